This is an optimization exercise on Yosys and OpenROAD, whose aim is small area, a short achievable clock period and few clock cycles, not a production implementation. Only simulation tests tie the RTL to the original design; equivalence was not proved. Runs are listed by start time; runs that overlapped did not see each other's results, and the first one shown may already differ from the original design. The series may have gaps, and a smaller design here may also do less where the tests do not look. No activity file was given, so power comes from the tool's default toggle rates.

===== design/flow/run.sh =====
#!/bin/bash
# synth_recipe.tcl (not shown) runs the flow's synth.tcl, then flattens the netlist and writes it again
# the make line also repeats each setting of config.mk as NAME=value (left out here)
make -C /OpenROAD-flow-scripts/flow DESIGN_CONFIG=/design/flow/config.mk WORK_HOME=/design/flow/orfs CLKGATE_MAP_FILE= SYNTH_SCRIPT=/design/flow/synth_recipe.tcl finish

===== design/flow/config.mk =====
export PLATFORM = sky130hd
export DESIGN_NAME = mp3
export DESIGN_NICKNAME = mp3
export VERILOG_FILES = /design/flow/design.v
export SDC_FILE = /design/flow/constraint.sdc
export NUM_CORES = 4
export LEC_CHECK = 0
export CAP_MARGIN = 20
export CORE_MARGIN = 2
export CORE_UTILIZATION = 40
export SLEW_MARGIN = 20

===== design/flow/design.v =====
package lc3b_types;
typedef logic [15:0] lc3b_word;
typedef logic  [7:0] lc3b_byte;
typedef logic  [8:0] lc3b_offset9;
typedef logic  [5:0] lc3b_offset6;
typedef logic  [2:0] lc3b_reg;
typedef logic  [2:0] lc3b_nzp;
typedef logic  [1:0] lc3b_mem_wmask;
typedef enum bit [3:0] {
    op_add  = 4'b0001,
    op_and  = 4'b0101,
    op_br   = 4'b0000,
    op_jmp  = 4'b1100,    
    op_jsr  = 4'b0100,    
    op_ldb  = 4'b0010,
    op_ldi  = 4'b1010,
    op_ldr  = 4'b0110,
    op_lea  = 4'b1110,
    op_not  = 4'b1001,
    op_rti  = 4'b1000,
    op_shf  = 4'b1101,
    op_stb  = 4'b0011,
    op_sti  = 4'b1011,
    op_str  = 4'b0111,
    op_trap = 4'b1111
} lc3b_opcode;
typedef enum bit [3:0] {
    alu_add,
    alu_and,
    alu_not,
    alu_pass,
    alu_sll,
    alu_srl,
    alu_sra
} lc3b_aluop;
typedef logic  [30-1:0] ctrl_signal_length;
typedef struct packed
{
	logic load_pc;
	logic load_ir;
	logic load_regfile;
	lc3b_aluop aluop;
	logic gccmux_sel;
	logic mem_read;
	logic mem_write;
	lc3b_mem_wmask mem_byte_enable;
	logic pcmux_sel;
	logic storemux_sel;
	logic alumux_sel;
	logic regfilemux_sel;
	logic load_cc;
	logic pcsr1mux_sel;
	logic imm5mux_sel;
	logic leamux_sel;
	logic offset6mux_sel;
	logic mdr_to_mar;
	logic jsr_sel;
	logic trap_sel;
	logic trapmux_sel;
	logic stb_high_byte_sel;
	logic jsr_direct;
	logic imm4mux_sel;
	logic byte_access;
	logic mem_indirect;
} ctrl_struct;
endpackage : lc3b_types
import lc3b_types::*;
module adj #(parameter width = 8)
(
    input [width-1:0] in,
    output lc3b_types::lc3b_word out
);
assign out = $signed({in, 1'b0});
endmodule
import lc3b_types::*;
module alu
(
    input lc3b_types::lc3b_aluop aluop,
    input lc3b_types::lc3b_word a, b,
    output lc3b_types::lc3b_word f
);
always_comb
begin
    case (aluop)
        alu_add: f = a + b;
        alu_and: f = a & b;
        alu_not: f = ~a;
        alu_pass: f = a;
        alu_sll: f = a << b;
        alu_srl: f = a >> b;
        alu_sra: f = $signed(a) >>> b;
        default: f = a;
    endcase
end
endmodule
import lc3b_types::*;
module br_adder
(
	input [8:0] offset9,
	input lc3b_types::lc3b_word pc,
	output lc3b_types::lc3b_word br_adder_out
);
always_comb 
	begin
		br_adder_out = $signed({offset9, 1'b0});
		br_adder_out +=pc;
	end
endmodule
import lc3b_types::*;
module branch_prediction_unit
(
	input clk, rst, stall, if_taken,
	input [16-1:0] source_pc, target_pc, source_ir, from_source,
	output [16-1:0]  to_target,
	output take_branch
);
logic true_branch;
logic [3:1] line_sel;
always_comb
begin
	true_branch = 0;
	if ((source_ir[15:12]==0) && (source_ir[11:9] != 0))
		true_branch = 1;
	line_sel = source_pc[3:1];
end
logic [16-1:0] array_src_pc, array_tgt_pc, array_from_source;
dp_array #(.width(16)) source_pc_array
(.*, .write(true_branch && (source_pc != array_src_pc) && !stall), 
.index(line_sel), .index_2(from_source[3:1]), .datain(source_pc), .dataout(array_src_pc), .dataout_2(array_from_source));
dp_array #(.width(16)) target_pc_array
(.*, .write(true_branch && (source_pc != array_src_pc) && !stall), 
.index(line_sel), .index_2(from_source[3:1]), .datain(target_pc), .dataout(array_tgt_pc), .dataout_2(to_target));
logic [1:0] array_hist_in, array_hist_out;
always_comb
begin
	array_hist_in = array_hist_out;
	if (source_pc == array_src_pc)
	begin
		if ((if_taken) && (array_hist_out != 2'b11))
			array_hist_in = array_hist_out+1;
		if ((!if_taken) && (array_hist_out != 2'b00))
			array_hist_in = array_hist_out-1;
	end
	if (source_pc != array_src_pc)
		array_hist_in = 2'b10;
end
logic [1:0] prediction;
dp_array #(.width(2)) branch_history
(.*, .write(true_branch && !stall), 
.index(line_sel), .index_2(from_source[3:1]), .datain(array_hist_in), .dataout(array_hist_out), .dataout_2(prediction));
assign take_branch = prediction[1] && (from_source==array_from_source);
endmodule
module cccomp #(parameter width = 3)
(
	input [width-1:0] a, b,
	output logic br_enb
);
always_comb
begin
	if ((a & b) == 0)
	br_enb = 0;
	else
	br_enb = 1;
end
endmodule
import lc3b_types::*;
module cpu
(
    input clk,
    input rst,
    output logic read_a,
    output logic write_a,
    output logic [1:0] wmask_a,
    output logic [15:0] address_a,
    output logic [15:0] wdata_a,
    input resp_a,
    input [15:0] rdata_a,
    output logic read_b,
    output logic write_b,
    output logic [1:0] wmask_b,
    output logic [15:0] address_b,
    output logic [15:0] wdata_b,
    input resp_b,
    input[15:0] rdata_b
);
assign wmask_a = 0;
assign wdata_a = 0;
assign write_a = 0;
logic [1:0] wmask_mux_out;
logic [15:0]
c_rdata_b, trap_mux_out, mem_read_mux_out, mem_write_mux_out, ex_DR_val, 
if_id_ir_out, id_ex_ir_out, ex_mem_ir_out, mem_wb_ir_out, 
if_id_pc_out, id_ex_pc_out, ex_mem_pc_out, mem_wb_pc_out,
jsr_adder_out, jsrmux_out,
sr1_out, sr2_out, regfilemux_out, fwd_data1, fwd_data2, fwd_to_mem_data,
id_ex_sr1_out, id_ex_sr2_out,
ex_mem_sr1_out, ex_mem_sr2_out,
pc_reg_out, pcmux_out, adj6_out, alumux_out, alu_out, br_dest, mem_wb_br_dest_out,
ex_mem_alu_out, mem_wb_mem_out, mem_wb_alu_out;
logic [7:0] ldb_mux_out;
logic [2:0] storemux_out, alu_cc, mem_cc, ex_mem_alu_nzp_out, gccmux_out, destReg_mux_out, cc_out, lea_cc, ex_CC_val;
logic branch_taken, c_resp_b;
logic [2:0] wb_reg_sel_0, wb_reg_sel_1;
logic [16-1:0] wb_reg_out_0, wb_reg_out_1;
lc3b_types::ctrl_struct decoder_out, id_ex_ctrl_out, ex_mem_ctrl_out, mem_wb_ctrl_out;
logic clear_if_id, clear_id_ex, clear_ex_mem, clear_mem_wb,	stall_pc, stall_if_id, stall_id_ex, stall_ex_mem, stall_mem_wb;
stall_unit stall_unit(.if_id_ir(if_id_ir_out), .id_ex_ir(id_ex_ir_out), .ex_mem_ir(ex_mem_ir_out),
.branch_taken(branch_taken),
.ir_read(read_a), .ir_write(write_a),  .ir_resp(resp_a),
.data_read(ex_mem_ctrl_out.mem_read), .data_write(ex_mem_ctrl_out.mem_write), .data_resp(c_resp_b),	
.*);
logic [16-1:0] predict_addr, predict_mux_out;
logic predict_take;
logic mis_predict, cor_predict;
assign mis_predict = (ex_mem_ir_out[15:12]==0) && (ex_mem_ir_out[11:9]!=0) &&  
(((ex_mem_alu_out+2 != id_ex_pc_out) && branch_taken) || ((ex_mem_pc_out+2 != id_ex_pc_out) && !branch_taken));
assign cor_predict = (ex_mem_ir_out[15:12]==0) && (ex_mem_ir_out[11:9]!=0) &&  
(((ex_mem_alu_out+2 == id_ex_pc_out) && branch_taken) || ((ex_mem_pc_out+2 == id_ex_pc_out) && !branch_taken));
decode_mux #(.width(16)) pcmux(.in_0(pc_reg_out+2), .out(pcmux_out),
.sel_1((branch_taken && (ex_mem_ir_out[15:12] == op_br)) || (ex_mem_ir_out[15:12] == op_jmp)), .in_1(ex_mem_alu_out), 
.sel_2(ex_mem_ir_out[15:12]==op_jsr), .in_2(jsrmux_out), 
.sel_3(ex_mem_ir_out[15:12]==op_trap), .in_3(c_rdata_b), 
.sel_4(cor_predict), .in_4(pc_reg_out+2), 
.sel_5(mis_predict &&  branch_taken), .in_5(ex_mem_alu_out), 
.sel_6(mis_predict && !branch_taken), .in_6(ex_mem_pc_out), 
.sel_7(0), .in_7(0));
logic redirect_mem;
assign redirect_mem = (ex_mem_ir_out[15:12] == op_jmp) || (ex_mem_ir_out[15:12] == op_jsr) || (ex_mem_ir_out[15:12] == op_trap);
mux2 #(.width(16)) predict_mux(.sel(predict_take && !mis_predict && !redirect_mem), .a(pcmux_out), .b(predict_addr), .f(predict_mux_out));
register #(.width(16)) pc_reg (.*, .clear(0), .load(!stall_pc), .in(predict_mux_out), .out(pc_reg_out));
assign address_a = pc_reg_out;
assign read_a = 1;
if_id_reg if_id_reg_1 (.*, .clear(clear_if_id || mis_predict), .load(!stall_if_id), .ir_in(rdata_a), .pc_in(pc_reg_out+2), .ir_out(if_id_ir_out), .pc_out(if_id_pc_out));
mux2 #(.width(3)) storemux( .sel(decoder_out.storemux_sel), .a(if_id_ir_out[2:0]), .b(if_id_ir_out[11:9]), .f(storemux_out) );  
regfile regfile(.*, .load(mem_wb_ctrl_out.load_regfile), .dest(destReg_mux_out), .in(regfilemux_out), .src_a(if_id_ir_out[8:6]), .src_b(storemux_out), .reg_a(sr1_out), .reg_b(sr2_out));
opcode_decoder decoder(.IR(if_id_ir_out), .ctrl_signal(decoder_out));
id_ex_reg id_ex_reg(.*, .clear(clear_id_ex || mis_predict), .load(!stall_id_ex), 
.ir_in(if_id_ir_out), .pc_in(if_id_pc_out), .ctrl_in(decoder_out), .reg_a_in(sr1_out), .reg_b_in(sr2_out),
.ir_out(id_ex_ir_out),.pc_out(id_ex_pc_out),.ctrl_out(id_ex_ctrl_out), .reg_a_out(id_ex_sr1_out), .reg_b_out(id_ex_sr2_out));
forwarding_to_ex forwarding_to_ex(.*,
.id_ex_ir(id_ex_ir_out), .Data1_in(id_ex_sr1_out), .Data2_in(id_ex_sr2_out),
.ex_mem_ir(ex_mem_ir_out), .ex_alu_data(ex_mem_alu_out),
.mem_wb_ir(mem_wb_ir_out), .mem_wb_data(regfilemux_out),
.Data1_out(fwd_data1), .Data2_out(fwd_data2));
adj  #(.width(6)) adj6 (.in(id_ex_ir_out[5:0]), .out(adj6_out));
logic [15:0] sext_imm5, sext_imm6;
assign sext_imm5 = $signed(id_ex_ir_out[4:0]);
assign sext_imm6 = $signed(id_ex_ir_out[5:0]);
decode_mux #(.width(16)) alumux ( .sel_1(id_ex_ctrl_out.alumux_sel), .sel_2(id_ex_ctrl_out.imm5mux_sel), .sel_3(id_ex_ctrl_out.imm4mux_sel), .sel_4(id_ex_ctrl_out.byte_access), .sel_5(0), .sel_6(0), .sel_7(0),
				.in_0(fwd_data2), .in_1(adj6_out), .in_2(sext_imm5), .in_3({12'b0,id_ex_ir_out[3:0]}), .in_4(sext_imm6), .in_5(0), .in_6(0), .in_7(0), 
				.out(alumux_out) );
alu ex_alu (.aluop(id_ex_ctrl_out.aluop), .a(fwd_data1), .b(alumux_out), .f(alu_out));
gencc alu_gencc (.in(alu_out), .out(alu_cc));
br_adder br_adder(.offset9(id_ex_ir_out[8:0]), .pc(id_ex_pc_out), .br_adder_out(br_dest));
gencc lea_gencc (.in(br_dest), .out(lea_cc));
mux2 #(.width(16)) dr_val_mux( .sel((id_ex_ir_out[15:12]==op_lea) || (id_ex_ir_out[15:12]==op_br)), .a(alu_out), .b(br_dest), .f(ex_DR_val) );
mux2 #(.width(3)) cc_mux( .sel(id_ex_ir_out[15:12]==op_lea), .a(alu_cc), .b(lea_cc), .f(ex_CC_val) );
ex_mem_reg ex_mem_reg(.*, .clear(clear_ex_mem || mis_predict), .load(!stall_ex_mem),  
.pc_in(id_ex_pc_out), .ir_in(id_ex_ir_out), .reg_a_in(fwd_data1), .reg_b_in(fwd_data2), 
.ctrl_in(id_ex_ctrl_out), .alu_nzp_in(ex_CC_val), .alu_in(ex_DR_val),
.pc_out(ex_mem_pc_out), .ir_out(ex_mem_ir_out), .reg_a_out(ex_mem_sr1_out), .reg_b_out(ex_mem_sr2_out), 
.ctrl_out(ex_mem_ctrl_out), .alu_nzp_out(ex_mem_alu_nzp_out), .alu_out(ex_mem_alu_out) );
mux2 #(.width(16)) trap_mux( .sel(ex_mem_ir_out[15:12]==op_trap), .a(ex_mem_alu_out), .b({7'b0,ex_mem_ir_out[7:0],1'b0}), .f(trap_mux_out) );
forwarding_to_mem forwarding_to_mem(.*, 
.load_regfile(mem_wb_ctrl_out.load_regfile), .mem_wb_reg_data(regfilemux_out), 
.data_in(ex_mem_sr2_out), .ex_mem_ir(ex_mem_ir_out), .mem_wb_ir(mem_wb_ir_out),
.data_out(fwd_to_mem_data));
mux2 #(.width(16)) mem_write_mux( .sel(ex_mem_ctrl_out.byte_access && trap_mux_out[0]), 
                                  .a(fwd_to_mem_data), .b({fwd_to_mem_data[7:0],8'b0}),
	                               .f(mem_write_mux_out) );
decode_mux #(.width(2)) wmask_mux( .sel_1(ex_mem_ctrl_out.byte_access && ~trap_mux_out[0]), .sel_2(ex_mem_ctrl_out.byte_access && trap_mux_out[0]), .sel_3(0), .sel_4(0), .sel_5(0), .sel_6(0), .sel_7(0),
                     .in_0(2'b11), .in_1(2'b01), .in_2(2'b10), .in_3(0), .in_4(0), .in_6(0), .in_7(0),
	                  .out(wmask_mux_out) );
mem_indirect mem_indirect
(.*,  
.stldi(ex_mem_ctrl_out.mem_indirect),              
.c_read_b(ex_mem_ctrl_out.mem_read),               .p_read_b(read_b),
.c_write_b(ex_mem_ctrl_out.mem_write),             .p_write_b(write_b),
.c_wmask_b(wmask_mux_out),                         .p_wmask_b(wmask_b),
.c_address_b(trap_mux_out),                        .p_address_b(address_b),
.c_wdata_b(mem_write_mux_out),                     .p_wdata_b(wdata_b),
.c_resp_b(c_resp_b),                               .p_resp_b(resp_b),
.c_rdata_b(c_rdata_b),                             .p_rdata_b(rdata_b)
);
mux2 #(.width(8)) ldb_mux( .sel(trap_mux_out[0]), .a(c_rdata_b[7:0]), .b(c_rdata_b[15:8]), .f(ldb_mux_out));
mux2 #(.width(16)) mem_read_mux( .sel(ex_mem_ctrl_out.byte_access), .a(c_rdata_b), .b({8'b0,ldb_mux_out}), .f(mem_read_mux_out));
gencc mem_gencc (.in(c_rdata_b), .out(mem_cc));
mux2 #(.width(3)) gccmux ( .sel(ex_mem_ctrl_out.gccmux_sel), .a(ex_mem_alu_nzp_out), .b(mem_cc), .f(gccmux_out) );
register #(.width(3)) cc_reg  (.*, .load(ex_mem_ctrl_out.load_cc), .clear(0), .in(gccmux_out), .out(cc_out));
cccomp cccomp(.a(cc_out), .b(ex_mem_ir_out[11:9]), .br_enb(branch_taken));
jsr_adder jsr_adder (.offset11(ex_mem_ir_out[10:0]), .pc(ex_mem_pc_out), .out(jsr_adder_out));
mux2 #(.width(16)) jsrmux( .sel(ex_mem_ctrl_out.jsr_direct), .a(ex_mem_alu_out), .b(jsr_adder_out), .f(jsrmux_out) );
branch_prediction_unit branch_prediction_unit
(.*, .stall(stall_ex_mem), .if_taken(branch_taken), .from_source(pc_reg_out+2), .to_target(predict_addr), .take_branch(predict_take),
.source_pc(ex_mem_pc_out), .source_ir(ex_mem_ir_out), .target_pc(ex_mem_alu_out));
mem_wb_reg mem_wb_reg(.*,  .clear(clear_mem_wb), .load(!stall_mem_wb),
.pc_in(ex_mem_pc_out), .ir_in(ex_mem_ir_out), .mem_in(mem_read_mux_out), .alu_in(ex_mem_alu_out), .ctrl_in(ex_mem_ctrl_out),
.pc_out(mem_wb_pc_out), .ir_out(mem_wb_ir_out), .mem_out(mem_wb_mem_out), .alu_out(mem_wb_alu_out), .ctrl_out(mem_wb_ctrl_out)
);
decode_mux #(.width(16)) regfilemux( .sel_1(mem_wb_ctrl_out.regfilemux_sel), .sel_2((mem_wb_ir_out[15:12] == op_trap)||(mem_wb_ir_out[15:12] == op_jsr)), .sel_3(0), .sel_4(0), .sel_5(0), .sel_6(0), .sel_7(0),
              .in_0(mem_wb_alu_out), .in_1(mem_wb_mem_out), .in_2(mem_wb_pc_out), .in_3(0), .in_4(0), .in_5(0), .in_6(0), .in_7(0), 
				  .out(regfilemux_out));
mux2 #(.width(3)) destReg_mux( .sel((mem_wb_ir_out[15:12] == op_trap)||(mem_wb_ir_out[15:12] == op_jsr)), .a(mem_wb_ir_out[11:9]), .b(7), .f(destReg_mux_out) );
wb_retain wb_retain(.*, .clear(0), .load(!stall_mem_wb && mem_wb_ctrl_out.load_regfile), .reg_sel(destReg_mux_out), .reg_in(regfilemux_out),
.reg_sel_0(wb_reg_sel_0), .reg_sel_1(wb_reg_sel_1),
.reg_out_0(wb_reg_out_0), .reg_out_1(wb_reg_out_1));
endmodule
module decode_mux #(parameter width = 16)
(
	input sel_1, sel_2, sel_3, sel_4, sel_5, sel_6, sel_7,
	input [width-1:0] in_0, in_1, in_2, in_3, in_4, in_5, in_6, in_7,
	output logic [width-1:0] out
);
always_comb
begin
	out = in_0;
	if (sel_1)
	out = in_1;
	if (sel_2)
	out = in_2;
	if (sel_3)
	out = in_3;
	if (sel_4)
	out = in_4;
	if (sel_5)
	out = in_5;
	if (sel_6)
	out = in_6;
	if (sel_7)
	out = in_7;
end
endmodule
import lc3b_types::*;
module dp_array #(parameter width = 128)
(
    input clk,
    input rst,
    input write,
    input [2:0] index, index_2,
    input [width-1:0] datain,
    output logic [width-1:0] dataout, dataout_2
);
logic [width-1:0] data [7:0];
always_ff @(posedge clk)
begin
    if (rst)
    begin
        for (int i = 0; i < 8; i++)
            data[i] <= 1'b0;
    end
    else if (write == 1)
    begin
        data[index] <= datain;
    end
end
assign dataout = data[index];
assign dataout_2 = data[index_2];
endmodule
import lc3b_types::*;
module ex_mem_reg
(
    input clk,
    input rst,
    input load,
	 input clear,
	 input lc3b_types::ctrl_struct ctrl_in,
	 input [2:0] alu_nzp_in,
    input [16-1:0] pc_in, ir_in, reg_a_in, reg_b_in, alu_in,
    output logic [2:0] alu_nzp_out,
	 output logic [16-1:0] pc_out, ir_out, reg_a_out, reg_b_out, alu_out,
	 output lc3b_types::ctrl_struct ctrl_out
);
register #(.width(16)) ir (.*, .in(ir_in), .out(ir_out));
register #(.width(16)) pc (.*, .in(pc_in), .out(pc_out));
register #(.width(16)) reg_a (.*, .in(reg_a_in), .out(reg_a_out));
register #(.width(16)) reg_b (.*, .in(reg_b_in), .out(reg_b_out));
register #(.width(3)) alu_nzp(.*, .in(alu_nzp_in), .out(alu_nzp_out));
register #(.width(30)) ctrl (.*, .in(ctrl_in), .out(ctrl_out));
register #(.width(16)) alu_reg (.*, .in(alu_in), .out(alu_out));
lc3b_types::lc3b_opcode operation;
assign operation = lc3b_types::lc3b_opcode'(ir_out[15:12]);
endmodule
import lc3b_types::*;
module forwarding_to_ex
(
	input [2:0] wb_reg_sel_0, wb_reg_sel_1,
	input [16-1:0] wb_reg_out_0, wb_reg_out_1,
	input lc3b_types::lc3b_word id_ex_ir,
	input lc3b_types::lc3b_word Data1_in, Data2_in,
	input lc3b_types::lc3b_word ex_mem_ir,
	input lc3b_types::lc3b_word ex_alu_data,
	input lc3b_types::lc3b_word mem_wb_ir,
	input lc3b_types::lc3b_word mem_wb_data,
	output lc3b_types::lc3b_word Data1_out, Data2_out
);
logic [2:0] Reg1_sel, Reg2_sel;
logic [3:0] fwd_num;
always_comb
begin
	Reg1_sel = id_ex_ir[8:6];
	Reg2_sel = id_ex_ir[2:0];
	if ((id_ex_ir[15:12] == op_stb) || (id_ex_ir[15:12] == op_sti) || (id_ex_ir[15:12] == op_str))
		Reg2_sel = id_ex_ir[11:9];
end
always_comb
begin
	Data1_out = Data1_in;
	Data2_out = Data2_in;
	fwd_num = 0;
	if(wb_reg_sel_1 == Reg1_sel)
		Data1_out = wb_reg_out_1;
	if(wb_reg_sel_1 == Reg2_sel)
		Data2_out = wb_reg_out_1;
	if ((wb_reg_sel_1 == Reg1_sel) || (wb_reg_sel_1 == Reg2_sel))
		fwd_num = 4;
	if(wb_reg_sel_0 == Reg1_sel)
		Data1_out = wb_reg_out_0;
	if(wb_reg_sel_0 == Reg2_sel)
		Data2_out = wb_reg_out_0;
	if ((wb_reg_sel_0 == Reg1_sel) || (wb_reg_sel_0 == Reg2_sel))
		fwd_num = 3;
	if ((mem_wb_ir[15:12] == op_add) ||
		(mem_wb_ir[15:12] == op_and) ||
		(mem_wb_ir[15:12] == op_ldb) ||
		(mem_wb_ir[15:12] == op_ldi) ||
		(mem_wb_ir[15:12] == op_ldr) ||
		(mem_wb_ir[15:12] == op_lea) ||
		(mem_wb_ir[15:12] == op_not) ||
		(mem_wb_ir[15:12] == op_shf))
	begin
		if (mem_wb_ir[11:9] == Reg1_sel)
			Data1_out = mem_wb_data;
		if (mem_wb_ir[11:9] == Reg2_sel)
			Data2_out = mem_wb_data;
		if ((mem_wb_ir[11:9] == Reg1_sel) || (mem_wb_ir[11:9] == Reg2_sel))
			fwd_num = 2;
	end
	if ((ex_mem_ir[15:12] == op_add) ||
		(ex_mem_ir[15:12] == op_and) ||
		(ex_mem_ir[15:12] == op_lea) ||
		(ex_mem_ir[15:12] == op_not) ||
		(ex_mem_ir[15:12] == op_shf))
	begin
		if (ex_mem_ir[11:9] == Reg1_sel)
			Data1_out = ex_alu_data;
		if (ex_mem_ir[11:9] == Reg2_sel)
			Data2_out = ex_alu_data;
		if ((ex_mem_ir[11:9] == Reg1_sel) || (ex_mem_ir[11:9] == Reg2_sel))
			fwd_num = 1;
	end
end
endmodule
import lc3b_types::*;
module forwarding_to_mem
(
	input load_regfile,
	input [16-1:0] data_in, mem_wb_reg_data, ex_mem_ir, mem_wb_ir,	
	input [2:0] wb_reg_sel_0, wb_reg_sel_1,
	input [16-1:0] wb_reg_out_0, wb_reg_out_1,
	output logic [16-1:0] data_out
);
logic [1:0] fwd_num;
always_comb
begin
	data_out = data_in;
	fwd_num = 0;
	if (ex_mem_ir[11:9]==wb_reg_sel_1)
	begin
		data_out = wb_reg_out_1;
		fwd_num = 3;
	end
	if (ex_mem_ir[11:9]==wb_reg_sel_0)
	begin
		data_out = wb_reg_out_0;
		fwd_num = 2;
	end
	if ((ex_mem_ir[11:9]==mem_wb_ir[11:9]) && load_regfile)
	begin
		data_out = mem_wb_reg_data;
		fwd_num = 1;
	end
end
endmodule
import lc3b_types::*;
module gencc
(
    input lc3b_types::lc3b_word in,
    output lc3b_types::lc3b_nzp out
);
always_comb
begin
    if (in[15] == 1'b1)
        out = 3'b100;
    else if (|in)
        out = 3'b001;
    else
        out = 3'b010;
end
endmodule
import lc3b_types::*;
module id_ex_reg
(
    input clk,
    input rst,
    input load,
	 input clear,
	 input lc3b_types::ctrl_struct ctrl_in,
    input [16-1:0] pc_in, ir_in, reg_a_in, reg_b_in,
    output logic [16-1:0] pc_out, ir_out, reg_a_out, reg_b_out,
	 output lc3b_types::ctrl_struct ctrl_out
);
register #(.width(16)) ir (.*, .in(ir_in), .out(ir_out));
register #(.width(16)) pc (.*, .in(pc_in), .out(pc_out));
register #(.width(16)) reg_a (.*, .in(reg_a_in), .out(reg_a_out));
register #(.width(16)) reg_b (.*, .in(reg_b_in), .out(reg_b_out));
register #(.width(30)) ctrl (.*, .in(ctrl_in), .out(ctrl_out));
lc3b_types::lc3b_opcode operation;
assign operation = lc3b_types::lc3b_opcode'(ir_out[15:12]);
endmodule
import lc3b_types::*;
module if_id_reg
(
    input clk,
    input rst,
    input load,
	 input clear,
    input [16-1:0] pc_in, ir_in,
    output logic [16-1:0] pc_out, ir_out
);
register #(.width(16)) ir (.*, .in(ir_in), .out(ir_out));
register #(.width(16)) pc (.*, .in(pc_in), .out(pc_out));
lc3b_types::lc3b_opcode operation;
assign operation = lc3b_types::lc3b_opcode'(ir_out[15:12]);
endmodule
import lc3b_types::*;
module jsr_adder
(
	input [10:0] offset11,
	input lc3b_types::lc3b_word pc,
	output lc3b_types::lc3b_word out
);
always_comb 
	begin
		out = $signed({offset11, 1'b0});
		out +=pc;
	end
endmodule
import lc3b_types::*;
module mem_indirect
(
    input clk,
    input rst,
	 input stldi,
    input c_read_b,
    input c_write_b,
    input [1:0] c_wmask_b,
    input [15:0] c_address_b,
    input [15:0] c_wdata_b,
    output logic c_resp_b,
    output logic [15:0] c_rdata_b,
    output logic p_read_b,
    output logic p_write_b,
    output logic [1:0] p_wmask_b,
    output logic [15:0] p_address_b,
    output logic [15:0] p_wdata_b,
    input p_resp_b,
    input[15:0] p_rdata_b
);
logic indir_state;
logic [15:0] indir_addr;
always_comb
begin
	p_read_b = c_read_b;
	p_write_b = c_write_b;
	p_wmask_b = c_wmask_b;
	p_address_b = c_address_b;
	p_wdata_b = c_wdata_b;
	c_resp_b = p_resp_b;
	c_rdata_b = p_rdata_b;
	if (stldi && ~indir_state)
	begin
		p_read_b = 1;
		p_write_b = 0;
		c_resp_b = 0;
	end
	if (stldi && indir_state)
	begin
		p_address_b = indir_addr;
	end
end
always_ff @(posedge clk)
begin
	if (p_resp_b && stldi && ~indir_state)
		indir_addr <= p_rdata_b;
end
always_ff @(posedge clk)
begin
	if (rst)
		indir_state <= 0;
	else
	if (~indir_state && p_resp_b && stldi)
		indir_state <= 1;
	else	
	if ( indir_state && p_resp_b)
		indir_state <= 0;
end
endmodule
import lc3b_types::*;
module mem_wb_reg
(
    input clk,
    input rst,
    input load,
	 input clear,
	 input lc3b_types::ctrl_struct ctrl_in,
    input [16-1:0] pc_in, ir_in, mem_in, alu_in,
	 output logic [16-1:0] pc_out, ir_out, mem_out, alu_out,
	 output lc3b_types::ctrl_struct ctrl_out
);
register #(.width(16)) ir (.*, .in(ir_in), .out(ir_out));
register #(.width(16)) pc (.*, .in(pc_in), .out(pc_out));
register #(.width(30)) ctrl (.*, .in(ctrl_in), .out(ctrl_out));
register #(.width(16)) mem_reg (.*, .in(mem_in), .out(mem_out));
register #(.width(16)) alu_reg (.*, .in(alu_in), .out(alu_out));
lc3b_types::lc3b_opcode operation;
assign operation = lc3b_types::lc3b_opcode'(ir_out[15:12]);
endmodule
import lc3b_types::*;
module mp3
(
    input clk,
    input rst,
    output logic read_a,
    output logic write_a,
    output logic [1:0] wmask_a,
    output logic [15:0] address_a,
    output logic [15:0] wdata_a,
    input resp_a,
    input [15:0] rdata_a,
    output logic read_b,
    output logic write_b,
    output logic [1:0] wmask_b,
    output logic [15:0] address_b,
    output logic [15:0] wdata_b,
    input resp_b,
    input[15:0] rdata_b
);
cpu cpu(.*);
endmodule
module mux2 #(parameter width = 16)
(
	input sel,
	input [width-1:0] a, b,
	output logic [width-1:0] f
);
always_comb
begin
	if (sel == 0)
	f = a;
	else
	f = b;
end
endmodule
import lc3b_types::*;
module opcode_decoder
(
	input [15:0] IR,
	output lc3b_types::ctrl_struct ctrl_signal
);
logic [3:0] opcode;
assign opcode = IR[15:12];
always_comb
begin
	ctrl_signal.load_pc = 0;
	ctrl_signal.load_ir = 0;
	ctrl_signal.load_regfile = 0;
	ctrl_signal.aluop = alu_add;
	ctrl_signal.mem_read = 0;
	ctrl_signal.mem_write = 0;
	ctrl_signal.mem_byte_enable = 0;
	ctrl_signal.storemux_sel = 0;
	ctrl_signal.alumux_sel = 0;
	ctrl_signal.regfilemux_sel = 0;
	ctrl_signal.load_cc = 0;
	ctrl_signal.pcsr1mux_sel = 0;
	ctrl_signal.imm5mux_sel = 0;
	ctrl_signal.leamux_sel = 0;
	ctrl_signal.offset6mux_sel = 0;
	ctrl_signal.mdr_to_mar = 0;
	ctrl_signal.jsr_sel = 0;
	ctrl_signal.trap_sel = 0;
	ctrl_signal.trapmux_sel = 0;
	ctrl_signal.stb_high_byte_sel = 0;
	ctrl_signal.gccmux_sel = 0;
	ctrl_signal.jsr_direct = 0;
	ctrl_signal.imm4mux_sel = 0;
	ctrl_signal.byte_access = 0;
	ctrl_signal.pcmux_sel = 0;
	ctrl_signal.mem_indirect = 0;
	case (opcode)
		op_add:
		begin
			ctrl_signal.aluop = alu_add;
			ctrl_signal.load_regfile = 1;
			ctrl_signal.regfilemux_sel = 0;
			ctrl_signal.load_cc = 1;
			if(IR[5])
				ctrl_signal.imm5mux_sel = 1;
		end
		op_and:
		begin
			ctrl_signal.aluop = alu_and;
			ctrl_signal.load_regfile = 1;
			ctrl_signal.load_cc = 1;
			if(IR[5])
				ctrl_signal.imm5mux_sel = 1;
		end
		op_br:
		begin
			ctrl_signal.load_pc = 1;
		end
		op_jmp:               
		begin
			ctrl_signal.aluop = alu_pass;
			ctrl_signal.load_pc = 1;
		end
		op_jsr:               
		begin
			ctrl_signal.aluop = alu_pass;
			ctrl_signal.load_regfile = 1;
			if (IR[11])
					ctrl_signal.jsr_direct = 1;
		end
		op_ldb:
		begin
			ctrl_signal.alumux_sel = 1;
			ctrl_signal.aluop = alu_add;   
			ctrl_signal.mem_read = 1;
			ctrl_signal.regfilemux_sel = 1;
			ctrl_signal.load_regfile = 1;
			ctrl_signal.gccmux_sel = 1;
			ctrl_signal.load_cc = 1;
			ctrl_signal.byte_access = 1;
		end
		op_ldi:
		begin
			ctrl_signal.alumux_sel = 1;
			ctrl_signal.aluop = alu_add;   
			ctrl_signal.mem_read = 1;
			ctrl_signal.regfilemux_sel = 1;
			ctrl_signal.load_regfile = 1;
			ctrl_signal.gccmux_sel = 1;
			ctrl_signal.load_cc = 1;
			ctrl_signal.mem_indirect = 1;
		end
		op_ldr:
		begin
			ctrl_signal.alumux_sel = 1;
			ctrl_signal.aluop = alu_add;   
			ctrl_signal.mem_read = 1;
			ctrl_signal.regfilemux_sel = 1;
			ctrl_signal.load_regfile = 1;
			ctrl_signal.gccmux_sel = 1;
			ctrl_signal.load_cc = 1;
		end
		op_lea:
		begin
			ctrl_signal.load_regfile = 1;
			ctrl_signal.load_cc = 1;
		end
		op_not:
		begin
			ctrl_signal.aluop = alu_not;
			ctrl_signal.load_regfile = 1;
			ctrl_signal.load_cc = 1;
		end
		op_rti:
		begin
		end
		op_shf:
		begin
			ctrl_signal.imm4mux_sel = 1;
			if (IR[4] == 0)
				ctrl_signal.aluop = alu_sll;
			if (IR[4] && !IR[5])
				ctrl_signal.aluop = alu_srl;
			if (IR[4] && IR[5])
				ctrl_signal.aluop = alu_sra;
			ctrl_signal.load_regfile = 1;
			ctrl_signal.load_cc = 1;
		end
		op_stb:
		begin
			ctrl_signal.alumux_sel = 1;
			ctrl_signal.aluop = alu_add;   
			ctrl_signal.storemux_sel = 1;
			ctrl_signal.mem_write = 1;
			ctrl_signal.byte_access = 1;			
		end
		op_sti:
		begin
			ctrl_signal.alumux_sel = 1;
			ctrl_signal.aluop = alu_add;   
			ctrl_signal.storemux_sel = 1;
			ctrl_signal.mem_write = 1;
			ctrl_signal.mem_indirect = 1;
		end
		op_str:
		begin
			ctrl_signal.alumux_sel = 1;
			ctrl_signal.aluop = alu_add;   
			ctrl_signal.storemux_sel = 1;
			ctrl_signal.mem_write = 1;
		end
		op_trap:
		begin
			ctrl_signal.mem_read = 1;
			ctrl_signal.load_regfile = 1;
		end
	endcase
end
endmodule
import lc3b_types::*;
module regfile
(
    input clk,
    input rst,
    input load,
    input lc3b_types::lc3b_word in,
    input lc3b_types::lc3b_reg src_a, src_b, dest,
    output lc3b_types::lc3b_word reg_a, reg_b
);
lc3b_types::lc3b_word data [7:0]  ;
always_ff @(posedge clk)
begin
    if (rst)
    begin
        for (int i = 0; i < 8; i++)
            data[i] <= 16'b0;
    end
    else if (load == 1)
    begin
        data[dest] <= in;
    end
end
always_comb
begin
    reg_a = data[src_a];
    reg_b = data[src_b];
end
endmodule
module register #(parameter width = 16)
(
    input clk,
    input rst,
    input load,
	 input clear,
    input [width-1:0] in,
    output logic [width-1:0] out
);
logic [width-1:0] data;
always_ff @(posedge clk)
begin
	if (load)
	begin
		data <= in;
	end
	if (clear || rst)
	begin
		data <= 0;
	end
end
always_comb
begin
	out = data;
end
endmodule
import lc3b_types::*;
module stall_unit
(
	input lc3b_types::lc3b_word if_id_ir, id_ex_ir, ex_mem_ir,
	input branch_taken,
	input ir_read,  ir_write,  ir_resp,
	input data_read, data_write, data_resp,
	output logic clear_if_id, clear_id_ex, clear_ex_mem, clear_mem_wb,
	output logic stall_pc, stall_if_id, stall_id_ex, stall_ex_mem, stall_mem_wb
);
logic [3:0] stall_num;
always_comb
begin
	stall_num = 0;
	if ((ir_read || ir_write) && !ir_resp)
		stall_num = 1;
	if ((if_id_ir[15:12]==op_jmp) || (id_ex_ir[15:12]==op_jmp) || (ex_mem_ir[15:12]==op_jmp))
		stall_num = 11;
	if ((if_id_ir[15:12]==op_trap) || (id_ex_ir[15:12]==op_trap) || (ex_mem_ir[15:12]==op_trap))
		stall_num = 11;
	if ((if_id_ir[15:12]==op_jsr) || (id_ex_ir[15:12]==op_jsr) || (ex_mem_ir[15:12]==op_jsr))
		stall_num = 11;
	if ((ir_read || ir_write) && !ir_resp)
		stall_num = 11;
	if (((ex_mem_ir[15:12] == op_ldb) || (ex_mem_ir[15:12] == op_ldi) || (ex_mem_ir[15:12] == op_ldr)) &&
	(id_ex_ir[15:12] != op_br) && !(id_ex_ir[11] && (id_ex_ir[15:12] == op_jsr)) && (id_ex_ir[15:12] != op_lea) && (id_ex_ir[15:12] != op_rti) && (id_ex_ir[15:12] != op_trap) &&
	((ex_mem_ir[11:9] == id_ex_ir[8:6]) ||	((ex_mem_ir[11:9] == id_ex_ir[2:0]) && !id_ex_ir[5] && ((id_ex_ir[15:12] == op_add) || (id_ex_ir[15:12] == op_and)))))
		stall_num = 3;
	if ((data_read || data_write) && !data_resp)
		stall_num = 4;
	if (((ir_read || ir_write) && !ir_resp) || ((data_read || data_write) && !data_resp))
		stall_num = 5;
end
always_comb
begin
	stall_pc = 0;
	stall_if_id = 0;	clear_if_id = 0;
	stall_id_ex = 0;	clear_id_ex = 0;	
	stall_ex_mem = 0;	clear_ex_mem = 0;
	stall_mem_wb = 0;	clear_mem_wb = 0;
	case (stall_num)
		1:  
		begin
			stall_pc = 1;
			clear_if_id = 1;
		end
		11:  
		begin
			clear_if_id = 1;
		end
		2:  
		begin
			stall_pc = 1;
			stall_if_id = 1;
			clear_id_ex = 1;
		end
		3:  
		begin
			stall_pc = 1;
			stall_if_id = 1;
			stall_id_ex = 1;
			clear_ex_mem = 1;
		end
		4:  
		begin
			stall_pc = 1;
			stall_if_id = 1;
			stall_id_ex = 1;
			stall_ex_mem = 1;
			clear_mem_wb = 1;
		end
		5:  
		begin
			stall_pc = 1;
			stall_if_id = 1;
			stall_id_ex = 1;
			stall_ex_mem = 1;
			stall_mem_wb = 1;
		end
		default: ;
	endcase
end
endmodule
import lc3b_types::*;
module wb_retain
(
    input clk,
    input rst,
    input load,
	 input clear,
    input [2:0] reg_sel,
	 output logic [2:0] reg_sel_0, reg_sel_1,
	 input [16-1:0] reg_in,
	 output logic [16-1:0] reg_out_0, reg_out_1
);
register #(.width( 3)) wb_sel_0 (.*, .in(reg_sel  ), .out(reg_sel_0));
register #(.width( 3)) wb_sel_1 (.*, .in(reg_sel_0), .out(reg_sel_1));
register #(.width(16)) wb_out_0 (.*, .in(reg_in   ), .out(reg_out_0));
register #(.width(16)) wb_out_1 (.*, .in(reg_out_0), .out(reg_out_1));
endmodule

===== design/flow/constraint.sdc =====
create_clock -name core_clock -period 8.0 [get_ports {clk}]
set_input_delay 1.6000 -clock core_clock [delete_from_list [all_inputs] [get_ports {clk}]]
set_output_delay 1.6000 -clock core_clock [all_outputs]
set_load 0.01 [all_outputs]

==> qor.yml, run 1 <==
cts:
  clock_tree_from_tritoncts: "yes"
  cts.sinks: 719
  post_cts_buffers: 0
  clock_latency_ns: 0.69
  ctsHtreeMaxLevel: 3
  cts_max_path_buffers: 3
  ctsResizeCount: 0
  cts_root_buf: "clkbuf_16"
  tritoncts.num_buffers: 80
  clk_pin_slew_worst_setup_hold_paths_ns: 0.06
  cts_hold_buf: 0
sta:
  worst_slew_pin_slew_ns: 1.099
  setup_repair_after_global_routing_missed_its_margin: "false"
  timing_max_transition_violations_final: 0
  max_freq_ghz: 0.1394
  setup-violations-final: 0
  timing.setup.tns_ns: 0
  period_minus_slack_ns: 7.173
  clock_tree_skew_after_final_layout_ns: 0.04617
  final.period_utilization_pct: 89.67
  timing.max_slew.rel_slack_pct: 25.96
  final_hold_viol_count: 0
placement:
  final_weighted_congestion_of_routability_driven_global_placement: 0.9629
  portBuffers: 87
  post-place-cells: 5646
  placedInstanceArea_um2: 44450
  detailed_place_hpwl_um: 107600
setup_path:
  path_buf_inv: 1
  critPathMaxFanout: 10
  worst_setup_path_end_kind: "flop"
  rr_startpoint: "cpu.id_ex_reg.ir.data[12]"
  cp.depth: 25
  r2r-end: "cpu.ex_mem_reg.alu_nzp.data[1]"
  regToRegSetupSlack_ns: 0.83
  cp.required_ns: 8.62
  worstPathArrival_ns: 7.79
  critical_path.startpoint_type: "flop"
  timing.setup.critical_path_class: "reg -> reg"
  r2r.worst_path.cells: 25
  critPathMostFrequentCell: "a21oi_1"
  crit_end: "cpu.ex_mem_reg.alu_nzp.data[1]"
  cp_slowest_stage_delay_ns: 0.63
  critical_path.startpoint: "cpu.id_ex_reg.ir.data[12]"
  worst_path_max_delay_cell: "a221oi_2"
  crit_family: "compound AO/OA/AOI/OAI gates"
logic_synthesis:
  ys_ff_latch: 719
  synth_top_area_share_pct: 29.63
  yosys.area.top_type: "edfxtp_1"
  synth_cell_types: 100
  postSynth.asyncResetShare_pct: 0
  postSynthAreaPerCell_um2: 9.586
  synth-warning-count: 57
  synth.cell_area_um2: 42170
  post_synth_main_area_contributors: "edfxtp_1, dfxtp_1, mux4_2"
  netlist_instances: 4399
  seq_area_frac_synth_pct: 44.01
  postSynth.topFlopCell: "edfxtp_1"
  synth_edf_count: 416
finish:
  design.final.nets: 4426
  reg.largest.list: "cpu.branch_prediction_unit.source_pc_array.data (128), cpu.branch_prediction_unit.target_pc_array.data (128), cpu.regfile.data (128)"
  layout.cells.most_common: "nand2_1"
  antennaDiodeCount: 0
  area_growth_pct: 11.66
  layout-drive-gt1-share_pct: 12.24
  finish.cell_count_without_fillers: 5796
  leading_cell_types_in_the_layout_fill_and_taps_excluded: "nand2_1, nor2_1, edfxtp_1, a21oi_1, dfxtp_1"
  final_cell_area_excluding_filler_cells_um2: 47080
  final.fill_count: 10050
floorplanning:
  die_span_y_um: 328.7
  die-width_um: 328.7
  initial_utilization_pct: 40.17
  fp-row-count: 119
  top_level_ports: 108
  placeableCoreArea_um2: 105000
  die_outline_area_um2: 108000
outcome:
  run_status: "no timing/DRC/antenna violations"
min_path:
  hp-class: "reg -> reg"
global_route:
  globalRouteOverflowTotal: 0
  number_of_global_route_vias_before_repair: 33440
  global_route_wire_length_before_repair_um: 229000
  track_usage_pct: 28.59
  antenna_found_initial: 0
  largest_net_degree_at_the_start_of_global_routing: 133
detailed_routing:
  detailroute.via_count: 35150
  routed_wirelength_um: 156300
  drt_first_iter_violations: 4436
  wire_per_inst_um: 26.97
  ant_nets: 0
  detail_route.vias_per_cell: 6.064
  drt_pre_antenna_iters: 6
  drcViolationCount: 0
power_and_ir_drop:
  power_density_nw_per_um2: 197.3
  irDropWorstVdd_uv: 181.9
  leakagePower_nw: 16.51
flow_run:
  maxCapViolations: 0
## metal layers
| layer | global-route usage, % | part of all wire [%] |
|---|---|---|
| met5 | 0 | 0 |
| met4 | 12.47 | 4.6 |
| met3 | 3.938 | 8.0 |
| met2 | 46.18 | 46 |
| met1 | 38.36 | 41 |
## worst min path at each step
stage                                 endpoint  cells past startpoint  slack, ns                             from
5_1_grt           cpu.ex_mem_reg.ctrl.data[22]                      2       0.46      cpu.id_ex_reg.ctrl.data[22]
6_report          cpu.ex_mem_reg.ctrl.data[22]                      2       0.43      cpu.id_ex_reg.ctrl.data[22]
4_1_cts           cpu.ex_mem_reg.ctrl.data[22]                      2       0.42      cpu.id_ex_reg.ctrl.data[22]
3_5_place_dp      cpu.ex_mem_reg.ctrl.data[20]                      2       0.45      cpu.id_ex_reg.ctrl.data[20]
2_1_floorplan  cpu.mem_wb_reg.mem_reg.data[10]                      2       0.43  cpu.mem_wb_reg.mem_reg.data[10]
3_3_place_gp   cpu.mem_wb_reg.alu_reg.data[10]                      2       0.44  cpu.mem_wb_reg.alu_reg.data[10]
## area by class of cell
cell class | count | area (um^2) | area share (%)
multi-input cells | 3227 | 21920 | 46.56
flip-flops and latches | 719 | 18570 | 39.43
clock buffers | 118 | 2241 | 4.760
repair buffers | 226 | 1937 | 4.114
well taps | 1391 | 1740 | 3.697
clock inverters | 31 | 361.6 | 0.7680
inverters | 84 | 315.3 | 0.6697
## worst register-to-register path, cell delays in order (launching register included)
cell and delay, ns:
dfxtp_1 0.56, and2_1 0.42, a211oi_2 0.17, a221oi_2 0.63, a2bb2oi_2 0.38, a311oi_1 0.25, a21boi_1 0.27, inv_2 0.06
ha_1 0.24, fa_1 0.41, a21o_1 0.19, a21oi_1 0.24, o21bai_1 0.12, a2111o_1 0.47, a31o_2 0.26, a21oi_1 0.28
xnor2_1 0.11, a211oi_1 0.24, a211o_1 0.13, o311ai_1 0.10, o32ai_1 0.33, o2111ai_1 0.17, or4_4 0.45, nor4b_4 0.30
a21oi_1 0.11, a211oi_2 0.21
## synth_stat cells (20+ instances only)
cell type / number
clkbuf_1: 303
buf_4: 23
o211ai_1: 42
nor2_1: 469
nand2_1: 599
a21oi_1: 322
dfxtp_1: 303
nand4_1: 21
edfxtp_1: 416
and2_1: 232
nor2b_1: 20
and3_1: 26
xor2_1: 57
inv_1: 77
mux2i_1: 186
nand3_1: 79
nor3_1: 86
a211oi_1: 99
o21ai_0: 170
nor4_1: 23
o22ai_1: 35
a311oi_1: 25
ha_1: 49
mux4_2: 159
mux2_2: 30
nand2b_1: 39
buf_1: 46
buf_2: 23
a22oi_1: 21
xnor2_1: 99
## power breakdown
part / switching, W / internal [W] / leakage (nW)
registers: 0.000116 / 0.00403 / 6.74
logic: 0.000911 / 0.000508 / 8.51
clock network: 0.00162 / 0.00210 / 1.26
total: 0.00265 / 0.00664 / 16.5
## metrics by stage
| step | util, % | hold WS (ns) | worst slack (ns) | total power [W] |
|---|---|---|---|---|
| 2_1_floorplan | - | 0.4316 | 1.375 | 0.005080 |
| 3_3_place_gp | 42.34 | 0.4407 | 0.9814 | 0.005605 |
| 3_5_place_dp | 42.34 | 0.4452 | 0.9656 | 0.005605 |
| 4_1_cts | 44.82 | 0.4162 | 0.9727 | 0.009290 |
| 5_1_grt | 44.85 | 0.4645 | 0.3880 | 0.009554 |
| 6_report | 44.85 | 0.4257 | 0.8268 | 0.009290 |
## cell families (layout without fill, tap and decap cells)
group                      count (synthesis)  in the layout  synth area share [%]
xor gates and xnor gates                 156            156                 3.240
muxes                                    375            375                 13.71
buffers and inverters                    483            459                 4.644
and+or+nand+nor                         1686           1686                 18.61
DFF                                      719            719                 44.01
adders and majority gates                 52             52                 1.596
other                                      2             32               0.01781
AOI/OAI and AO/OA                        926            926                 14.17
Testbench counts, summed over its fixed seeds: cycles 163,753.
==> run 2, diff against run 1 <==
==> design/flow/design.v (replaced) <==
module mp3
(
    input clk,
    input rst,
    output logic read_a,
    output logic write_a,
    output logic [1:0] wmask_a,
    output logic [15:0] address_a,
    output logic [15:0] wdata_a,
    input resp_a,
    input [15:0] rdata_a,
    output logic read_b,
    output logic write_b,
    output logic [1:0] wmask_b,
    output logic [15:0] address_b,
    output logic [15:0] wdata_b,
    input resp_b,
    input [15:0] rdata_b
);
assign read_a  = 1'b1;
assign write_a = 1'b0;
assign wmask_a = 2'b00;
assign wdata_a = 16'h0000;
logic [15:0] pc;           
logic [15:0] ir;           
logic [15:0] opa, opb;     
logic [15:0] ptr;          
logic        ind;          
logic [2:0]  cc;           
logic [15:0] rf [0:7];
wire [3:0] eop = ir[15:12];
wire e_add  = eop == 4'b0001;
wire e_and  = eop == 4'b0101;
wire e_not  = eop == 4'b1001;
wire e_shf  = eop == 4'b1101;
wire e_lea  = eop == 4'b1110;
wire e_jsr  = eop == 4'b0100;
wire e_trap = eop == 4'b1111;
wire e_ldr  = eop == 4'b0110;
wire e_ldb  = eop == 4'b0010;
wire e_ldi  = eop == 4'b1010;
wire e_str  = eop == 4'b0111;
wire e_stb  = eop == 4'b0011;
wire e_sti  = eop == 4'b1011;
wire e_store = e_str | e_stb | e_sti;
wire e_load  = e_ldr | e_ldb | e_ldi;
wire e_indir = e_ldi | e_sti;
wire e_req   = e_load | e_store | e_trap;
wire [15:0] st_off = e_stb ? {{10{ir[5]}}, ir[5:0]} : {{9{ir[5]}}, ir[5:0], 1'b0};
wire [15:0] addb   = e_store ? st_off : opb;
wire [15:0] sum    = opa + addb;
logic [15:0] shres;
always_comb begin
    if (!ir[4])      shres = opa << ir[3:0];
    else if (!ir[5]) shres = opa >> ir[3:0];
    else             shres = $signed(opa) >>> ir[3:0];
end
logic [15:0] alures;
always_comb begin
    if (e_and)      alures = opa & opb;
    else if (e_not) alures = ~opa;
    else if (e_shf) alures = shres;
    else            alures = sum;       
end
wire [15:0] ldval = e_ldb ? {8'h00, sum[0] ? rdata_b[15:8] : rdata_b[7:0]} : rdata_b;
wire [15:0] wbd   = e_load ? ldval : (e_trap ? pc : alures);
wire [15:0] ccsrc = e_load ? rdata_b : alures;
wire e_wr   = e_add | e_and | e_not | e_shf | e_lea | e_load | e_jsr | e_trap;
wire e_setc = e_add | e_and | e_not | e_shf | e_lea | e_load;
wire [2:0] wd = (e_jsr | e_trap) ? 3'd7 : ir[11:9];
wire stall = e_req & (!resp_b | (e_indir & !ind));
wire [2:0] cc_e    = {ccsrc[15], ccsrc == 16'h0000, !ccsrc[15] && ccsrc != 16'h0000};
wire [2:0] cc_next = e_setc ? cc_e : cc;
assign read_b    = e_load | e_trap | (e_sti & !ind);
assign write_b   = (e_str | e_stb) | (e_sti & ind);
assign address_b = ind ? ptr : sum;
assign wmask_b   = e_stb ? (sum[0] ? 2'b10 : 2'b01) : 2'b11;
assign wdata_b   = e_stb ? {opb[7:0], opb[7:0]} : opb;
always_ff @(posedge clk) begin
    if (rst)
        ind <= 1'b0;
    else if (e_indir && resp_b)
        ind <= !ind;
end
always_ff @(posedge clk) begin
    if (!ind)
        ptr <= rdata_b;
end
always_ff @(posedge clk) begin
    if (!stall && e_wr)
        rf[wd] <= wbd;
    if (!stall && e_setc)
        cc <= cc_e;
end
wire [15:0] fi  = rdata_a;
wire [3:0]  fop = fi[15:12];
wire f_br    = fop == 4'b0000;
wire f_jmp   = fop == 4'b1100;
wire f_jsr   = fop == 4'b0100;
wire f_lea   = fop == 4'b1110;
wire f_trap  = fop == 4'b1111;
wire f_ldb   = fop == 4'b0010;
wire f_ldw   = fop == 4'b0110 || fop == 4'b1010;    
wire f_store = fop[1:0] == 2'b11 && fop[3:2] != 2'b11;
wire f_imm   = (fop == 4'b0001 || fop == 4'b0101) && fi[5];
wire [2:0] ra = fi[8:6];
wire [2:0] rb = f_store ? fi[11:9] : fi[2:0];
wire [15:0] fa = (e_wr && wd == ra) ? wbd : rf[ra];
wire [15:0] fb = (e_wr && wd == rb) ? wbd : rf[rb];
wire [15:0] pc2 = pc + 16'd2;
wire [15:0] boff = (f_jsr ? {{4{fi[10]}}, fi[10:0], 1'b0} : {{6{fi[8]}}, fi[8:0], 1'b0});
wire [15:0] tgt  = pc2 + boff;
wire taken  = f_br && ((fi[11:9] & cc_next) != 3'b000);
logic [15:0] npc;
always_comb begin
    if (e_trap)                        npc = rdata_b;
    else if (taken || (f_jsr && fi[11])) npc = tgt;
    else if (f_jmp || f_jsr)           npc = fa;
    else                               npc = pc2;
end
logic [15:0] na, nb;
always_comb begin
    if (f_lea || f_jsr) na = pc2;
    else if (f_trap)    na = 16'h0000;
    else                na = fa;
    if (f_lea)          nb = {{6{fi[8]}}, fi[8:0], 1'b0};
    else if (f_jsr)     nb = 16'h0000;
    else if (f_trap)    nb = {7'b0, fi[7:0], 1'b0};
    else if (f_imm)     nb = {{11{fi[4]}}, fi[4:0]};
    else if (f_ldw)     nb = {{9{fi[5]}}, fi[5:0], 1'b0};
    else if (f_ldb)     nb = {{10{fi[5]}}, fi[5:0]};
    else                nb = fb;
end
always_ff @(posedge clk) begin
    if (rst) begin
        pc <= 16'h0000;
        ir <= 16'h0000;
    end else if (!stall) begin
        pc <= npc;
        ir <= e_trap ? 16'h0000 : fi;
    end
end
always_ff @(posedge clk) begin
    if (!stall) begin
        opa <= na;
        opb <= nb;
    end
end
assign address_a = pc;
endmodule
==> run 2 against run 1 <==
Net effect:
- sequential share of layout area decreased by 5.2 points
- synthesized cell count decreased by 65%
- still clean
- global-route usage decreased by 0.97 points
- routed wire length decreased by 64%
- cell area decreased by 63%
- first-iteration DRC count decreased by 68%
==> qor.yml, run 2 <==
outcome:
  run_status: "no timing/DRC/antenna violations"
finish:
  final_cell_area_excluding_filler_cells_um2: 17490  # -63%
  layout.cells.most_common: "edfxtp_1"
  area_growth_pct: 12.42
  antennaDiodeCount: 0  # unchanged
  top_register_by_number_of_flip_flops: "rf"
  leading_cell_types_in_the_layout_fill_and_taps_excluded: "edfxtp_1, nand2_1, nor2_1, o21ai_0, a21oi_1"
  layout-drive-gt1-share_pct: 14.46  # +2.2 points
  design.final.nets: 1643  # -63%
  utilization_pct: 45.35  # +0.50 points
  largest_register_ff_count: 128
logic_synthesis:
  synth.cell_area_um2: 15550  # -63%
  yosys.area.top_type: "edfxtp_1"
  post_synth_mux_area_share_pct: 18.45  # +4.7 points
  netlist_instances: 1554  # -65%
  post_synth_fa_ha_maj_area_fraction_pct: 2.751  # +1.2 points
  seq_area_frac_synth_pct: 38.42  # -5.6 points
  synth_edf_count: 179  # -57%
  postSynth.topFlopCell: "edfxtp_1"
  yosys.area_share.xor_xnor_pct: 2.027  # -1.2 points
  synth-warning-count: 1  # -98%
  synth_cell_types: 85  # -15%
  ys_ff_latch: 209  # -71%
  postSynthAreaPerCell_um2: 10.01  # +4.4%
  simple_gate_portion_of_the_synthesized_area_pct: 14.07  # -4.5 points
  synth_top_family_by_area: "multiplexers"
  synth_top_cells_by_count: "edfxtp_1, nand2_1, nor2_1"
  post_synth_main_area_contributors: "edfxtp_1, mux4_2, dfxtp_1"
  synth_top_area_share_pct: 34.56  # +4.9 points
  synth_compound_gate_area_share_pct: 18.34  # +4.2 points
  post-synth-top-count-cell: "edfxtp_1"
  postSynth.asyncResetShare_pct: 0  # unchanged
setup_path:
  critical_path.startpoint_type: "flop"
  worstPathArrival_ns: 5.22  # -2.57 ns
  cp.required_ns: 6.40  # -2.22 ns
  crit_family: "compound AO/OA/AOI/OAI gates"
  critPathMaxFanout: 18  # +8
  worst_setup_path_end_kind: "primary output"
  critical_path.cell_chain: "nand2_1, nor3_2, buf_4, mux2i_1, o21ai_0, ha_1, o21ai_0, nor2_1, o31ai_1, a21oi_1, and2_1, o31ai_1, clkdlybuf4s50_1"
  timing.setup.critical_path_class: "reg -> out"
  worst_path_max_delay_cell: "clkdlybuf4s50_1"
  path_buf_inv: 2  # +1
  cp_slowest_stage_delay_ns: 0.67  # +0.04 ns
detailed_routing:
  drt_first_iter_violations: 1402  # -68%
  drt_pre_antenna_iters: 5  # -1
  detail_route.vias_per_cell: 6.436  # +6.1%
  drcViolationCount: 0  # unchanged
  routed_wirelength_um: 56690  # -64%
  ant_nets: 0  # unchanged
  detailroute.via_count: 13570  # -61%
  wire_per_inst_um: 26.88  # -0.33%
floorplanning:
  die_outline_area_um2: 40480  # -63%
  die-width_um: 201.2  # -39%
  fp-row-count: 72  # -39%
  top_level_ports: 108  # unchanged
  initial_utilization_pct: 40.34  # +0.17 points
  placeableCoreArea_um2: 38560  # -63%
  die_span_y_um: 201.2  # -39%
sta:
  setup-violations-final: 0  # unchanged
  timing.max_slew.rel_slack_pct: 35.93  # +10 points
  setup_repair_after_global_routing_missed_its_margin: "false"
  period_minus_slack_ns: 6.821  # -0.3527 ns
  clock_tree_skew_after_final_layout_ns: 0.02498  # -0.02118 ns
  timing_max_transition_violations_final: 0  # unchanged
  final_hold_viol_count: 0  # unchanged
  final.period_utilization_pct: 85.26  # -4.4 points
  worst_slew_pin_slew_ns: 0.9410  # -0.1580 ns
  timing.setup.tns_ns: 0  # unchanged
  max_freq_ghz: 0.1466  # +5.2%
placement:
  placedInstanceArea_um2: 16730  # -62%
  portBuffers: 86  # -1.1%
  detailed_place_hpwl_um: 40510  # -62%
  final_weighted_congestion_of_routability_driven_global_placement: 0.9554  # -0.78%
global_route:
  number_of_global_route_vias_before_repair: 12970  # -61%
  globalRouteOverflowTotal: 0  # unchanged
  track_usage_pct: 27.62  # -0.97 points
  global_route_wire_length_before_repair_um: 84940  # -63%
  largest_net_degree_at_the_start_of_global_routing: 55  # -59%
  antenna_found_initial: 1  # +1
flow_run:
  maxCapViolations: 0  # unchanged
cts:
  clock_tree_from_tritoncts: "yes"
  post_cts_buffers: 0  # unchanged
  ctsResizeCount: 0  # unchanged
  tritoncts.num_buffers: 25  # -69%
  cts_root_buf: "clkbuf_16"
  cts_hold_buf: 0  # unchanged
  clock_latency_ns: 0.56  # -0.13 ns
  cts_max_path_buffers: 3  # unchanged
  clk_pin_slew_worst_setup_hold_paths_ns: 0.06  # about the same
  ctsHtreeMaxLevel: 1  # -2
  cts.sinks: 209  # -71%
power_and_ir_drop:
  power_density_nw_per_um2: 247.3  # +25%
  leakagePower_nw: 6.249  # -62%
  irDropWorstVdd_uv: 175.5  # -3.5%
min_path:
  hp-class: "reg -> reg"
[run 2: cell types whose count changed in the layout (fill, tap and decap cells not counted), sizes merged, moves of 75 or more]
cell | previous run | this run
a211oi | 104 | 29
nand2 | 599 | 152
edfxtp | 416 | 179
nor2 | 469 | 119
mux2i | 186 | 49
a21oi | 323 | 103
clkbuf | 118 | 30
xnor2 | 99 | 19
dfxtp | 303 | 30
buf | 140 | 41
and2 | 235 | 28
[run 2: final cells by class]
cell class / instances / area (um^2)
Clock inverter: 14 / 97.59
Fill cell: 3755 / 21070
Timing Repair Buffer: 125 / 1144
Tap cell: 518 / 648.1
Multi-Input combinational cell: 1165 / 8782
Clock buffer: 30 / 654.4
Inverter: 48 / 180.2
Sequential cell: 209 / 5979
[run 2: kinds of logic after synthesis]
kind of cell	Yosys count
buffers and inverters	198
AO/OA/AOI/OAI	438
AND/OR/NAND/NOR	467
multiplexers	171
XOR/XNOR	36
other	2
adder cells (fa/ha/maj)	33
flip-flops	209
[run 2: per-stage QoR]
| stage | worst slack [ns] | power, W | instances | hold slack, ns |
|---|---|---|---|---|
| after floorplan | 2.412 | 0.002530 | 1572 | 0.5640 |
| after global placement | 1.773 | 0.003219 | 2065 | 0.5403 |
| after detailed placement | 1.601 | 0.003234 | 2065 | 0.5499 |
| after CTS | 1.195 | 0.004296 | 2109 | 0.5581 |
| after global routing | 0.8138 | 0.004504 | 2109 | 0.6147 |
| final | 1.179 | 0.004324 | 2109 | 0.5649 |
[run 2: final timing paths]
path           from             to  slack, ns  cells past startpoint
min reg2reg   ir[9]          ir[9]       0.56                      2
max          ir[13]  address_b[12]       1.18                     13
min           ir[9]          ir[9]       0.56                      2
max reg2reg  ir[13]         pc[15]       1.51                     15
[run 2: report_power, final]
part	total [W]	switching (W)	internal (W)
combinational	0.00171	0.00104	0.000670
clock	0.00106	0.000474	0.000589
sequential	0.00155	0.000164	0.00139
total	0.00432	0.00167	0.00265
[run 2: worst min-delay path: cells and delay by family (launching register included)]
family / cells / cell delay [ns]
AOI/OAI and AO/OA: 1 / 0.06
DFF: 1 / 0.37
and+or+nand+nor: 1 / 0.08
[run 2: routing by layer]
metal	global-route usage (%)	vias up	wire length, um
met3	4.859	143	5902
met4	11.71	0	2785
met5	0	-	0
met2	42.54	845	25190
met1	38.49	6639	22820
li1	-	5947	-
Testbench counts for the RTL of run 2, summed over its fixed seeds: cycles 126,939.
==> run 3, diff against run 2 <==
==> design/flow/design.v (replaced) <==
module mp3
(
    input clk,
    input rst,
    output logic read_a,
    output logic write_a,
    output logic [1:0] wmask_a,
    output logic [15:0] address_a,
    output logic [15:0] wdata_a,
    input resp_a,
    input [15:0] rdata_a,
    output logic read_b,
    output logic write_b,
    output logic [1:0] wmask_b,
    output logic [15:0] address_b,
    output logic [15:0] wdata_b,
    input resp_b,
    input [15:0] rdata_b
);
assign read_a  = 1'b1;
assign write_a = 1'b0;
assign wmask_a = 2'b00;
assign wdata_a = 16'h0000;
logic [15:0] pc;           
logic [15:0] opa, opb;     
logic [15:0] sd;           
logic [5:0]  ir;           
logic [2:0]  wd;           
logic        ind;          
logic [2:0]  cc;           
logic [15:0] rf [0:7];
logic k_and, k_not, k_shf, k_ldb, k_stb, k_load, k_trap;
logic k_rd, k_wrd, k_sti, k_indir, k_req, k_wr, k_setc;
wire [15:0] sum = opa + opb;
logic [15:0] shres;
always_comb begin
    if (!ir[4])      shres = opa << ir[3:0];
    else if (!ir[5]) shres = opa >> ir[3:0];
    else             shres = $signed(opa) >>> ir[3:0];
end
logic [15:0] alures;
always_comb begin
    if (k_and)       alures = opa & opb;
    else if (k_not)  alures = ~opa;
    else if (k_shf)  alures = shres;
    else if (k_trap) alures = pc;        
    else             alures = sum;       
end
wire [15:0] ldval = k_ldb ? {8'h00, sum[0] ? rdata_b[15:8] : rdata_b[7:0]} : rdata_b;
wire [15:0] wbd   = k_load ? ldval : alures;
wire [15:0] ccsrc = k_load ? rdata_b : alures;
wire stall  = k_req & (!resp_b | (k_indir & !ind));
wire p1done = k_indir & !ind & resp_b;
wire [2:0] cc_e    = {ccsrc[15], ccsrc == 16'h0000, !ccsrc[15] && ccsrc != 16'h0000};
wire [2:0] cc_next = k_setc ? cc_e : cc;
assign read_b    = k_rd | (k_sti & !ind);
assign write_b   = k_wrd | (k_sti & ind);
assign address_b = sum;
assign wmask_b   = k_stb ? (sum[0] ? 2'b10 : 2'b01) : 2'b11;
assign wdata_b   = sd;
always_ff @(posedge clk) begin
    if (rst)
        ind <= 1'b0;
    else if (k_indir && resp_b)
        ind <= !ind;
end
always_ff @(posedge clk) begin
    if (!stall && k_wr)
        rf[wd] <= wbd;
    if (!stall && k_setc)
        cc <= cc_e;
end
wire [15:0] fi  = rdata_a;
wire [3:0]  fop = fi[15:12];
wire f_add   = fop == 4'b0001;
wire f_and   = fop == 4'b0101;
wire f_not   = fop == 4'b1001;
wire f_shf   = fop == 4'b1101;
wire f_lea   = fop == 4'b1110;
wire f_br    = fop == 4'b0000;
wire f_jmp   = fop == 4'b1100;
wire f_jsr   = fop == 4'b0100;
wire f_trap  = fop == 4'b1111;
wire f_ldr   = fop == 4'b0110;
wire f_ldb   = fop == 4'b0010;
wire f_ldi   = fop == 4'b1010;
wire f_str   = fop == 4'b0111;
wire f_stb   = fop == 4'b0011;
wire f_sti   = fop == 4'b1011;
wire f_store = f_str | f_stb | f_sti;
wire f_load  = f_ldr | f_ldb | f_ldi;
wire f_imm   = (f_add | f_and) & fi[5];
wire [2:0] ra  = fi[8:6];
wire [2:0] rb  = f_store ? fi[11:9] : fi[2:0];
wire [15:0] fa = (k_wr && wd == ra) ? wbd : rf[ra];
wire [15:0] fb = (k_wr && wd == rb) ? wbd : rf[rb];
wire [15:0] pc2  = pc + 16'd2;
wire [15:0] boff = f_jsr ? {{4{fi[10]}}, fi[10:0], 1'b0} : {{6{fi[8]}}, fi[8:0], 1'b0};
wire [15:0] tgt  = pc2 + boff;
wire taken = f_br && ((fi[11:9] & cc_next) != 3'b000);
logic [15:0] npc;
always_comb begin
    if (k_trap)                          npc = rdata_b;
    else if (taken || (f_jsr && fi[11])) npc = tgt;
    else if (f_jmp || f_jsr)             npc = fa;
    else                                 npc = pc2;
end
logic [15:0] na, nb;
always_comb begin
    if (f_lea || f_jsr)      na = pc2;
    else if (f_trap)         na = 16'h0000;
    else                     na = fa;
    if (f_lea)               nb = {{6{fi[8]}}, fi[8:0], 1'b0};
    else if (f_jsr)          nb = 16'h0000;
    else if (f_trap)         nb = {7'b0, fi[7:0], 1'b0};
    else if (f_imm)          nb = {{11{fi[4]}}, fi[4:0]};
    else if (f_ldb || f_stb) nb = {{10{fi[5]}}, fi[5:0]};
    else if (f_load || f_store) nb = {{9{fi[5]}}, fi[5:0], 1'b0};
    else                     nb = fb;
end
wire [15:0] nsd = f_stb ? {fb[7:0], fb[7:0]} : fb;
always_ff @(posedge clk) begin
    if (rst || (!stall && k_trap)) begin
        {k_and, k_not, k_shf, k_ldb, k_stb, k_load, k_trap} <= '0;
        {k_rd, k_wrd, k_sti, k_indir, k_req, k_wr, k_setc} <= '0;
    end else if (!stall) begin
        k_and   <= f_and;
        k_not   <= f_not;
        k_shf   <= f_shf;
        k_ldb   <= f_ldb;
        k_stb   <= f_stb;
        k_load  <= f_load;
        k_trap  <= f_trap;
        k_rd    <= f_load | f_trap;
        k_wrd   <= f_str | f_stb;
        k_sti   <= f_sti;
        k_indir <= f_ldi | f_sti;
        k_req   <= f_load | f_store | f_trap;
        k_wr    <= f_add | f_and | f_not | f_shf | f_lea | f_load | f_jsr | f_trap;
        k_setc  <= f_add | f_and | f_not | f_shf | f_lea | f_load;
    end
end
always_ff @(posedge clk) begin
    if (rst)
        pc <= 16'h0000;
    else if (!stall)
        pc <= npc;
end
always_ff @(posedge clk) begin
    if (!stall) begin
        opa <= na;
        opb <= nb;
        sd  <= nsd;
        ir  <= fi[5:0];
        wd  <= (f_jsr || f_trap) ? 3'd7 : fi[11:9];
    end else if (p1done) begin
        opa <= rdata_b;
        opb <= 16'h0000;
    end
end
assign address_a = pc;
endmodule
--- a/design/flow/config.mk
+++ b/design/flow/config.mk
@@ -9,3 +9,4 @@
 export CORE_MARGIN = 2
 export CORE_UTILIZATION = 40
+export SETUP_SLACK_MARGIN = 4.0
 export SLEW_MARGIN = 20
==> run 3 against run 2 <==
Net effect:
- sequential power hardly changed
- clock skew is 0.0045 ns higher
- cell area is 9.9% higher
- area after synthesis is 1.9% lower
- clock-buffer cell count is 1 lower
- register-to-register slack better by 2.2 ns
- fmax is 51% higher
- critical endpoint unchanged
- largest cell class unchanged
- highest routed layer unchanged
==> qor.yml, run 3 <==
outcome:
  run_status: "no timing/DRC/antenna violations"
logic_synthesis:
  synth_top_cells_by_count: "edfxtp_1, nand2_1, nor2_1"
  netlist_instances: 1484  # -4.5%
  synth_edf_count: 188  # +5.0%
  synth_top_area_share_pct: 36.98  # +2.4 points
  postSynth.asyncResetShare_pct: 0  # unchanged
  synth.cell_area_um2: 15270  # -1.9%
  yosys.area.top_type: "edfxtp_1"
  ys_ff_latch: 219  # +4.8%
  post_synth_main_area_contributors: "edfxtp_1, mux4_2, mux2i_1"
  synth_cell_types: 89  # +4.7%
  postSynthAreaPerCell_um2: 10.29  # +2.8%
  post-synth-top-count-cell: "edfxtp_1"
  synth-warning-count: 1  # unchanged
  postSynth.topFlopCell: "edfxtp_1"
  seq_area_frac_synth_pct: 41.05  # +2.6 points
detailed_routing:
  routed_wirelength_um: 59570  # +5.1%
  drcViolationCount: 0  # unchanged
  wire_per_inst_um: 27.57  # +2.6%
  detailroute.via_count: 13670  # +0.71%
  ant_nets: 0  # unchanged
  drt_first_iter_violations: 1418  # +1.1%
  drt_pre_antenna_iters: 5  # unchanged
  detail_route.vias_per_cell: 6.326  # -1.7%
setup_path:
  worst_path_max_delay_cell: "edfxtp_1"
  cp.depth: 10  # -3
  regToRegSetupSlack_ns: 3.66  # +2.15 ns
  path_buf_inv: 2  # unchanged
  timing.setup.critical_path_class: "reg -> out"
  worst_setup_path_end_kind: "primary output"
  critical_path.cell_chain: "ha_4, inv_2, fa_2, nor2b_4, o31a_1, o2111a_2, o211ai_1, and2_4, xnor2_4, buf_6"
  critPathMaxFanout: 5  # -13
  r2r-end: "pc[2]"
  rr_startpoint: "opa[0]"
  critical_path.startpoint: "opa[0]"
  crit_end: "address_b[12]"
  critical_path.startpoint_type: "flop"
  worstPathArrival_ns: 2.91  # -2.31 ns
  cp_slowest_stage_delay_ns: 0.46  # -0.21 ns
  r2r.worst_path.cells: 19  # +4
  crit_family: "compound AO/OA/AOI/OAI gates"
  cp.required_ns: 6.40  # about the same
placement:
  detailed_place_hpwl_um: 40600  # +0.22%
  portBuffers: 86  # unchanged
  placedInstanceArea_um2: 16680  # -0.34%
  final_weighted_congestion_of_routability_driven_global_placement: 0.9797  # +2.5%
  place_worst_setup_slack_ns: 2.061  # +0.4602 ns
global_route:
  number_of_global_route_vias_before_repair: 13230  # +2.1%
  global_route_wire_length_before_repair_um: 86120  # +1.4%
  globalRouteOverflowTotal: 0  # unchanged
  largest_net_degree_at_the_start_of_global_routing: 66  # +20%
  track_usage_pct: 29.52  # +1.9 points
  antenna_found_initial: 1  # unchanged
finish:
  area_growth_pct: 25.85
  design.final.nets: 1700  # +3.5%
  layout.cells.most_common: "edfxtp_1"
  final.fill_count: 3418  # -9.0%
  leading_cell_types_in_the_layout_fill_and_taps_excluded: "edfxtp_1, nand2_1, nor2_1, buf_4, a21oi_1"
  top_register_by_number_of_flip_flops: "rf"
  layout-drive-gt1-share_pct: 26.20  # +12 points
  largest_register_ff_count: 128  # unchanged
  final_cell_area_excluding_filler_cells_um2: 19210  # +9.9%
power_and_ir_drop:
  leakagePower_nw: 7.101  # +14%
  post-layout-total-power_w: 0.004589  # +6.1%
  power_density_nw_per_um2: 238.9  # -3.4%
  irDropWorstVdd_uv: 188.3  # +7.3%
sta:
  worst_slew_pin_slew_ns: 0.9301  # -0.01092 ns
  setup_slack_ns: 3.491  # +2.312 ns
  setup_repair_after_global_routing_missed_its_margin: "true"
  final.period_utilization_pct: 56.36  # -29 points
  max_freq_ghz: 0.2218  # +51%
  clock_tree_skew_after_final_layout_ns: 0.02946  # +0.004476 ns
  final_hold_viol_count: 0  # unchanged
  setup-violations-final: 0  # unchanged
  period_minus_slack_ns: 4.509  # -2.312 ns
  timing.max_slew.rel_slack_pct: 37.66  # +1.7 points
  timing.setup.tns_ns: 0  # unchanged
  worst_hold_slack_ns: 0.4594  # -0.1055 ns
  timing_max_transition_violations_final: 0  # unchanged
cts:
  clock_tree_from_tritoncts: "yes"
  tritoncts.num_buffers: 25  # unchanged
  clock_latency_ns: 0.54  # -0.02 ns
  ctsHtreeMaxLevel: 1  # unchanged
  cts.sinks: 219  # +4.8%
  cts_max_path_buffers: 3  # unchanged
  clk_pin_slew_worst_setup_hold_paths_ns: 0.06  # about the same
  cts_root_buf: "clkbuf_16"
min_path:
  hp-class: "reg -> reg"
flow_run:
  maxCapViolations: 0  # unchanged
floorplanning:
  placeableCoreArea_um2: 37670  # -2.3%
  initial_utilization_pct: 40.53  # +0.19 points
  die_span_y_um: 199.4  # -0.91%
  top_level_ports: 108  # unchanged
  die-width_um: 199.4  # -0.91%
  die_outline_area_um2: 39740  # -1.8%
  fp-row-count: 71  # -1.4%
run 3: cell count changes after synthesis, sizes merged, moves of 10 or more:
cell	before	now
nor3	26	36
a21o	24	10
nor2	119	129
nand3	53	34
o21a	8	18
a221oi	6	16
buf	61	45
o22ai	30	17
mux2i	49	67
mux2	33	16
and2	28	14
o21ai	107	96
clkbuf	89	74
run 3: timing repair:
action	4_1_cts	5_1_grt
pin swaps	49	28
hold buffers	0	0
gates resized for setup	216	67
buffers inserted	59	37
setup endpoints to repair	77	47
gates cloned	3	3
run 3: per-stage QoR:
| stage | std cells | utilization (%) |
|---|---|---|
| floorplan | 1502 | - |
| global placement | 2013 | 44.27 |
| detailed placement | 2013 | 44.27 |
| CTS | 2120 | 49.15 |
| global route | 2161 | 51.01 |
| finish | 2161 | 51.01 |
run 3: layout make-up:
cell class                 count  area, um^2  share of cell area (%)
clock inverter                16       143.9                  0.7489
inverter                      41       157.7                  0.8206
tap                          511       639.4                   3.328
multi-input combinational   1124        9245                   48.12
antenna                        1       2.502                 0.01303
timing repair buffer         220        2106                   10.96
sequential                   219        6267                   32.62
clock buffer                  29       650.6                   3.387
run 3: kinds of logic after synthesis:
group | after synthesis | share of synthesized area [%]
simple gates | 470 | 14.39
compound gates | 392 | 16.93
flops | 219 | 41.05
mux | 164 | 17.60
buf+inv | 160 | 4.655
xor+xnor | 44 | 2.524
fa+ha+maj | 33 | 2.803
other cells | 2 | 0.04919
run 3: worst min path at each step:
stage,startpoint,endpoint,slack (ns),depth (start not counted)
6_report,k_load,k_load,0.46,2
5_1_grt,k_load,k_load,0.50,2
4_1_cts,k_load,k_load,0.46,2
3_5_place_dp,k_load,k_load,0.45,2
3_3_place_gp,k_load,k_load,0.44,2
2_1_floorplan,k_rd,k_rd,0.43,2
run 3: tightest hold or removal path, cell delays in order, from the launching register on:
cell	delay (ns)
dfxtp_1	0.31
nand2_1	0.05
a21oi_1	0.05
run 3: power by group:
group          switching (W)  internal [W]  total (W)  leakage, nW
sequential         0.0000909       0.00145    0.00154         2.04
combinational        0.00112      0.000812    0.00193         4.68
clock               0.000473      0.000648    0.00112        0.382
total                0.00168       0.00291    0.00459         7.10
run 3: layer usage:
metal  GRT usage (%)  vias up  part of all wire (%)
met4           17.01        0                   6.5
met3           5.738      220                   9.3
li1                -     5946                     -
met5               0        -                     0
met2           47.55      787                    46
met1           37.19     6718                    38
Testbench counts for the RTL of run 3, summed over its fixed seeds: cycles 126,939.
==> run 4, diff against run 3 <==
--- a/design/flow/config.mk
+++ b/design/flow/config.mk
@@ -8,5 +8,5 @@
 export CAP_MARGIN = 20
 export CORE_MARGIN = 2
-export CORE_UTILIZATION = 40
+export CORE_UTILIZATION = 60
 export SETUP_SLACK_MARGIN = 4.0
 export SLEW_MARGIN = 20
==> run 4 against run 3 <==
Net effect:
- power decreased by 3.7%
- sequential share of layout area grew 1.3 points
- highest routed layer is now met5
- via count rose by 2.9%
- largest cell class unchanged
- worst hold slack gained 0.0077 ns
- critical path depth fell by 3
- still clean on timing, DRC and antenna
- routed wire length down 5.3%
==> qor.yml, run 4 <==
sta:
  timing_max_transition_violations_final: 0  # unchanged
  final_hold_viol_count: 0  # unchanged
  clock_tree_skew_after_final_layout_ns: 0.02194  # -0.007522 ns
  setup-violations-final: 0  # unchanged
  timing.max_slew.rel_slack_pct: 26.58  # -11 points
  final.period_utilization_pct: 54.85  # -1.5 points
  timing.setup.tns_ns: 0  # unchanged
  worst_slew_pin_slew_ns: 1.095  # +0.1652 ns
  period_minus_slack_ns: 4.388  # -0.1209 ns
  setup_repair_after_global_routing_missed_its_margin: "true"
  max_freq_ghz: 0.2279  # +2.8%
finish:
  top_register_by_number_of_flip_flops: "rf"
  layout-drive-gt1-share_pct: 24.03  # -2.2 points
  design.final.nets: 1685  # -0.88%
  layout.cells.most_common: "edfxtp_1"
  leading_cell_types_in_the_layout_fill_and_taps_excluded: "edfxtp_1, nand2_1, nor2_1, buf_4, a21oi_1"
  largest_register_ff_count: 128  # unchanged
  area_growth_pct: 20.98
  utilization_pct: 73.55  # +23 points
detailed_routing:
  met3_length_um: 7183  # +29%
  met2RoutedLength_um: 25940  # -5.1%
  ant_nets: 0  # unchanged
  routed_wirelength_um: 56390  # -5.3%
  drt_pre_antenna_iters: 7  # +2
  top_routing_layer_used: "met5"
  drcViolationCount: 0  # unchanged
  route.layer.met1.wl_um: 18990  # -17%
  detail_route.vias_per_cell: 7.169  # +13%
  drt_first_iter_violations: 2203  # +55%
  detailroute.via_count: 14070  # +2.9%
  wire_per_inst_um: 28.72  # +4.2%
global_route:
  antenna_found_initial: 2  # +1
  number_of_global_route_vias_before_repair: 13530  # +2.3%
  largest_net_degree_at_the_start_of_global_routing: 56  # -15%
  globalRouteOverflowTotal: 0  # unchanged
  track_usage_pct: 42.02  # +12 points
  global_route_wire_length_before_repair_um: 83120  # -3.5%
setup_path:
  crit_family: "flip-flops"
  critPathMaxFanout: 9  # +4
  r2r.worst_path.cells: 14  # -5
  path_buf_inv: 1  # -1
  regToRegSetupSlack_ns: 3.66  # about the same
  timing.setup.critical_path_class: "reg -> out"
  r2r-end: "pc[7]"
  critical_path.startpoint_type: "flop"
  rr_startpoint: "k_trap"
  critical_path.cell_chain: "ha_1, nand2_1, o21bai_1, nor2_1, mux2_4, a221oi_2, buf_2"
  cp.required_ns: 6.40  # about the same
  worstPathArrival_ns: 2.79  # -0.12 ns
  cp_slowest_stage_delay_ns: 0.62  # +0.16 ns
  worst_path_max_delay_cell: "edfxtp_1"
  worst_setup_path_end_kind: "primary output"
cts:
  cts_root_buf: "clkbuf_16"
  clock_tree_from_tritoncts: "yes"
  cts_hold_buf: 0  # unchanged
  clk_pin_slew_worst_setup_hold_paths_ns: 0.06  # about the same
  cts.sinks: 219  # unchanged
  tritoncts.num_buffers: 25  # unchanged
  clock_latency_ns: 0.55  # about the same
  ctsHtreeMaxLevel: 1  # unchanged
  cts_max_path_buffers: 3  # unchanged
power_and_ir_drop:
  leakagePower_nw: 6.881  # -3.1%
  power_density_nw_per_um2: 239.3  # +0.18%
  irDropWorstVdd_uv: 214.7  # +14%
min_path:
  worst_hold_startpoint: "k_rd"
  timing.hold.worst_endpoint: "k_rd"
  whs_path_depth: 2  # unchanged
  hp-class: "reg -> reg"
placement:
  detailed_place_hpwl_um: 37470  # -7.7%
  portBuffers: 86  # unchanged
  final_weighted_congestion_of_routability_driven_global_placement: 1.046  # +6.8%
logic_synthesis:
  netlist_instances: 1484  # unchanged
  yosys.area.top_type: "edfxtp_1"
  simple_gate_portion_of_the_synthesized_area_pct: 14.39  # unchanged
  synth_cell_types: 89  # unchanged
  post-synth-top-count-cell: "edfxtp_1"
  postSynth.topFlopCell: "edfxtp_1"
  seq_area_frac_synth_pct: 41.05  # unchanged
  postSynth.asyncResetShare_pct: 0  # unchanged
  synth.cell_area_um2: 15270  # unchanged
  synth-warning-count: 1  # unchanged
  synth_edf_count: 188  # unchanged
  postSynthAreaPerCell_um2: 10.29  # unchanged
  synth_top_family_by_area: "multiplexers"
  post_synth_main_area_contributors: "edfxtp_1, mux4_2, mux2i_1"
  synth_compound_gate_area_share_pct: 16.93  # unchanged
  synth_top_area_share_pct: 36.98  # unchanged
  synth_top_cells_by_count: "edfxtp_1, nand2_1, nor2_1"
  ys_ff_latch: 219  # unchanged
  post_synth_fa_ha_maj_area_fraction_pct: 2.803  # unchanged
  yosys.area_share.xor_xnor_pct: 2.524  # unchanged
  post_synth_mux_area_share_pct: 17.60  # unchanged
floorplanning:
  placeableCoreArea_um2: 25110  # -33%
  fp-row-count: 58  # -18%
  die-width_um: 163.5  # -18%
  die_span_y_um: 163.5  # -18%
  top_level_ports: 108  # unchanged
  die_outline_area_um2: 26740  # -33%
  initial_utilization_pct: 60.80  # +20 points
outcome:
  run_status: "no timing/DRC/antenna violations"
flow_run:
  maxCapViolations: 0  # unchanged
-- run 4: cell counts after synthesis --
No cell type changed its count.
-- run 4: power breakdown --
| part | switching [W] | internal [W] |
|---|---|---|
| sequential | 0.000106 | 0.00145 |
| clock | 0.000478 | 0.000638 |
| combinational | 0.00103 | 0.000718 |
-- run 4: how the worst max path moves through the flow --
stage                startpoint             to  slack, ns  cells past startpoint
global placement    rdata_a[13]         opb[8]       2.21                     14
detailed placement  rdata_a[13]         opb[8]       2.11                     14
floorplan            rdata_a[0]         pc[15]       3.95                     14
CTS                      opa[1]  address_b[15]       3.63                      9
global route             k_trap          pc[7]       3.54                     14
finish                  opa[11]  address_b[13]       3.61                      7
-- run 4: cell families (layout without fill, tap and decap cells) --
logic type	after synthesis	in the layout
compound gates	392	392
buf+inv	160	288
flops	219	219
other cells	2	22
simple gates	470	471
mux	164	164
xor+xnor	44	44
fa+ha+maj	33	33
-- run 4: layout make-up --
type	count	area (um^2)
repair buffers	205	1853
diodes	2	5.005
clock inverters	13	131.4
clock buffers	29	640.6
well taps	330	412.9
inverters	41	157.7
multi-input cells	1124	9002
flip-flops and latches	219	6266
fillers	1786	6640
-- run 4: worst register-to-register path, stage by stage, from the launching register on --
cell	delay, ns
dfxtp_1	0.38
buf_4	0.49
inv_2	0.37
nand2_1	0.14
o311ai_1	0.09
a221o_1	0.41
a311oi_4	0.45
a21boi_1	0.26
o21bai_2	0.12
a2111o_1	0.42
o21a_4	0.27
nor2_4	0.31
buf_6	0.19
mux2i_2	0.21
o22ai_1	0.09
-- run 4: stage by stage --
stage	hold WS (ns)	setup slack [ns]	power, W	instance area, um^2	std cells
floorplan	0.4321	3.946	0.002461	15490	1502
global placement	0.4521	2.206	0.003018	16450	1832
detailed placement	0.4543	2.111	0.003039	16450	1832
CTS	0.4624	3.625	0.004270	18000	1930
global route	0.5022	3.539	0.004564	18460	1961
finish	0.4671	3.612	0.004420	18470	1963
-- run 4: per-layer routing --
layer | track usage [%] | vias to the layer above
met1 | 51.29 | 6726
met2 | 67.61 | 1111
met3 | 10.16 | 309
met5 | 0 | -
met4 | 25.92 | 2
li1 | - | 5924
-- run 4: what timing repair did --
action / in CTS / in global routing
gates cloned: 3 / 1
resized for setup: 174 / 59
buffers inserted: 53 / 30
endpoints found under the setup margin: 74 / 55
pin swaps: 40 / 23
==> run 5, diff against run 4 <==
--- a/design/flow/design.v
+++ b/design/flow/design.v
@@ -47,5 +47,5 @@
     else             alures = sum;       
 end
-wire [15:0] ldval = k_ldb ? {8'h00, sum[0] ? rdata_b[15:8] : rdata_b[7:0]} : rdata_b;
+wire [15:0] ldval = k_ldb ? {8'h00, alo[0] ? rdata_b[15:8] : rdata_b[7:0]} : rdata_b;
 wire [15:0] wbd   = k_load ? ldval : alures;
 wire [15:0] ccsrc = k_load ? rdata_b : alures;
@@ -56,6 +56,13 @@
 assign read_b    = k_rd | (k_sti & !ind);
 assign write_b   = k_wrd | (k_sti & ind);
-assign address_b = sum;
-assign wmask_b   = k_stb ? (sum[0] ? 2'b10 : 2'b01) : 2'b11;
+wire [6:0] alo;
+wire       ac7;
+add7 alow (.a(opa[6:0]), .b(opb[6:0]), .s(alo), .co(ac7));
+wire [8:0] ahi_inc, ahi_dec;
+incdec9 u_ahi (.a(opa[15:7]), .inc(ahi_inc), .dec(ahi_dec));
+wire [8:0] ahi;
+csel9 apick (.c(ac7), .h1(opb[15] ? opa[15:7] : ahi_inc), .h0(opb[15] ? ahi_dec : opa[15:7]), .y(ahi));
+assign address_b = {ahi, alo};
+assign wmask_b   = k_stb ? (alo[0] ? 2'b10 : 2'b01) : 2'b11;
 assign wdata_b   = sd;
 always_ff @(posedge clk) begin
@@ -109,9 +116,8 @@
 always_comb begin
     if (f_lea || f_jsr)      na = pc2;
-    else if (f_trap)         na = 16'h0000;
+    else if (f_trap)         na = {7'b0, fi[7:0], 1'b0};
     else                     na = fa;
     if (f_lea)               nb = {{6{fi[8]}}, fi[8:0], 1'b0};
-    else if (f_jsr)          nb = 16'h0000;
-    else if (f_trap)         nb = {7'b0, fi[7:0], 1'b0};
+    else if (f_jsr || f_trap) nb = 16'h0000;
     else if (f_imm)          nb = {{11{fi[4]}}, fi[4:0]};
     else if (f_ldb || f_stb) nb = {{10{fi[5]}}, fi[5:0]};
@@ -161,2 +167,26 @@
 assign address_a = pc;
 endmodule
+module add7
+(
+    input  [6:0] a, b,
+    output logic [6:0] s,
+    output logic co
+);
+assign {co, s} = a + b;
+endmodule
+module incdec9
+(
+    input  [8:0] a,
+    output logic [8:0] inc, dec
+);
+assign inc = a + 9'd1;
+assign dec = a - 9'd1;
+endmodule
+module csel9
+(
+    input        c,
+    input  [8:0] h1, h0,
+    output logic [8:0] y
+);
+assign y = c ? h1 : h0;
+endmodule
--- a/design/flow/config.mk
+++ b/design/flow/config.mk
@@ -11,2 +11,3 @@
 export SETUP_SLACK_MARGIN = 4.0
 export SLEW_MARGIN = 20
+export SYNTH_HIERARCHICAL = 1
==> run 5 against run 4 <==
Net effect:
- still clean on timing, DRC and antenna
- combinational power grew 5%
- die area up 5.8%
- first-iteration DRC count shrank 3.2%
- area after synthesis is 6.0% higher
- sequential share of layout area fell by 0.79 points
- critical path depth is 7 higher
- core utilization down 2.8 points
- clock power down 6%
- sequential cell count is the same
- cell area rose by 2.4%
- via count rose by 1.3%
- worst hold slack better by 0.0018 ns
- critical path type is now reg -> reg
- critical endpoint is now pc[4]
- largest power group unchanged
==> qor.yml, run 5 <==
outcome:
  run_status: "no timing/DRC/antenna violations"
cts:
  cts_hold_buf: 0  # unchanged
  tritoncts.num_buffers: 24  # -4.0%
  clk_pin_slew_worst_setup_hold_paths_ns: 0.07  # about the same
  clock_latency_ns: 0.54  # about the same
  cts.sinks: 219  # unchanged
  clock_tree_from_tritoncts: "yes"
  ctsHtreeMaxLevel: 1  # unchanged
  cts_max_path_buffers: 3  # unchanged
  cts_root_buf: "clkbuf_16"
logic_synthesis:
  postSynthAreaPerCell_um2: 10.25  # -0.39%
  synth_top_cells_by_count: "edfxtp_1, nand2_1, a21oi_1"
  synth_edf_count: 188  # unchanged
  netlist_instances: 1579  # +6.4%
  ys_ff_latch: 219  # unchanged
  post_synth_main_area_contributors: "edfxtp_1, mux4_2, mux2i_1"
  synth-warning-count: 7  # +6
  postSynth.topFlopCell: "edfxtp_1"
  synth.cell_area_um2: 16180  # +6.0%
  synth_top_area_share_pct: 34.89  # -2.1 points
  seq_area_frac_synth_pct: 38.73  # -2.3 points
  post-synth-top-count-cell: "edfxtp_1"
  synth_cell_types: 93  # +4.5%
  yosys.area.top_type: "edfxtp_1"
  postSynth.asyncResetShare_pct: 0  # unchanged
placement:
  final_weighted_congestion_of_routability_driven_global_placement: 1.058  # +1.1%
  detailed_place_hpwl_um: 37710  # +0.63%
  portBuffers: 86  # unchanged
detailed_routing:
  ant_nets: 0  # unchanged
  detailroute.via_count: 14260  # +1.3%
  drt_pre_antenna_iters: 6  # -1
  detail_route.vias_per_cell: 7.057  # -1.6%
  routed_wirelength_um: 55520  # -1.5%
  wire_per_inst_um: 27.48  # -4.3%
  drcViolationCount: 0  # unchanged
  drt_first_iter_violations: 2132  # -3.2%
global_route:
  globalRoute.busiestLayer: "met2"
  number_of_global_route_vias_before_repair: 13530  # -0.059%
  track_usage_pct: 39.14  # -2.9 points
  largest_net_degree_at_the_start_of_global_routing: 48  # -14%
  grt_util_met2_pct: 62.69  # -4.9 points
  gr-usage-met1_pct: 51.28  # about the same
  global_route_wire_length_before_repair_um: 83700  # +0.70%
  antenna_found_initial: 1  # -1
  grtUsageMet3_pct: 6.911  # -3.2 points
  globalRouteOverflowTotal: 0  # unchanged
floorplanning:
  die_outline_area_um2: 28300  # +5.8%
  initial_utilization_pct: 60.54  # -0.26 points
  top_level_ports: 108  # unchanged
  placeableCoreArea_um2: 26730  # +6.4%
  die_span_y_um: 168.2  # +2.9%
  die-width_um: 168.2  # +2.9%
  fp-row-count: 60  # +3.4%
sta:
  timing.setup.tns_ns: 0  # unchanged
  setup-violations-final: 0  # unchanged
  max_freq_ghz: 0.2320  # +1.8%
  timing_max_transition_violations_final: 0  # unchanged
  worst_slew_pin_slew_ns: 0.9543  # -0.1410 ns
  final.period_utilization_pct: 53.89  # -0.97 points
  clock_tree_skew_after_final_layout_ns: 0.03984  # +0.01790 ns
  timing.max_slew.rel_slack_pct: 36.03  # +9.5 points
  setup_repair_after_global_routing_missed_its_margin: "true"
  final_hold_viol_count: 0  # unchanged
  period_minus_slack_ns: 4.311  # -0.07722 ns
finish:
  top_register_by_number_of_flip_flops: "rf"
  area_of_combinational_cells_with_multiple_inputs_um2: 9761  # +8.4%
  area_growth_pct: 16.86
  leading_cell_types_in_the_layout_fill_and_taps_excluded: "edfxtp_1, nand2_1, nor2_1, a21oi_1, mux4_2"
  layout.cells.most_common: "edfxtp_1"
  largest_register_ff_count: 128  # unchanged
  utilization_pct: 70.75  # -2.8 points
  final.fill_count: 1959  # +9.7%
  design.final.nets: 1739  # +3.2%
  layout-drive-gt1-share_pct: 21.51  # -2.5 points
  sequential_cell_area_um2: 6266  # unchanged
setup_path:
  path_buf_inv: 2  # +1
  worstPathArrival_ns: 4.76  # +1.97 ns
  critPathMaxFanout: 5  # -4
  timing.setup.critical_path_class: "reg -> reg"
  critical_path.cell_chain: "buf_6, fa_1, mux2_4, o211ai_1, nor4_2, o311ai_2, nand4_1, a311oi_2, nand4_1, buf_6, or2_4, o21ai_4, o21ai_0, a211oi_1"
  worst_setup_path_end_kind: "flop"
  cp_slowest_stage_delay_ns: 0.55  # -0.07 ns
  cp.required_ns: 8.45  # +2.05 ns
  crit_family: "compound AO/OA/AOI/OAI gates"
  critical_path.startpoint_type: "flop"
  worst_path_max_delay_cell: "edfxtp_1"
power_and_ir_drop:
  leakagePower_nw: 7.022  # +2.1%
  power_density_nw_per_um2: 235.7  # -1.5%
  irDropWorstVdd_uv: 255.2  # +19%
min_path:
  hp-class: "reg -> reg"
flow_run:
  maxCapViolations: 0  # unchanged
-- run 5: changes by cell type in the layout (fill, tap and decap cells not counted), sizes merged, moves of 13 or more --
cell	before	now
mux2	16	42
nor2	129	116
buf	133	95
xnor2	27	43
nand2	147	160
mux2i	67	80
a21oi	106	121
-- run 5: worst paths after layout --
check / from / to / slack (ns) / cells after the start
max: opb[1] / pc[4] / 3.69 / 14
min: k_rd / k_rd / 0.47 / 2
max reg2reg: opb[1] / pc[4] / 3.69 / 14
min reg2reg: k_rd / k_rd / 0.47 / 2
-- run 5: metrics by stage --
stage / setup WS (ns) / instances / power (W) / cell area (um^2) / hold WS [ns]
final: 3.689 / 2020 / 0.004457 / 18910 / 0.4690
after global placement: 2.432 / 1927 / 0.003134 / 17240 / 0.4520
after detailed placement: 2.381 / 1927 / 0.003161 / 17240 / 0.4640
after floorplan: 3.924 / 1597 / 0.002606 / 16390 / 0.4321
after global routing: 3.654 / 2019 / 0.004622 / 18910 / 0.5068
after CTS: 3.743 / 2009 / 0.004343 / 18610 / 0.4723
-- run 5: metal layers --
layer  wire [um]  part of all wire (%)
met1       20410                    37
met2       25240                    45
met3        5932                    11
met4        3935                   7.1
met5           0                     0
-- run 5: area by class of cell --
type,count,share of cell area (%)
Clock inverter,13,0.5956
Multi-Input combinational cell,1200,51.62
Clock buffer,31,3.315
Inverter,50,0.9926
Antenna cell,1,0.01323
Tap cell,341,2.256
Timing Repair Buffer,165,8.066
Sequential cell,219,33.14
-- run 5: report_power, final --
part,leakage [nW],internal [W],switching [W]
clock network,0.356,0.000590,0.000458
logic,4.63,0.000779,0.00106
registers,2.04,0.00145,0.000117
-- run 5: what timing repair did --
| action | 4_1_cts | 5_1_grt |
|---|---|---|
| buffers inserted | 34 | 10 |
| pin swaps | 24 | 20 |
| endpoints found under the setup margin | 88 | 59 |
| gates cloned | 4 | 0 |
| resized for setup | 150 | 56 |
-- run 5: tightest hold or removal path, cell delays in order (launching register included) --
cell	delay, ns
dfxtp_1	0.31
nand2_1	0.06
a21oi_1	0.05
-- run 5: kinds of logic after synthesis --
family | synth area share (%)
flops | 38.73
simple gates | 14.14
xor+xnor | 3.085
fa+ha+maj | 3.464
mux | 19.56
compound gates | 15.93
buf+inv | 5.049
other cells | 0.04641
-- run 5: per-module statistics from Yosys (local to each module, per instance) --
| module | cell area (um^2) | cells inside | flops+latches |
|---|---|---|---|
| csel9 | 146.4 | 10 | 0 |
| mp3 | 15460 | 1490 | 219 |
| add7 | 286.5 | 37 | 0 |
| incdec9 | 286.5 | 42 | 0 |
Testbench counts for the RTL of run 5, summed over its fixed seeds: cycles 126,939.
==> run 6, diff against run 5 <==
--- a/design/flow/design.v
+++ b/design/flow/design.v
@@ -47,5 +47,5 @@
     else             alures = sum;       
 end
-wire [15:0] ldval = k_ldb ? {8'h00, alo[0] ? rdata_b[15:8] : rdata_b[7:0]} : rdata_b;
+wire [15:0] ldval = k_ldb ? {8'h00, sum[0] ? rdata_b[15:8] : rdata_b[7:0]} : rdata_b;
 wire [15:0] wbd   = k_load ? ldval : alures;
 wire [15:0] ccsrc = k_load ? rdata_b : alures;
@@ -56,13 +56,6 @@
 assign read_b    = k_rd | (k_sti & !ind);
 assign write_b   = k_wrd | (k_sti & ind);
-wire [6:0] alo;
-wire       ac7;
-add7 alow (.a(opa[6:0]), .b(opb[6:0]), .s(alo), .co(ac7));
-wire [8:0] ahi_inc, ahi_dec;
-incdec9 u_ahi (.a(opa[15:7]), .inc(ahi_inc), .dec(ahi_dec));
-wire [8:0] ahi;
-csel9 apick (.c(ac7), .h1(opb[15] ? opa[15:7] : ahi_inc), .h0(opb[15] ? ahi_dec : opa[15:7]), .y(ahi));
-assign address_b = {ahi, alo};
-assign wmask_b   = k_stb ? (alo[0] ? 2'b10 : 2'b01) : 2'b11;
+assign address_b = sum;
+assign wmask_b   = k_stb ? (sum[0] ? 2'b10 : 2'b01) : 2'b11;
 assign wdata_b   = sd;
 always_ff @(posedge clk) begin
@@ -116,8 +109,9 @@
 always_comb begin
     if (f_lea || f_jsr)      na = pc2;
-    else if (f_trap)         na = {7'b0, fi[7:0], 1'b0};
+    else if (f_trap)         na = 16'h0000;
     else                     na = fa;
     if (f_lea)               nb = {{6{fi[8]}}, fi[8:0], 1'b0};
-    else if (f_jsr || f_trap) nb = 16'h0000;
+    else if (f_jsr)          nb = 16'h0000;
+    else if (f_trap)         nb = {7'b0, fi[7:0], 1'b0};
     else if (f_imm)          nb = {{11{fi[4]}}, fi[4:0]};
     else if (f_ldb || f_stb) nb = {{10{fi[5]}}, fi[5:0]};
@@ -167,26 +161,2 @@
 assign address_a = pc;
 endmodule
-module add7
-(
-    input  [6:0] a, b,
-    output logic [6:0] s,
-    output logic co
-);
-assign {co, s} = a + b;
-endmodule
-module incdec9
-(
-    input  [8:0] a,
-    output logic [8:0] inc, dec
-);
-assign inc = a + 9'd1;
-assign dec = a - 9'd1;
-endmodule
-module csel9
-(
-    input        c,
-    input  [8:0] h1, h0,
-    output logic [8:0] y
-);
-assign y = c ? h1 : h0;
-endmodule
--- a/design/flow/config.mk
+++ b/design/flow/config.mk
@@ -6,4 +6,5 @@
 export NUM_CORES = 4
 export LEC_CHECK = 0
+export ABC_AREA = 1
 export CAP_MARGIN = 20
 export CORE_MARGIN = 2
@@ -11,3 +12,2 @@
 export SETUP_SLACK_MARGIN = 4.0
 export SLEW_MARGIN = 20
-export SYNTH_HIERARCHICAL = 1
==> run 6 against run 5 <==
Net effect:
- non-clock buffer count rose by 36
- via count rose by 19%
- sequential share of layout area rose by 0.18 points
==> qor.yml, run 6 <==
global_route:
  antenna_found_initial: 1  # unchanged
  track_usage_pct: 41.73  # +2.6 points
  globalRouteOverflowTotal: 0  # unchanged
  number_of_global_route_vias_before_repair: 15180  # +12%
  largest_net_degree_at_the_start_of_global_routing: 76  # +58%
  global_route_wire_length_before_repair_um: 89030  # +6.4%
power_and_ir_drop:
  leakagePower_nw: 8.063  # +15%
  irDropWorstVdd_uv: 233.9  # -8.3%
  power_density_nw_per_um2: 232.7  # -1.3%
floorplanning:
  placeableCoreArea_um2: 25910  # -3.0%
  top_level_ports: 108  # unchanged
  die_outline_area_um2: 27520  # -2.7%
  die-width_um: 165.9  # -1.4%
  initial_utilization_pct: 60.69  # +0.15 points
  fp-row-count: 59  # -1.7%
  die_span_y_um: 165.9  # -1.4%
outcome:
  run_status: "no timing/DRC/antenna violations"
cts:
  ctsHtreeMaxLevel: 1  # unchanged
  clock_tree_from_tritoncts: "yes"
  clk_pin_slew_worst_setup_hold_paths_ns: 0.06  # about the same
  clock_latency_ns: 0.56  # +0.02 ns
  cts_root_buf: "clkbuf_16"
  cts_max_path_buffers: 3  # unchanged
  cts.sinks: 219  # unchanged
  tritoncts.num_buffers: 23  # -4.2%
  cts_hold_buf: 0  # unchanged
finish:
  layout-drive-gt1-share_pct: 15.66  # -5.9 points
  final_cell_area_excluding_filler_cells_um2: 18810  # -0.52%
  leading_cell_types_in_the_layout_fill_and_taps_excluded: "nand2_1, nor2_1, edfxtp_1, inv_1, o21ai_0"
  layout.cells.most_common: "nand2_1"
  largest_register_ff_count: 128  # unchanged
  antennaDiodeCount: 0  # -1
  design.final.nets: 2326  # +34%
  area_growth_pct: 19.62
  top_register_by_number_of_flip_flops: "rf"
  utilization_pct: 72.60  # +1.8 points
sta:
  setup_slack_ns: 3.940  # +0.2511 ns
  setup-violations-final: 0  # unchanged
  final.period_utilization_pct: 50.75  # -3.1 points
  period_minus_slack_ns: 4.060  # -0.2511 ns
  clock_tree_skew_after_final_layout_ns: 0.04018  # +0.0003395 ns
  timing.setup.tns_ns: 0  # unchanged
  final_hold_viol_count: 0  # unchanged
  setup_repair_after_global_routing_missed_its_margin: "true"
  max_freq_ghz: 0.2463  # +6.2%
  timing.max_slew.rel_slack_pct: 27.68  # -8.4 points
  timing_max_transition_violations_final: 0  # unchanged
  worst_slew_pin_slew_ns: 1.085  # +0.1305 ns
  worst_hold_slack_ns: 0.4686  # -0.0003600 ns
logic_synthesis:
  postSynthAreaPerCell_um2: 7.331  # -28%
  synth.cell_area_um2: 15730  # -2.8%
  postSynth.topFlopCell: "edfxtp_1"
  post_synth_main_area_contributors: "edfxtp_1, nand2_1, o21ai_0"
  netlist_instances: 2145  # +36%
  synth_edf_count: 188  # unchanged
  synth-warning-count: 1  # -6
  seq_area_frac_synth_pct: 39.85  # +1.1 points
  yosys.area.top_type: "edfxtp_1"
  postSynth.asyncResetShare_pct: 0  # unchanged
  post-synth-top-count-cell: "nand2_1"
  ys_ff_latch: 219  # unchanged
  synth_cell_types: 56  # -40%
  synth_top_cells_by_count: "nand2_1, nor2_1, o21ai_0"
  synth_top_area_share_pct: 35.90  # +1.0 points
setup_path:
  worstPathArrival_ns: 4.42  # -0.34 ns
  rr_startpoint: "ir[1]"
  timing.setup.critical_path_class: "in -> reg"
  worst_setup_path_end_kind: "flop"
  cp.required_ns: 8.36  # -0.09 ns
  r2r.worst_path.cells: 18  # +4
  critical_path.startpoint_type: "primary input"
  critPathMaxFanout: 10  # +5
  critical_path.startpoint: "rdata_a[11]"
placement:
  final_weighted_congestion_of_routability_driven_global_placement: 1.002  # -5.2%
  place_worst_setup_slack_ns: 2.215  # -0.1662 ns
  portBuffers: 86  # unchanged
  detailed_place_hpwl_um: 39970  # +6.0%
  placedInstanceArea_um2: 16680  # -3.3%
detailed_routing:
  drt_pre_antenna_iters: 6  # unchanged
  wire_per_inst_um: 23.36  # -15%
  detailroute.via_count: 17000  # +19%
  drcViolationCount: 0  # unchanged
  detail_route.vias_per_cell: 6.518  # -7.6%
  ant_nets: 0  # unchanged
  drt_first_iter_violations: 3279  # +54%
  routed_wirelength_um: 60920  # +9.7%
min_path:
  hp-class: "reg -> reg"
  worst_hold_startpoint: "k_sti"
  whs_path_depth: 2  # unchanged
flow_run:
  maxCapViolations: 0  # unchanged
==> run 6: cell types whose count changed after synthesis, moves of 21 or more <==
cell,delta
mux2i_1,-79
nand2_1,+363
nor3_1,-24
xnor2_1,-41
nand3_1,+137
mux2_2,-30
o21ai_0,+124
mux4_2,-81
nand2_2,+21
inv_1,+155
a21oi_1,+45
nor2_1,+94
==> run 6: report_power, final <==
group | leakage (nW) | internal [W] | switching [W]
Combinational | 5.68 | 0.000634 | 0.00116
Clock | 0.347 | 0.000569 | 0.000473
Sequential | 2.04 | 0.00144 | 0.0000988
==> run 6: final cells by class <==
cell class / instances / area [um^2]
sequential: 219 / 6267
multi-input combinational: 1602 / 8673
timing repair buffer: 201 / 1921
inverter: 208 / 805.8
timing repair inverter: 2 / 12.51
clock buffer: 32 / 649.4
tap: 335 / 419.2
fill: 2065 / 7101
clock inverter: 9 / 62.56
==> run 6: through the flow <==
step                total power, W  instances
global placement          0.003030       2486
detailed placement        0.003052       2486
floorplan                 0.002448       2163
global route              0.004517       2608
CTS                       0.004197       2579
finish                    0.004378       2608
==> run 6: what timing repair did <==
action / 4_1_cts / 5_1_grt
setup endpoints to repair: 79 / 50
gates resized for setup: 141 / 111
cloned: 7 / 1
pin swaps: 20 / 43
setup buffers: 45 / 28
==> run 6: path summary, 6_finish.rpt <==
check / to / slack (ns)
min: k_sti / 0.47
min reg2reg: k_sti / 0.47
max reg2reg: pc[6] / 4.20
max: opb[5] / 3.94
==> run 6: critical path, stage by stage <==
cell and delay, ns:
clkdlybuf4s50_1 0.53, inv_2 0.09, o21ai_4 0.16, buf_12 0.17, xor2_1 0.09, nor4_2 0.27, buf_4 0.21, clkinvlp_4 0.28
buf_4 0.25, o21ai_4 0.25, a21oi_1 0.12, o22ai_1 0.13, nand2_1 0.07, a21oi_1 0.19
==> run 6: logic make-up after synthesis <==
kind of cell	Yosys count	share of synthesized area [%]
xor+xnor	26	1.448
buf+inv	342	9.341
other cells	2	0.04776
flops	219	39.85
compound gates	527	19.12
fa+ha+maj	33	2.721
simple gates	996	27.47
==> run 6: routing by layer <==
metal	vias to the layer above	GRT usage, %	part of all wire [%]
met4	2	17.81	5.5
met3	237	9.914	16
met1	7791	59.88	38
li1	7493	-	-
met2	1476	60.64	41
met5	-	0	0.021
Testbench counts for the RTL of run 6, summed over its fixed seeds: cycles 126,939.
==> run 7, diff against run 6 <==
--- a/design/flow/design.v
+++ b/design/flow/design.v
@@ -25,5 +25,4 @@
 logic [15:0] opa, opb;     
 logic [15:0] sd;           
-logic [5:0]  ir;           
 logic [2:0]  wd;           
 logic        ind;          
@@ -35,7 +34,7 @@
 logic [15:0] shres;
 always_comb begin
-    if (!ir[4])      shres = opa << ir[3:0];
-    else if (!ir[5]) shres = opa >> ir[3:0];
-    else             shres = $signed(opa) >>> ir[3:0];
+    if (!opb[4])      shres = opa << opb[3:0];        
+    else if (!opb[5]) shres = opa >> opb[3:0];
+    else              shres = $signed(opa) >>> opb[3:0];
 end
 logic [15:0] alures;
@@ -92,7 +91,8 @@
 wire f_imm   = (f_add | f_and) & fi[5];
 wire [2:0] ra  = fi[8:6];
-wire [2:0] rb  = f_store ? fi[11:9] : fi[2:0];
+wire [2:0] rb  = (fi[13] & fi[12]) ? fi[11:9] : fi[2:0];    
 wire [15:0] fa = (k_wr && wd == ra) ? wbd : rf[ra];
-wire [15:0] fb = (k_wr && wd == rb) ? wbd : rf[rb];
+wire hit_b = k_wr && ((fi[13] & fi[12]) ? (wd == fi[11:9]) : (wd == fi[2:0]));
+wire [15:0] fb = hit_b ? wbd : rf[rb];
 wire [15:0] pc2  = pc + 16'd2;
 wire [15:0] boff = f_jsr ? {{4{fi[10]}}, fi[10:0], 1'b0} : {{6{fi[8]}}, fi[8:0], 1'b0};
@@ -115,4 +115,5 @@
     else if (f_trap)         nb = {7'b0, fi[7:0], 1'b0};
     else if (f_imm)          nb = {{11{fi[4]}}, fi[4:0]};
+    else if (f_shf)          nb = {10'b0, fi[5:0]};
     else if (f_ldb || f_stb) nb = {{10{fi[5]}}, fi[5:0]};
     else if (f_load || f_store) nb = {{9{fi[5]}}, fi[5:0], 1'b0};
@@ -152,5 +153,4 @@
         opb <= nb;
         sd  <= nsd;
-        ir  <= fi[5:0];
         wd  <= (f_jsr || f_trap) ? 3'd7 : fi[11:9];
     end else if (p1done) begin
==> run 7 against run 6 <==
Net effect:
- sequential power decreased by 3%
- worst setup slack improved by 0.045 ns
- sequential cell count decreased by 6
- global-route usage decreased by 0.71 points
==> qor.yml, run 7 <==
detailed_routing:
  detail_route.vias_per_cell: 6.419  # -1.5%
  drt_pre_antenna_iters: 7  # +1
  drt_first_iter_violations: 2714  # -17%
  drcViolationCount: 0  # unchanged
  wire_per_inst_um: 22.16  # -5.1%
  detailroute.via_count: 16540  # -2.7%
  routed_wirelength_um: 57080  # -6.3%
  ant_nets: 0  # unchanged
setup_path:
  r2r.worst_path.cells: 28  # +10
  r2r-end: "pc[10]"
  crit_family: "buffers and inverters"
  critPathMaxFanout: 4  # -6
  path_buf_inv: 6  # unchanged
  rr_startpoint: "opb[0]"
  worstPathArrival_ns: 2.41  # -2.01 ns
  timing.setup.critical_path_class: "reg -> out"
  cp_slowest_stage_delay_ns: 0.46  # -0.07 ns
  worst_setup_path_end_kind: "primary output"
  worst_path_max_delay_cell: "edfxtp_1"
  critPathMostFrequentCell: "nand2_1"
  cp.required_ns: 6.40  # -1.96 ns
  critical_path.startpoint_type: "flop"
  regToRegSetupSlack_ns: 4.24  # +0.04 ns
  critical_path.cell_chain: "buf_12, ha_4, inv_4, fa_2, inv_1, nand2_1, nand3_2, buf_6, buf_4, nand3b_1, nand2_1, nand2_1, nand2_1, buf_2"
power_and_ir_drop:
  leakagePower_nw: 7.751  # -3.9%
  irDropWorstVdd_uv: 217.4  # -7.1%
  power_density_nw_per_um2: 241.5  # +3.8%
sta:
  timing.setup.tns_ns: 0  # unchanged
  final_hold_viol_count: 0  # unchanged
  worst_hold_slack_ns: 0.4977  # +0.02910 ns
  worst_slew_pin_slew_ns: 0.9752  # -0.1096 ns
  setup_repair_after_global_routing_missed_its_margin: "true"
  period_minus_slack_ns: 4.014  # -0.04543 ns
  final.period_utilization_pct: 50.18  # -0.57 points
  max_freq_ghz: 0.2491  # +1.1%
  timing.max_slew.rel_slack_pct: 34.90  # +7.2 points
  timing_max_transition_violations_final: 0  # unchanged
  setup-violations-final: 0  # unchanged
  clock_tree_skew_after_final_layout_ns: 0.01115  # -0.02903 ns
  setup_slack_ns: 3.986  # +0.04543 ns
cts:
  clock_tree_from_tritoncts: "yes"
  ctsHtreeMaxLevel: 1  # unchanged
  clk_pin_slew_worst_setup_hold_paths_ns: 0.07  # about the same
  cts_max_path_buffers: 3  # unchanged
  cts.sinks: 213  # -2.7%
  cts_hold_buf: 0  # unchanged
  cts_root_buf: "clkbuf_16"
  tritoncts.num_buffers: 22  # -4.3%
  clock_latency_ns: 0.53  # -0.03 ns
logic_synthesis:
  synth_top_cells_by_count: "nand2_1, o21ai_0, a21oi_1"
  synth_edf_count: 182  # -3.2%
  synth.cell_area_um2: 15490  # -1.5%
  synth_top_area_share_pct: 35.28  # -0.62 points
  post-synth-top-count-cell: "nand2_1"
  seq_area_frac_synth_pct: 39.29  # -0.56 points
  postSynth.topFlopCell: "edfxtp_1"
  synth-warning-count: 1  # unchanged
  ys_ff_latch: 213  # -2.7%
  netlist_instances: 2136  # -0.42%
  post_synth_main_area_contributors: "edfxtp_1, nand2_1, o21ai_0"
  synth_cell_types: 50  # -11%
  postSynth.asyncResetShare_pct: 0  # unchanged
  yosys.area.top_type: "edfxtp_1"
  postSynthAreaPerCell_um2: 7.252  # -1.1%
placement:
  final_weighted_congestion_of_routability_driven_global_placement: 0.9855  # -1.7%
  placedInstanceArea_um2: 16460  # -1.3%
  detailed_place_hpwl_um: 38960  # -2.5%
  place_worst_setup_slack_ns: 2.425  # +0.2102 ns
  post-place-cells: 2472  # -0.56%
  portBuffers: 86  # unchanged
min_path:
  worst_hold_startpoint: "k_rd"
  whs_path_depth: 2  # unchanged
  timing.hold.worst_endpoint: "k_rd"
  hp-class: "reg -> reg"
floorplanning:
  die-width_um: 164.7  # -0.73%
  top_level_ports: 108  # unchanged
  placeableCoreArea_um2: 25250  # -2.5%
  fp-row-count: 58  # -1.7%
  die_outline_area_um2: 27120  # -1.5%
  initial_utilization_pct: 61.34  # +0.65 points
  die_span_y_um: 164.7  # -0.73%
finish:
  finish.cell_count_without_fillers: 2576  # -1.2%
  area_growth_pct: 18.17
  final_cell_area_excluding_filler_cells_um2: 18300  # -2.7%
  leading_cell_types_in_the_layout_fill_and_taps_excluded: "nand2_1, o21ai_0, a21oi_1, edfxtp_1, inv_1"
  largest_register_ff_count: 128  # unchanged
  design.final.nets: 2299  # -1.2%
  layout.cells.most_common: "nand2_1"
  final.fill_count: 2065  # unchanged
  top_register_by_number_of_flip_flops: "rf"
  layout-drive-gt1-share_pct: 13.81  # -1.8 points
global_route:
  globalRouteOverflowTotal: 0  # unchanged
  antenna_found_initial: 1  # unchanged
  global_route_wire_length_before_repair_um: 83850  # -5.8%
  largest_net_degree_at_the_start_of_global_routing: 83  # +9.2%
  number_of_global_route_vias_before_repair: 15020  # -1.0%
  track_usage_pct: 41.02  # -0.71 points
outcome:
  run_status: "no timing/DRC/antenna violations"
flow_run:
  maxCapViolations: 0  # unchanged
[run 7: cell types whose count changed after synthesis, sizes merged, moves of 8 or more]
cell	before	now
nand3	195	179
nand2	555	543
o22ai	29	19
nor2	215	181
o21ai	225	269
o221ai	24	16
inv	206	194
a21oi	178	211
[run 7: per-layer routing]
metal	global-route usage, %	part of all wire, %	wire, um	vias to the layer above
li1	-	-	-	7457
met1	55.56	37	21220	7557
met2	63.81	44	25040	1285
met3	8.840	14	7933	237
met4	17.75	5.1	2887	0
met5	0	0	0	-
[run 7: worst register-to-register path, delay by kind of cell (launching register included)]
| kind | cells | cell delay (ns) |
|---|---|---|
| compound gates | 3 | 0.47 |
| xor+xnor | 1 | 0.13 |
| fa+ha+maj | 2 | 0.48 |
| buf+inv | 5 | 0.51 |
| flops | 1 | 0.43 |
| simple gates | 17 | 1.63 |
[run 7: final cells by class]
cell class / count / area (um^2) / area share [%]
Timing Repair inverter: 3 / 22.52 / 0.1230
Clock buffer: 28 / 573.1 / 3.131
Multi-Input combinational cell: 1609 / 8553 / 46.73
Tap cell: 330 / 412.9 / 2.256
Sequential cell: 213 / 6087 / 33.26
Clock inverter: 11 / 132.6 / 0.7246
Antenna cell: 2 / 5.005 / 0.02734
Timing Repair Buffer: 183 / 1728 / 9.440
Inverter: 197 / 789.5 / 4.313
[run 7: worst max-delay path by stage]
stage / startpoint / endpoint / slack (ns) / depth (start not counted)
2_1_floorplan: rdata_a[12] / pc[14] / 4.00 / 18
3_3_place_gp: rdata_a[12] / opb[12] / 2.53 / 14
5_1_grt: opb[0] / address_b[12] / 3.85 / 11
4_1_cts: rdata_a[8] / pc[7] / 3.78 / 16
3_5_place_dp: rdata_a[12] / opb[12] / 2.43 / 14
6_report: opb[0] / address_b[14] / 3.99 / 14
[run 7: logic make-up after synthesis]
kind of cell,count (synthesis),share of synthesized area [%]
simple gates,944,26.45
compound gates,585,20.74
buf+inv,334,9.273
flops,213,39.29
fa+ha+maj,34,2.843
xor+xnor,24,1.357
other cells,2,0.04848
[run 7: repair_timing]
action                     CTS  global route
setup endpoints to repair   82            60
resized for setup          121           101
cloned                       6             4
setup buffers               34            19
pin swaps                    7            20
[run 7: through the flow]
| step | power [W] | utilization, % |
|---|---|---|
| final | 0.004421 | 72.48 |
| after global routing | 0.004615 | 72.46 |
| after CTS | 0.004289 | 70.64 |
| after detailed placement | 0.003180 | 65.16 |
| after global placement | 0.003155 | 65.16 |
| after floorplan | 0.002570 | - |
[run 7: where the power goes]
group          internal (W)  total (W)  switching (W)
clock              0.000576    0.00102       0.000445
combinational      0.000663    0.00191        0.00125
sequential          0.00141    0.00149      0.0000792
total               0.00265    0.00442        0.00177
Testbench counts for the RTL of run 7, summed over its fixed seeds: cycles 126,939.
==> run 8, diff against run 7 <==
--- a/design/flow/config.mk
+++ b/design/flow/config.mk
@@ -10,4 +10,4 @@
 export CORE_MARGIN = 2
 export CORE_UTILIZATION = 60
-export SETUP_SLACK_MARGIN = 4.0
+export SETUP_SLACK_MARGIN = 4.2
 export SLEW_MARGIN = 20
==> run 8 against run 7 <==
Net effect:
- sequential cell count unchanged
- core utilization increased by 3.0 points
- clock-buffer cell count did not move
- cell count is 1.3% higher
- critical path depth is 3 lower
- die area unchanged
- sequential share of layout area is 1.3 points lower
- first-iteration DRC count is 11% higher
- worst setup slack improved by 0.067 ns
- register-to-register slack improved by 0.04 ns
- highest routed layer is now met5
- sequential power about the same
- via count rose by 3.3%
==> qor.yml, run 8 <==
outcome:
  run_status: "no timing/DRC/antenna violations"
finish:
  largest_register_ff_count: 128  # unchanged
  top_register_by_number_of_flip_flops: "rf"
  layout.cells.most_common: "nand2_1"
  area_growth_pct: 23.04
  utilization_pct: 75.47  # +3.0 points
  antennaDiodeCount: 0  # -2
  layout-drive-gt1-share_pct: 18.51  # +4.7 points
  final_cell_area_excluding_filler_cells_um2: 19060  # +4.1%
  design.final.nets: 2334  # +1.5%
  leading_cell_types_in_the_layout_fill_and_taps_excluded: "nand2_1, o21ai_0, a21oi_1, edfxtp_1, inv_1"
setup_path:
  crit_family: "simple AND/OR/NAND/NOR gates"
  worstPathArrival_ns: 2.35  # -0.06 ns
  cp.required_ns: 6.40  # about the same
  critical_path.startpoint_type: "flop"
  critPathMaxFanout: 4  # unchanged
  worst_setup_path_end_kind: "primary output"
  critPathMostFrequentCell: "nand2_1"
  path_buf_inv: 3  # -3
  critical_path.cell_chain: "ha_4, buf_4, nand2_1, inv_1, nand3_2, nor2_1, nor2_1, nand2_1, nand2_1, nand2_1, buf_2"
  worst_path_max_delay_cell: "edfxtp_1"
  cp_slowest_stage_delay_ns: 0.53  # +0.07 ns
  timing.setup.critical_path_class: "reg -> out"
sta:
  clock_tree_skew_after_final_layout_ns: 0.03087  # +0.01972 ns
  final_hold_viol_count: 0  # unchanged
  period_minus_slack_ns: 3.947  # -0.06749 ns
  worst_hold_slack_ns: 0.4960  # -0.001646 ns
  timing.setup.tns_ns: 0  # unchanged
  setup-violations-final: 0  # unchanged
  final.period_utilization_pct: 49.33  # -0.84 points
  timing_max_transition_violations_final: 0  # unchanged
  max_freq_ghz: 0.2534  # +1.7%
  setup_repair_after_global_routing_missed_its_margin: "true"
  worst_slew_pin_slew_ns: 1.128  # +0.1530 ns
  timing.max_slew.rel_slack_pct: 23.99  # -11 points
cts:
  clk_pin_slew_worst_setup_hold_paths_ns: 0.06  # about the same
  cts_hold_buf: 0  # unchanged
  clock_latency_ns: 0.55  # +0.02 ns
  clock_tree_from_tritoncts: "yes"
  cts.sinks: 213  # unchanged
  tritoncts.num_buffers: 23  # +4.5%
  cts_max_path_buffers: 3  # unchanged
  cts_root_buf: "clkbuf_16"
  ctsHtreeMaxLevel: 1  # unchanged
floorplanning:
  die_span_y_um: 164.7  # unchanged
  fp-row-count: 58  # unchanged
  placeableCoreArea_um2: 25250  # unchanged
  die_outline_area_um2: 27120  # unchanged
  top_level_ports: 108  # unchanged
  initial_utilization_pct: 61.34  # unchanged
  die-width_um: 164.7  # unchanged
logic_synthesis:
  synth.cell_area_um2: 15490  # unchanged
  synth_top_cells_by_count: "nand2_1, o21ai_0, a21oi_1"
  yosys.area.top_type: "edfxtp_1"
  synth_top_area_share_pct: 35.28  # unchanged
  post-synth-top-count-cell: "nand2_1"
  ys_ff_latch: 213  # unchanged
  seq_area_frac_synth_pct: 39.29  # unchanged
  synth-warning-count: 1  # unchanged
  postSynth.topFlopCell: "edfxtp_1"
  netlist_instances: 2136  # unchanged
  synth_edf_count: 182  # unchanged
  postSynthAreaPerCell_um2: 7.252  # unchanged
  postSynth.asyncResetShare_pct: 0  # unchanged
  synth_cell_types: 50  # unchanged
  post_synth_main_area_contributors: "edfxtp_1, nand2_1, o21ai_0"
detailed_routing:
  drt_first_iter_violations: 3000  # +11%
  detail_route.vias_per_cell: 6.543  # +1.9%
  wire_per_inst_um: 23.18  # +4.6%
  ant_nets: 0  # unchanged
  drcViolationCount: 0  # unchanged
  detailroute.via_count: 17080  # +3.3%
  drt_pre_antenna_iters: 7  # unchanged
  routed_wirelength_um: 60500  # +6.0%
placement:
  detailed_place_hpwl_um: 38720  # -0.62%
  placedInstanceArea_um2: 16430  # -0.14%
  portBuffers: 86  # unchanged
  final_weighted_congestion_of_routability_driven_global_placement: 1.004  # +1.8%
min_path:
  hp-class: "reg -> reg"
global_route:
  track_usage_pct: 42.78  # +1.8 points
  antenna_found_initial: 1  # unchanged
  largest_net_degree_at_the_start_of_global_routing: 82  # -1.2%
  number_of_global_route_vias_before_repair: 15070  # +0.33%
  global_route_wire_length_before_repair_um: 86680  # +3.4%
  globalRouteOverflowTotal: 0  # unchanged
power_and_ir_drop:
  irDropWorstVdd_uv: 226.2  # +4.0%
  post-layout-total-power_w: 0.004676  # +5.8%
  leakagePower_nw: 8.077  # +4.2%
  power_density_nw_per_um2: 245.3  # +1.6%
flow_run:
  maxCapViolations: 0  # unchanged
## run 8: cell counts after synthesis
Identical to the previous run, type by type.
## run 8: repair_timing
item                       CTS  global route
pin swaps                   25            38
cloned                      10             4
setup endpoints to repair   84            61
setup buffers               53            36
resized for setup          206           139
## run 8: through the flow
stage	instances	setup slack [ns]
detailed placement	2466	2.309
floorplan	2154	4.167
global route	2610	4.029
finish	2610	4.053
global placement	2466	2.347
CTS	2570	4.045
## run 8: routing by layer
layer	GRT usage, %	wire, um	vias to the layer above
li1	-	-	7537
met1	57.18	21440	7722
met2	64.40	25870	1503
met3	10.87	9214	314
met4	22.17	3973	2
met5	0	11	-
## run 8: power by group
group	switching [W]	internal, W	total (W)
Combinational	0.00133	0.000757	0.00209
Clock	0.000460	0.000630	0.00109
Sequential	0.0000873	0.00141	0.00150
Total	0.00188	0.00280	0.00468
## run 8: worst min-delay path: cells and delay by family, from the launching register on
| kind | cells | cell delay (ns) |
|---|---|---|
| flip-flops | 1 | 0.33 |
| AND/OR/NAND/NOR | 1 | 0.07 |
| AO/OA/AOI/OAI | 1 | 0.05 |
## run 8: worst paths after layout
check	start	endpoint	slack [ns]	depth (start not counted)
worst min-delay path	k_indir	k_indir	0.50	2
worst min register to register	k_indir	k_indir	0.50	2
worst max register to register	opb[0]	pc[15]	4.28	26
worst max-delay path	opa[11]	address_b[14]	4.05	11
## run 8: cells by family after synthesis
group                      count (synthesis)  share of synthesized area, %
AOI/OAI and AO/OA                        585                         20.74
xor gates and xnor gates                  24                         1.357
adders and majority gates                 34                         2.843
buffers and inverters                    334                         9.273
DFF                                      213                         39.29
other                                      2                       0.04848
and+or+nand+nor                          944                         26.45
## run 8: cell type report
cell class	instances	area, um^2
Multi-Input combinational cell	1609	8837
Fill cell	1895	6196
Sequential cell	213	6087
Timing Repair Buffer	217	2135
Inverter	197	809.5
Clock buffer	28	594.3
Tap cell	330	412.9
Clock inverter	13	158.9
Timing Repair inverter	3	23.77
==> run 9, diff against run 8 <==
--- a/design/flow/config.mk
+++ b/design/flow/config.mk
@@ -9,5 +9,5 @@
 export CAP_MARGIN = 20
 export CORE_MARGIN = 2
-export CORE_UTILIZATION = 60
-export SETUP_SLACK_MARGIN = 4.2
+export CORE_UTILIZATION = 65
+export SETUP_SLACK_MARGIN = 4.0
 export SLEW_MARGIN = 20
==> run 9 against run 8 <==
Net effect:
- clock power is 6% lower
- sequential share of layout area increased by 1.3 points
- cell area fell by 4.0%
- synthesized cell count is the same
- largest cell class unchanged
- via count barely moved
- cell count decreased by 1.8%
- combinational power shrank 8%
- register-to-register slack worse by 0.19 ns
- die area down 7.5%
- sequential cell count is the same
==> qor.yml, run 9 <==
cts:
  cts_max_path_buffers: 3  # unchanged
  clock_tree_from_tritoncts: "yes"
  cts.sinks: 213  # unchanged
  clk_pin_slew_worst_setup_hold_paths_ns: 0.06  # about the same
  clock_latency_ns: 0.52  # -0.03 ns
  ctsHtreeMaxLevel: 1  # unchanged
  tritoncts.num_buffers: 23  # unchanged
  cts_root_buf: "clkbuf_16"
  cts_hold_buf: 0  # unchanged
finish:
  finish.cell_count_without_fillers: 2564  # -1.8%
  final.fill_count: 1679  # -11%
  layout.cells.most_common: "nand2_1"
  top_register_by_number_of_flip_flops: "rf"
  layout-drive-gt1-share_pct: 13.47  # -5.0 points
  leading_cell_types_in_the_layout_fill_and_taps_excluded: "nand2_1, o21ai_0, a21oi_1, edfxtp_1, inv_1"
  design.final.nets: 2297  # -1.6%
  area_growth_pct: 18.12
  largest_register_ff_count: 128  # unchanged
setup_path:
  cp.required_ns: 6.40  # about the same
  worstPathArrival_ns: 2.46  # +0.11 ns
  critical_path.startpoint: "opb[0]"
  critical_path.startpoint_type: "flop"
  timing.setup.critical_path_class: "reg -> out"
  rr_startpoint: "opb[3]"
  worst_setup_path_end_kind: "primary output"
  r2r.worst_path.cells: 15  # -42%
  critPathMaxFanout: 3  # -1
detailed_routing:
  detail_route.vias_per_cell: 6.660  # +1.8%
  met2RoutedLength_um: 24900  # -3.8%
  route.layer.met1.wl_um: 20320  # -5.2%
  wire_per_inst_um: 22.90  # -1.2%
  ant_nets: 0  # unchanged
  drcViolationCount: 0  # unchanged
  routed_wirelength_um: 58720  # -2.9%
  drt_pre_antenna_iters: 7  # unchanged
  top_routing_layer_used: "met4"
  met3_length_um: 8921  # -3.2%
  drt_first_iter_violations: 3204  # +6.8%
  detailroute.via_count: 17080  # -0.0059%
sta:
  timing.setup.tns_ns: 0  # unchanged
  setup-violations-final: 0  # unchanged
  timing.max_slew.rel_slack_pct: 27.90  # +3.9 points
  max_freq_ghz: 0.2465  # -2.7%
  period_minus_slack_ns: 4.056  # +0.1096 ns
  worst_slew_pin_slew_ns: 1.078  # -0.05064 ns
  final_hold_viol_count: 0  # unchanged
  setup_slack_ns: 3.944  # -0.1096 ns
  setup_repair_after_global_routing_missed_its_margin: "true"
  timing_max_transition_violations_final: 0  # unchanged
  final.period_utilization_pct: 50.70  # +1.4 points
  worst_hold_slack_ns: 0.4880  # -0.008079 ns
  clock_tree_skew_after_final_layout_ns: 0.01358  # -0.01728 ns
floorplanning:
  placeableCoreArea_um2: 23400  # -7.3%
  top_level_ports: 108  # unchanged
  initial_utilization_pct: 66.19  # +4.9 points
  die_outline_area_um2: 25080  # -7.5%
  die_span_y_um: 158.4  # -3.8%
  die-width_um: 158.4  # -3.8%
  fp-row-count: 56  # -3.4%
global_route:
  number_of_global_route_vias_before_repair: 15210  # +0.92%
  largest_net_degree_at_the_start_of_global_routing: 82  # unchanged
  antenna_found_initial: 2  # +1
  globalRouteOverflowTotal: 0  # unchanged
  track_usage_pct: 44.76  # +2.0 points
  global_route_wire_length_before_repair_um: 84860  # -2.1%
power_and_ir_drop:
  irDropWorstVdd_uv: 185.9  # -18%
  leakagePower_nw: 7.765  # -3.9%
  post-layout-total-power_w: 0.004459  # -4.6%
  power_density_nw_per_um2: 243.7  # -0.67%
flow_run:
  maxCapViolations: 0  # unchanged
min_path:
  hp-class: "reg -> reg"
  worst_hold_startpoint: "k_rd"
  whs_path_depth: 2  # unchanged
logic_synthesis:
  postSynth.topFlopCell: "edfxtp_1"
  post_synth_main_area_contributors: "edfxtp_1, nand2_1, o21ai_0"
  postSynth.asyncResetShare_pct: 0  # unchanged
  yosys.area.top_type: "edfxtp_1"
  synth_top_area_share_pct: 35.28  # unchanged
  postSynthAreaPerCell_um2: 7.252  # unchanged
  synth_top_cells_by_count: "nand2_1, o21ai_0, a21oi_1"
  netlist_instances: 2136  # unchanged
  synth.cell_area_um2: 15490  # unchanged
  synth-warning-count: 1  # unchanged
  seq_area_frac_synth_pct: 39.29  # unchanged
  synth_edf_count: 182  # unchanged
  post-synth-top-count-cell: "nand2_1"
  synth_cell_types: 50  # unchanged
  ys_ff_latch: 213  # unchanged
placement:
  portBuffers: 86  # unchanged
  place_worst_setup_slack_ns: 2.520  # +0.2104 ns
  final_weighted_congestion_of_routability_driven_global_placement: 1.011  # +0.78%
  detailed_place_hpwl_um: 38290  # -1.1%
  post-place-cells: 2456  # -0.41%
outcome:
  run_status: "no timing/DRC/antenna violations"
==> run 9: routing by layer <==
metal	track usage (%)	vias up
met2	67.97	1593
li1	-	7455
met4	25.31	0
met1	58.91	7635
met5	0	-
met3	10.86	394
==> run 9: final cells by class <==
cell class	count	area (um^2)	share of cell area (%)
Sequential cell	213	6087	33.27
Inverter	197	789.5	4.315
Clock buffer	26	586.8	3.207
Multi-Input combinational cell	1607	8532	46.63
Tap cell	319	399.1	2.181
Timing Repair Buffer	181	1747	9.547
Clock inverter	14	120.1	0.6565
Antenna cell	3	7.507	0.04103
Timing Repair inverter	4	27.53	0.1504
==> run 9: cell families after synthesis <==
logic type,synth area share [%]
AND/OR/NAND/NOR,26.45
AO/OA/AOI/OAI,20.74
flip-flops,39.29
XOR/XNOR,1.357
buffers and inverters,9.273
other,0.04848
adder cells (fa/ha/maj),2.843
==> run 9: power breakdown <==
part	switching [W]	total [W]	internal, W	leakage [nW]
clock network	0.000444	0.00103	0.000589	0.345
registers	0.0000864	0.00150	0.00141	1.98
logic	0.00126	0.00193	0.000669	5.44
==> run 9: per-stage QoR <==
| step | util [%] | instance area (um^2) |
|---|---|---|
| 4_1_cts | 76.19 | 17830 |
| 6_report | 78.18 | 18300 |
| 3_5_place_dp | 70.11 | 16410 |
| 3_3_place_gp | 70.11 | 16410 |
| 5_1_grt | 78.16 | 18290 |
| 2_1_floorplan | - | 15560 |
==> run 9: path summary, 6_finish.rpt <==
check             endpoint  slack [ns]
max reg2reg        opa[10]        4.09
min reg2reg           k_rd        0.49
min                   k_rd        0.49
max          address_b[12]        3.94
==> run 9: worst max-delay path: stages (launching register included) <==
cell	delay, ns
edfxtp_1	0.41
buf_12	0.13
ha_4	0.13
inv_2	0.05
fa_2	0.37
buf_6	0.14
o21bai_4	0.16
nand4_1	0.15
nand3_1	0.10
nand2_1	0.06
and2_1	0.13
buf_2	0.13
==> run 9: what timing repair did <==
action                                  4_1_cts  5_1_grt
cloned                                        7        3
gates resized for setup                     123       92
setup buffers                                35       20
pin swaps                                    10       16
endpoints found under the setup margin       82       58
endpoints found under the hold margin         0        0

## what the ideal ports hide
Ports are ideal in the flow. The routed layouts listed here were re-timed in OpenROAD. Step 1 (the two cells are an assumption about what drives the block):
set clk [get_ports {clk}]
set_driving_cell -lib_cell sky130_fd_sc_hd__clkbuf_16 $clk
set_driving_cell -lib_cell sky130_fd_sc_hd__buf_2 [delete_from_list [all_inputs] $clk]
Step 2 also shifts input and output timing later by t, the mid clock arrival at the registers, as if the neighbouring blocks saw the same clock. a / b / c = no drivers / after step 1 / after step 2; a / b = the first two.
| run | t (ns) | setup WS [ns] | pins driven straight from the clock port |
|---|---|---|---|
| run 1 | 0.742 | 0.827 / 0.827 / 0.827 | 1 |
| run 2 | 0.593 | 1.179 / 1.130 / 1.515 | 1 |
| run 3 | 0.576 | 3.491 / 3.439 / 3.245 | 1 |
| run 4 | 0.591 | 3.612 / 3.561 / 3.199 | 1 |
| run 5 | 0.573 | 3.689 / 3.659 / 3.194 | 1 |
| run 6 | 0.591 | 3.940 / 3.953 / 3.373 | 1 |
| run 7 | 0.579 | 3.986 / 3.934 / 3.445 | 1 |
| run 8 | 0.589 | 4.053 / 4.003 / 3.630 | 1 |
| run 9 | 0.569 | 3.944 / 3.890 / 3.403 | 1 |
After both steps every run listed still meets setup and hold. For run 6, which loses most, drivers alone change the setup slack by +0.013 ns; drivers and shift together by -0.567 ns.
